This design comes from an exercise in tuning for small area, a short achievable clock period and few clock cycles on the open sky130 flow, not from production work. The RTL was checked by simulation tests, not by an equivalence proof against the original design. Runs are listed by start time; runs that overlapped did not see each other's results, and the first one shown may already differ from the original design. Some runs may be left out. An edit can pass the tests and still lose a function that they never use.

===== flow/run.sh =====
#!/bin/bash
# synth_recipe.tcl (not shown) runs the flow's synth.tcl, then flattens the netlist and writes it again
# the make line also repeats each setting of config.mk as NAME=value (left out here)
make -C /OpenROAD-flow-scripts/flow DESIGN_CONFIG=/design/flow/config.mk WORK_HOME=/design/flow/orfs CLKGATE_MAP_FILE= SYNTH_SCRIPT=/design/flow/synth_recipe.tcl finish

===== flow/config.mk =====
export PLATFORM = sky130hd
export DESIGN_NAME = PIPELINED_CPU_TOP
export DESIGN_NICKNAME = PIPELINED_CPU_TOP
export VERILOG_FILES = /design/flow/design.v
export SDC_FILE = /design/flow/constraint.sdc
export NUM_CORES = 4
export LEC_CHECK = 0
export CAP_MARGIN = 35
export CORE_MARGIN = 2
export CORE_UTILIZATION = 40
export PLACE_DENSITY = 0.6
export SLEW_MARGIN = 35

===== flow/constraint.sdc =====
create_clock -name core_clock -period 20.0 [get_ports {Clk}]
set_input_delay 4.0000 -clock core_clock [delete_from_list [all_inputs] [get_ports {Clk}]]
set_output_delay 4.0000 -clock core_clock [all_outputs]
set_load 0.01 [all_outputs]

===== flow/design.v =====
`timescale 1ns / 1ps
module csa_lvl #(parameter N = 3, parameter W = 64) (x, y);
    localparam M = 2 * (N / 3) + N % 3;
    input  [N*W-1:0] x;
    output [M*W-1:0] y;
    genvar g;
    generate
        for (g = 0; g < N / 3; g = g + 1) begin : G
            wire [W-1:0] a = x[(3*g)*W +: W];
            wire [W-1:0] b = x[(3*g+1)*W +: W];
            wire [W-1:0] c = x[(3*g+2)*W +: W];
            wire [W-1:0] m = (a & b) | (a & c) | (b & c);
            assign y[(2*g)*W +: W]   = a ^ b ^ c;
            assign y[(2*g+1)*W +: W] = {m[W-2:0], 1'b0};
        end
        if (N % 3 >= 1) begin : R1
            assign y[(2*(N/3))*W +: W] = x[(3*(N/3))*W +: W];
        end
        if (N % 3 == 2) begin : R2
            assign y[(2*(N/3)+1)*W +: W] = x[(3*(N/3)+1)*W +: W];
        end
    endgenerate
endmodule
module PIPELINED_CPU_TOP(Clk, Rst, IMemAddr, IMemData, DMemAddr, DMemWData, DMemWMask, DMemRData);
    input Clk, Rst;
    output [31:0] IMemAddr;
    input  [31:0] IMemData;
    output [31:0] DMemAddr;
    output [31:0] DMemWData;
    output [3:0]  DMemWMask;
    input  [31:0] DMemRData;
    reg  [9:0]  pc;                  
    reg  [31:0] id_ins;              
    reg  [9:0]  id_pc;
    reg         id_v;
    reg  [31:0] ex_a, ex_b;          
    reg  [15:0] ex_imm;
    reg  [4:0]  ex_dst;
    reg         ex_we, ex_late;      
    reg         ex_alusrc, ex_zext, ex_sub, ex_uns;
    reg         ex_sadd, ex_sslt, ex_slog, ex_ssh, ex_sse, ex_spa, ex_slui;
    reg  [1:0]  ex_lop;
    reg         ex_left, ex_rot, ex_arith, ex_var;
    reg         ex_seb, ex_seh, ex_movn, ex_movz;
    reg         ex_mneg, ex_muns;
    reg         ex_mul, ex_mfhi, ex_mflo, ex_mthi, ex_mtlo, ex_mhilo, ex_macc;
    reg  [1:0]  ex_ld, ex_st;        
    reg         ex_fa_m, ex_fa_w, ex_fb_m, ex_fb_w;
    reg  [31:0] mm_res, mm_wd;       
    reg  [3:0]  mm_wm;
    reg  [4:0]  mm_dst;
    reg         mm_we, mm_late;
    reg  [1:0]  mm_ld;
    reg         mm_mul, mm_mfhi, mm_mflo, mm_mthi, mm_mtlo, mm_mhilo, mm_macc;
    reg  [63:0] mm_ps, mm_pc;        
    reg  [31:0] hi, lo;
    reg  [31:0] wb_res, wb_rd;       
    reg  [4:0]  wb_dst;
    reg         wb_we;
    reg  [1:0]  wb_ld;
    wire [1:0]  wb_ba = wb_res[1:0];
    reg  [31:0] wb_ldv;
    always @(*) begin
        wb_ldv = 32'd0;
        case (wb_ld)
            2'b11: if (wb_ba == 2'b00) wb_ldv = wb_rd;
            2'b10: begin
                if (wb_ba == 2'b00)      wb_ldv = {{16{wb_rd[15]}}, wb_rd[15:0]};
                else if (wb_ba == 2'b10) wb_ldv = {{16{wb_rd[15]}}, wb_rd[31:16]};
            end
            2'b01: begin
                case (wb_ba)
                    2'b00: wb_ldv = {{24{wb_rd[7]}},  wb_rd[7:0]};
                    2'b01: wb_ldv = {{24{wb_rd[15]}}, wb_rd[15:8]};
                    2'b10: wb_ldv = {{24{wb_rd[15]}}, wb_rd[23:16]};
                    default: wb_ldv = {{24{wb_rd[15]}}, wb_rd[31:24]};
                endcase
            end
            default: wb_ldv = 32'd0;
        endcase
    end
    wire [31:0] wbval = (wb_ld != 2'b00) ? wb_ldv : wb_res;
    wire [5:0] op = id_ins[31:26];
    wire [4:0] rs = id_ins[25:21];
    wire [4:0] rt = id_ins[20:16];
    wire [4:0] rd = id_ins[15:11];
    wire [4:0] sa = id_ins[10:6];
    wire [5:0] fn = id_ins[5:0];
    reg d_we, d_late, d_rdrt;        
    reg d_alusrc, d_zext, d_sub, d_uns;
    reg d_sadd, d_sslt, d_slog, d_ssh, d_sse, d_spa, d_slui;
    reg [1:0] d_lop;
    reg d_left, d_rot, d_arith, d_var;
    reg d_seb, d_seh, d_movn, d_movz;
    reg d_mneg, d_muns;
    reg d_mul, d_mfhi, d_mflo, d_mthi, d_mtlo, d_mhilo, d_macc;
    reg [1:0] d_ld, d_st;
    reg d_urs, d_urt;                
    reg d_br, d_j, d_jal, d_jr;      
    reg d_brt;                       
    always @(*) begin
        d_we = 0; d_late = 0; d_rdrt = 0;
        d_alusrc = 0; d_zext = 0; d_sub = 0; d_uns = 0;
        d_sadd = 0; d_sslt = 0; d_slog = 0; d_ssh = 0; d_sse = 0; d_spa = 0; d_slui = 0;
        d_lop = 2'b00;
        d_left = 0; d_rot = 0; d_arith = 0; d_var = 0;
        d_seb = 0; d_seh = 0; d_movn = 0; d_movz = 0;
        d_mneg = 0; d_muns = 0;
        d_mul = 0; d_mfhi = 0; d_mflo = 0; d_mthi = 0; d_mtlo = 0; d_mhilo = 0; d_macc = 0;
        d_ld = 2'b00; d_st = 2'b00;
        d_urs = 0; d_urt = 0;
        d_br = 0; d_j = 0; d_jal = 0; d_jr = 0; d_brt = 0;
        case (op)
            6'b000000: begin
                d_we = 1; d_urs = 1; d_urt = 1;
                case (fn)
                    6'b100010: begin d_sadd = 1; d_sub = 1; end                   
                    6'b100100: begin d_slog = 1; d_lop = 2'b00; end               
                    6'b100101: begin d_slog = 1; d_lop = 2'b01; end               
                    6'b100110: begin d_slog = 1; d_lop = 2'b10; end               
                    6'b100111: begin d_slog = 1; d_lop = 2'b11; end               
                    6'b101010: begin d_sslt = 1; d_sub = 1; end                   
                    6'b101011: begin d_sslt = 1; d_sub = 1; d_uns = 1; end        
                    6'b000000: begin d_ssh = 1; d_left = 1; d_urs = 0; end        
                    6'b000010: begin                                              
                        d_urs = 0;
                        if (rs == 5'd0)      d_ssh = 1;
                        else if (rs == 5'd1) begin d_ssh = 1; d_rot = 1; end
                    end
                    6'b000011: begin d_ssh = 1; d_arith = 1; d_urs = 0; end       
                    6'b000100: begin d_ssh = 1; d_left = 1; d_var = 1; end        
                    6'b000110: begin d_ssh = 1; d_var = 1; d_rot = (sa != 5'd0); end  
                    6'b000111: begin d_ssh = 1; d_arith = 1; d_var = 1; end       
                    6'b001011: begin d_spa = 1; d_movn = 1; end                   
                    6'b001010: begin d_spa = 1; d_movz = 1; end                   
                    6'b011000: begin d_we = 0; d_mhilo = 1; end                   
                    6'b011001: begin d_we = 0; d_mhilo = 1; d_muns = 1; end       
                    6'b010000: begin d_mfhi = 1; d_late = 1; d_urs = 0; d_urt = 0; end  
                    6'b010010: begin d_mflo = 1; d_late = 1; d_urs = 0; d_urt = 0; end  
                    6'b010001: begin d_we = 0; d_spa = 1; d_mthi = 1; d_urt = 0; end   
                    6'b010011: begin d_we = 0; d_spa = 1; d_mtlo = 1; d_urt = 0; end   
                    6'b001000: begin d_we = 0; d_jr = 1; d_urs = 0; d_urt = 0; end     
                    default:   begin d_sadd = 1; end                              
                endcase
            end
            6'b000001: begin d_br = 1; end                                        
            6'b000010, 6'b000011: begin                                           
                d_j = ~op[0]; d_jal = op[0];
                d_urs = 1; d_urt = 1;
                case (fn)
                    6'b011000: d_mhilo = 1;                                       
                    6'b011001: begin d_mhilo = 1; d_muns = 1; end                 
                    6'b010001: begin d_spa = 1; d_mthi = 1; end                   
                    6'b010011: begin d_spa = 1; d_mtlo = 1; end                   
                    default: ;
                endcase
            end
            6'b000100, 6'b000101: begin d_br = 1; d_brt = 1; end                  
            6'b000110, 6'b000111: begin d_br = 1; end                             
            6'b001000, 6'b001001: begin d_we = 1; d_rdrt = 1; d_urs = 1; d_alusrc = 1; d_sadd = 1; end
            6'b001010: begin d_we = 1; d_rdrt = 1; d_urs = 1; d_alusrc = 1; d_sslt = 1; d_sub = 1; end
            6'b001011: begin d_we = 1; d_rdrt = 1; d_urs = 1; d_alusrc = 1; d_sslt = 1; d_sub = 1; d_uns = 1; end
            6'b001100: begin d_we = 1; d_rdrt = 1; d_urs = 1; d_alusrc = 1; d_zext = 1; d_slog = 1; d_lop = 2'b00; end
            6'b001101: begin d_we = 1; d_rdrt = 1; d_urs = 1; d_alusrc = 1; d_zext = 1; d_slog = 1; d_lop = 2'b01; end
            6'b001110: begin d_we = 1; d_rdrt = 1; d_urs = 1; d_alusrc = 1; d_zext = 1; d_slog = 1; d_lop = 2'b10; end
            6'b001111: begin d_we = 1; d_rdrt = 1; d_slui = 1; end
            6'b011100: begin
                d_urs = 1; d_urt = 1;
                case (fn)
                    6'b000010: begin d_we = 1; d_mul = 1; d_late = 1; end         
                    6'b000000: begin d_mhilo = 1; d_macc = 1; end                 
                    6'b000100: begin d_mhilo = 1; d_macc = 1; d_mneg = 1; end     
                    default:   begin d_we = 1; d_sadd = 1; end
                endcase
            end
            6'b011111: begin                                                      
                d_we = 1; d_urt = 1; d_sse = 1;
                d_seh = (sa == 5'b11000);
                d_seb = (sa == 5'b10000);
            end
            6'b100000: begin d_we = 1; d_rdrt = 1; d_urs = 1; d_alusrc = 1; d_sadd = 1; d_late = 1; d_ld = 2'b01; end
            6'b100001: begin d_we = 1; d_rdrt = 1; d_urs = 1; d_alusrc = 1; d_sadd = 1; d_late = 1; d_ld = 2'b10; end
            6'b100011: begin d_we = 1; d_rdrt = 1; d_urs = 1; d_alusrc = 1; d_sadd = 1; d_late = 1; d_ld = 2'b11; end
            6'b101000: begin d_urs = 1; d_urt = 1; d_alusrc = 1; d_sadd = 1; d_st = 2'b01; end
            6'b101001: begin d_urs = 1; d_urt = 1; d_alusrc = 1; d_sadd = 1; d_st = 2'b10; end
            6'b101011: begin d_urs = 1; d_urt = 1; d_alusrc = 1; d_sadd = 1; d_st = 2'b11; end
            default: ;
        endcase
    end
    wire [4:0] d_dst = d_rdrt ? rt : rd;
    wire       d_wen = d_we & (d_dst != 5'd0);
    wire        jal_w = id_v & d_jal;
    wire [10:0] pc1   = {1'b0, id_pc} + 11'd1;
    wire [31:0] link  = {19'd0, pc1, 2'b00};
    wire [31:0] rf_wd = Rst ? 32'd0 : wbval;
    wire [32*32-1:0] rfw;
    assign rfw[31:0] = 32'd0;
    genvar gi;
    generate
        for (gi = 1; gi < 32; gi = gi + 1) begin : RF
            reg  [31:0] q;
            wire en;
            wire [31:0] d;
            if (gi == 31) begin : L
                assign en = Rst | jal_w | (wb_we & (wb_dst == gi));
                assign d  = (jal_w & ~Rst) ? link : rf_wd;
            end else begin : N
                assign en = Rst | (wb_we & (wb_dst == gi));
                assign d  = rf_wd;
            end
            always @(posedge Clk) if (en) q <= d;
            assign rfw[gi*32 +: 32] = q;
        end
    endgenerate
    wire [31:0] rf_a = rfw[rs*32 +: 32];
    wire [31:0] rf_b = rfw[rt*32 +: 32];
    wire [31:0] id_a = (wb_we && wb_dst == rs) ? wbval : rf_a;
    wire [31:0] id_b = (wb_we && wb_dst == rt) ? wbval : rf_b;
    wire ex_w_rs = ex_we & (ex_dst == rs);
    wire ex_w_rt = ex_we & (ex_dst == rt);
    wire mm_w_rs = mm_we & (mm_dst == rs);
    wire mm_w_rt = mm_we & (mm_dst == rt);
    wire d_ctl   = d_br | d_jr;
    wire haz_lu  = ex_late & ((d_urs & ex_w_rs) | (d_urt & ex_w_rt));
    wire haz_br  = d_ctl & (ex_w_rs | (mm_late & mm_w_rs)) |
                   (d_br & d_brt) & (ex_w_rt | (mm_late & mm_w_rt));
    wire stall   = id_v & (haz_lu | haz_br);
    wire [31:0] br_a = mm_w_rs ? mm_res : id_a;
    wire [31:0] br_b = mm_w_rt ? mm_res : id_b;
    reg br_cond;
    always @(*) begin
        br_cond = 1'b0;
        case (op[2:0])
            3'b001: br_cond = (rt == 5'd0) ? br_a[31] : ((rt == 5'd1) ? ~br_a[31] : 1'b0);
            3'b100: br_cond = (br_a == br_b);
            3'b101: br_cond = (br_a != br_b);
            3'b110: br_cond = br_a[31] | (br_a == 32'd0);
            3'b111: br_cond = ~br_a[31] & (br_a != 32'd0);
            default: br_cond = 1'b0;
        endcase
    end
    wire signed [17:0] bt = $signed({8'd0, id_pc}) + 18'sd1 + $signed({{2{id_ins[15]}}, id_ins[15:0]});
    wire        bt_ok = (bt >= 18'sd0) && (bt <= 18'sd512);
    wire [9:0]  bt_pc = bt_ok ? bt[9:0] : 10'd0;
    wire        jt_ok = (id_ins[25:0] <= 26'd512);
    wire [9:0]  jt_pc = jt_ok ? id_ins[9:0] : 10'd0;
    wire        rt_ok = (br_a <= 32'd2048);
    wire [9:0]  jr_pc = rt_ok ? br_a[11:2] : 10'd0;
    wire take_b = id_v & d_br & br_cond;
    wire take_j = id_v & (d_j | d_jal);
    wire take_r = id_v & d_jr;
    wire redirect = ~stall & (take_b | take_j | take_r);
    wire [9:0] seq_pc = (pc == 10'd512) ? 10'd0 : pc + 10'd1;
    wire [9:0] nxt_pc = take_b ? bt_pc : (take_j ? jt_pc : (take_r ? jr_pc : seq_pc));
    assign IMemAddr = {20'd0, pc, 2'b00};
    always @(posedge Clk) begin
        if (Rst) begin
            pc <= 10'd0;
            id_v <= 1'b0;
        end else if (!stall) begin
            pc <= redirect ? nxt_pc : seq_pc;
            id_v <= ~redirect;
            id_ins <= IMemData;
            id_pc <= pc;
        end
    end
    wire go = id_v & ~stall & ~Rst;
    always @(posedge Clk) begin
        ex_a <= id_a;
        ex_b <= id_b;
        ex_imm <= id_ins[15:0];
        ex_dst <= d_dst;
        ex_fa_m <= ex_w_rs;
        ex_fb_m <= ex_w_rt;
        ex_fa_w <= mm_w_rs;
        ex_fb_w <= mm_w_rt;
        ex_alusrc <= d_alusrc; ex_zext <= d_zext; ex_sub <= d_sub; ex_uns <= d_uns;
        ex_lop <= d_lop;
        ex_left <= d_left; ex_rot <= d_rot; ex_arith <= d_arith; ex_var <= d_var;
        ex_seb <= d_seb; ex_seh <= d_seh;
        ex_mneg <= d_mneg; ex_muns <= d_muns;
        ex_sadd <= d_sadd; ex_sslt <= d_sslt; ex_slog <= d_slog; ex_ssh <= d_ssh;
        ex_sse <= d_sse; ex_spa <= d_spa; ex_slui <= d_slui;
        if (!go) begin
            ex_we <= 0; ex_late <= 0;
            ex_movn <= 0; ex_movz <= 0;
            ex_mul <= 0; ex_mfhi <= 0; ex_mflo <= 0; ex_mthi <= 0; ex_mtlo <= 0; ex_mhilo <= 0; ex_macc <= 0;
            ex_ld <= 2'b00; ex_st <= 2'b00;
        end else begin
            ex_we <= d_wen; ex_late <= d_late;
            ex_movn <= d_movn; ex_movz <= d_movz;
            ex_mul <= d_mul; ex_mfhi <= d_mfhi; ex_mflo <= d_mflo; ex_mthi <= d_mthi; ex_mtlo <= d_mtlo;
            ex_mhilo <= d_mhilo; ex_macc <= d_macc;
            ex_ld <= d_ld; ex_st <= d_st;
        end
    end
    wire [31:0] A  = (ex_fa_m & mm_we) ? mm_res : (ex_fa_w ? wbval : ex_a);
    wire [31:0] Bf = (ex_fb_m & mm_we) ? mm_res : (ex_fb_w ? wbval : ex_b);
    wire [31:0] immx = {{16{ex_imm[15] & ~ex_zext}}, ex_imm};
    wire [31:0] B  = ex_alusrc ? immx : Bf;
    wire [31:0] Bx  = ex_sub ? ~B : B;
    wire [32:0] sum = {1'b0, A} + {1'b0, Bx} + {32'd0, ex_sub};
    wire lt_s = (A[31] ^ B[31]) ? A[31] : sum[31];
    wire lt_u = ~sum[32];
    wire lt   = ex_uns ? lt_u : lt_s;
    reg [31:0] lg;
    always @(*) begin
        case (ex_lop)
            2'b00: lg = A & B;
            2'b01: lg = A | B;
            2'b10: lg = A ^ B;
            default: lg = ~(A | B);
        endcase
    end
    wire [4:0]  amt   = ex_var ? A[4:0] : ex_imm[10:6];
    wire        big   = ex_var & (ex_rot ? ((A[31:6] != 26'd0) | (A[5] & (A[4:0] != 5'd0)))
                                         : (A[31:5] != 27'd0));
    wire [4:0]  ramt  = ex_left ? (5'd0 - amt) : amt;
    wire [31:0] sin   = {Bf[31] & ~ex_arith, Bf[30:0]};
    wire [31:0] r1 = ramt[0] ? {sin[0],    sin[31:1]}  : sin;
    wire [31:0] r2 = ramt[1] ? {r1[1:0],   r1[31:2]}   : r1;
    wire [31:0] r3 = ramt[2] ? {r2[3:0],   r2[31:4]}   : r2;
    wire [31:0] r4 = ramt[3] ? {r3[7:0],   r3[31:8]}   : r3;
    wire [31:0] r5 = ramt[4] ? {r4[15:0],  r4[31:16]}  : r4;
    wire [31:0] thl;                  
    wire [31:0] thr;                  
    genvar gs;
    generate
        for (gs = 0; gs < 32; gs = gs + 1) begin : TH
            assign thl[gs] = (gs >= amt);
            assign thr[gs] = thl[31 - gs];
        end
    endgenerate
    wire [31:0] shmask = ex_rot ? 32'hFFFF_FFFF : (ex_left ? thl : thr);
    wire [31:0] shres  = big ? {ex_arith & Bf[31], 31'd0}
                             : ((r5 & shmask) | {ex_arith & Bf[31], 31'd0});
    wire [31:0] sev = ex_seh ? {{16{Bf[15]}}, Bf[15:0]} : (ex_seb ? {{24{Bf[7]}}, Bf[7:0]} : 32'd0);
    wire [31:0] res = ({32{ex_sadd}} & sum[31:0]) |
                      ({32{ex_sslt}} & {31'd0, lt}) |
                      ({32{ex_slog}} & lg) |
                      ({32{ex_ssh}}  & shres) |
                      ({32{ex_sse}}  & sev) |
                      ({32{ex_spa}}  & A) |
                      ({32{ex_slui}} & {ex_imm, 16'd0});
    wire bz = (Bf == 32'd0);
    wire x_we = ex_we & ~(ex_movn & bz) & ~(ex_movz & ~bz);
    wire [1:0] ea = sum[1:0];
    reg  [3:0]  x_wm;
    reg  [31:0] x_wd;
    always @(*) begin
        x_wm = 4'b0000;
        x_wd = Bf;
        case (ex_st)
            2'b11: if (ea == 2'b00) x_wm = 4'b1111;
            2'b10: begin
                x_wd = {2{Bf[15:0]}};
                if (ea == 2'b00) x_wm = 4'b0011;
                else if (ea == 2'b10) x_wm = 4'b1100;
            end
            2'b01: begin
                x_wd = {4{Bf[7:0]}};
                case (ea)
                    2'b00: x_wm = 4'b0001;
                    2'b01: x_wm = 4'b0010;
                    2'b10: x_wm = 4'b0100;
                    default: x_wm = 4'b1000;
                endcase
            end
            default: ;
        endcase
    end
    wire [32:0] ma = {A[31] & ~ex_muns, A};
    wire [33:0] mb = {{2{Bf[31] & ~ex_muns}}, Bf};        
    wire [34:0] a1 = {{2{ma[32]}}, ma};
    wire [34:0] a2 = {ma[32], ma, 1'b0};
    wire [19*64-1:0] rows;
    genvar gb;
    generate
        for (gb = 0; gb < 17; gb = gb + 1) begin : BO
            wire b0 = (gb == 0) ? 1'b0 : mb[2*gb-1];
            wire b1 = mb[2*gb];
            wire b2 = mb[2*gb+1];
            wire one = b1 ^ b0;
            wire two = (b2 & ~b1 & ~b0) | (~b2 & b1 & b0);
            wire neg = b2 ^ ex_mneg;
            wire [34:0] mag = one ? a1 : (two ? a2 : 35'd0);
            wire [34:0] p = mag ^ {35{neg}};
            wire [34:0] u = {~p[34], p[33:0]};
            wire [63:0] row = {29'd0, u} << (2 * gb);
            assign rows[gb*64 +: 64] = row;
            assign rows[17*64 + 2*gb] = neg;
            if (gb < 16) begin : Z
                assign rows[17*64 + 2*gb + 1] = 1'b0;
            end
        end
    endgenerate
    assign rows[17*64 + 63:17*64 + 33] = 31'd0;
    assign rows[18*64 +: 64] = 64'hAAAA_AAAC_0000_0000;
    wire [13*64-1:0] l1;
    wire [9*64-1:0]  l2;
    wire [6*64-1:0]  l3;
    wire [4*64-1:0]  l4;
    wire [3*64-1:0]  l5;
    wire [2*64-1:0]  l6;
    csa_lvl #(.N(19)) C1 (.x(rows), .y(l1));
    csa_lvl #(.N(13)) C2 (.x(l1), .y(l2));
    csa_lvl #(.N(9))  C3 (.x(l2), .y(l3));
    csa_lvl #(.N(6))  C4 (.x(l3), .y(l4));
    csa_lvl #(.N(4))  C5 (.x(l4), .y(l5));
    csa_lvl #(.N(3))  C6 (.x(l5), .y(l6));
    always @(posedge Clk) begin
        mm_res <= res;
        mm_wd  <= x_wd;
        mm_dst <= ex_dst;
        mm_ps  <= l6[63:0];
        mm_pc  <= l6[127:64];
        if (Rst) begin
            mm_wm <= 4'b0000; mm_we <= 0; mm_late <= 0; mm_ld <= 2'b00;
            mm_mul <= 0; mm_mfhi <= 0; mm_mflo <= 0; mm_mthi <= 0; mm_mtlo <= 0; mm_mhilo <= 0; mm_macc <= 0;
        end else begin
            mm_wm <= x_wm; mm_we <= x_we; mm_late <= ex_late; mm_ld <= ex_ld;
            mm_mul <= ex_mul; mm_mfhi <= ex_mfhi; mm_mflo <= ex_mflo; mm_mthi <= ex_mthi; mm_mtlo <= ex_mtlo;
            mm_mhilo <= ex_mhilo; mm_macc <= ex_macc;
        end
    end
    assign DMemAddr  = mm_res;
    assign DMemWData = mm_wd;
    assign DMemWMask = mm_wm;
    wire [63:0] acc = mm_macc ? {hi, lo} : 64'd0;
    wire [63:0] s3  = mm_ps ^ mm_pc ^ acc;
    wire [63:0] c3m = (mm_ps & mm_pc) | (mm_ps & acc) | (mm_pc & acc);
    wire [63:0] prod = s3 + {c3m[62:0], 1'b0};
    always @(posedge Clk) begin
        if (Rst) begin
            hi <= 32'd0;
            lo <= 32'd0;
        end else begin
            if (mm_mhilo | mm_mthi) hi <= mm_mthi ? mm_res : prod[63:32];
            if (mm_mhilo | mm_mtlo) lo <= mm_mtlo ? mm_res : prod[31:0];
        end
    end
    wire [31:0] m_res = mm_mul ? prod[31:0] : (mm_mfhi ? hi : (mm_mflo ? lo : mm_res));
    always @(posedge Clk) begin
        wb_res <= m_res;
        wb_rd  <= DMemRData;
        wb_dst <= mm_dst;
        wb_ld  <= mm_ld;
        if (Rst) wb_we <= 0;
        else     wb_we <= mm_we;
    end
endmodule

==> results of run 1 <==
-- sequential cells by signal, indices dropped and copies added, names as in the netlist, 10 cells and up --
name / flops
ex_a: 32
wb_res: 32
RF.q: 992
hi: 32
ex_imm: 16
ex_b: 32
id_ins: 32
id_pc: 10
pc: 10
lo: 32
wb_rd: 32
mm_pc: 59
mm_wd: 32
mm_res: 32
mm_ps: 64
-- cell families (layout without fill, tap and decap cells) --
group,count (synthesis),in the layout,share of synthesized area
buffers and inverters,1562,1606,0.06312
adders and majority gates,911,911,0.1441
other,1,34,0.00003506
DFF,1513,1513,0.3799
xor gates and xnor gates,827,827,0.06771
muxes,1030,1030,0.1280
AOI/OAI and AO/OA,2357,2357,0.1435
and+or+nand+nor,1705,1705,0.07367
-- critical path, stage by stage (launching register included) --
cell,delay (ns)
dfxtp_2,0.79
mux4_2,0.58
and3_1,0.20
a211oi_2,0.23
buf_4,0.31
a21oi_1,0.23
mux2i_1,0.70
clkinv_1,0.51
nor2_1,0.43
nand2b_4,0.58
o22ai_1,0.17
xor2_1,0.19
fa_1,0.55
inv_1,0.06
fa_1,0.58
fa_1,0.46
fa_1,0.50
inv_1,0.05
fa_1,0.52
fa_1,0.42
-- per-layer routing --
| metal | global-route usage | up-vias | part of all wire |
|---|---|---|---|
| li1 | - | 35790 | - |
| met1 | 0.4360 | 43890 | 0.39 |
| met2 | 0.4657 | 6084 | 0.42 |
| met3 | 0.09953 | 1329 | 0.13 |
| met4 | 0.1900 | 12 | 0.070 |
| met5 | 0 | - | 0.00026 |
-- layout by cell type (no fill, tap or decap), types with 463 or more instances in the layout --
cell type  Yosys  layout
nor2_1       620     599
a21oi_1      583     571
o22ai_1      575     571
mux2i_1      712     703
dfxtp_1      479     463
xnor2_1      501     474
edfxtp_1    1034    1034
nand2_1      503     489
inv_1        740     737
fa_1         535     535
-- area by class of cell --
| class | count | area [um2] |
|---|---|---|
| inverters | 773 | 2904 |
| repair buffers | 503 | 4290 |
| well taps | 3533 | 4420 |
| clock inverters | 99 | 985.9 |
| fillers | 24430 | 146400 |
| diodes | 12 | 30.03 |
| multi-input cells | 6852 | 60850 |
| flip-flops and latches | 1513 | 40670 |
| clock buffers | 231 | 5002 |
-- per-stage QoR --
step                      worst slack, ns  cell area, um2  hold slack, ns    util  cells
after floorplan                     13.31          107000          0.3096       -   9927
after global placement              11.43          112700          0.3450  0.4245  13170
after detailed placement            11.65          113000          0.3324  0.4255  13170
after CTS                           11.63          119000          0.3398  0.4481  13500
after global routing                11.49          119100          0.3573  0.4486  13500
final                               11.74          119200          0.3405  0.4487  13520
-- worst max-delay path by stage --
stage	from	endpoint	slack, ns	cells past startpoint
3_3_place_gp	wb_res[1]	mm_res[28]	11.43	25
4_1_cts	wb_res[1]	mm_ps[35]	11.63	21
2_1_floorplan	wb_ld[0]	mm_ps[44]	13.31	23
3_5_place_dp	wb_res[1]	mm_ps[35]	11.65	21
5_1_grt	wb_res[1]	mm_res[28]	11.49	25
6_report	wb_res[1]	mm_ps[31]	11.74	19
==> summary.md, run 1 <==
| Metric | Value |
|---|---|
| Drt first-iter violations | 12740 |
| Crit start category | register |
| Synthesized instance count | 9906 |
| Vias/cell | 6.445 |
| Initial core utilization | 0.4028 |
| CTS tree | yes |
| Placer Congestion | 0.9840 |
| CTS Hold Bufs | 0 |
| #FFs+latches synth | 1513 |
| Setup TNS Final | 0 ns |
| Clk latency of the worst-skew pair | 0.93 ns |
| Post-CTS setup buffer count | 0 |
| Post-synth top flop | edfxtp_1 |
| Final Cycle Share | 0.4131 |
| Routed Antenna Nets | 0 |
| DRT Pass-1 Iters | 6 |
| Post-Syn Area | 107000 um2 |
| Gr ovfl total | 0 |
| Slew HR | 0.2829 |
| Initial antenna violation count | 33 |
| Clk slew on worst S/H paths | 0.06 ns |
| CTS H-tree lvls | 4 |
| Sink Count | 1513 |
| Min-delay worst type | reg2reg |
| Fin crit period | 8.262 ns |
| Tot GR Track Use | 0.3263 |
| Detailed Place HPWL | 309100 um |
| Status | finished clean |
| Hold Path Depth | 0 |
| Max-slew violations | 0 |
| Fmax | 0.1210 GHz |
| Yosys cell types | 114 |
| Final setup vio count | 0 |
| Synth area leaders | edfxtp_1 29%, fa_1 10%, dfxtp_1 9.0% |
| Syn_area_per_cell | 10.80 um2 |
| Die ar. | 271600 um2 |
| Ports | 166 |
| Final Hold Vio Count | 0 |
| Vias in the first global route | 84880 |
| Area Growth Syn to Fin | 11.39% |
| Row count | 189 |
| CTS max path bufs | 4 |
| Ys Warns | 1 |
| Worst-Margin Slew | 1.046 ns |
| Vias | 87110 |
| Count of port buffers added during placement | 143 |
| Hold endpoint | wb_ld[1] |
| Sequential cell area fraction in the yosys report | 0.3799 |
| Die X | 521.1 um |
| Post-cts resize count | 0 |
| Area leader, netlist | edfxtp_1 |
| Post-synth ARST share | 0 |
| WL per Instance | 33.61 um |
| FF-to-FF End | mm_ps[31] |
| Die H | 521.1 um |
| EDFF count, synth | 1034 |
| Crit path DAT | 8.97 ns |
| Layout Nets | 10800 |
| Largest net degree at the start of global routing | 114 |
| First-pass GRT wire length | 637900 um |
| Post-synth top cells | 1034 x edfxtp_1, 740 x inv_1, 712 x mux2i_1, 620 x nor2_1, 583 x a21oi_1 |
| Kind of critical path | reg2reg |
| Share of the synthesized area in the top cell type | 0.2903 |
| Drt drc | 0 |
| Worst endpoint required time | 20.71 ns |
| Clock skew | 0.1297 ns |
| Root buffer cell | clkbuf_16 |
| Total CTS buffers | 183 |
| RSZ-0062 raised after global routing | false |
| Layout cell share with drive strength beyond 1 | 0.1225 |
| Top-count cell post-synth | edfxtp_1 |
| Final wirelength | 454300 um |
| Reg2Reg Depth | 19 |
| Critical path capture point type | register |
| Worst reg2reg setup slack | 11.74 ns |
| Max_cap viols | 0 |
| Reg-to-Reg Start | wb_res[1] |
| Hold_sp | mm_ld[1] |
| Worst Path Max Fanout | 38 |
| Core area | 265600 um2 |
Testbench counts, summed over its fixed seeds: cycles 30,774.
Power of run 1 is not shown: the default activity estimate is doubtful for this run.
==> run 2, diff against run 1 <==
--- a/flow/design.v
+++ b/flow/design.v
@@ -42,44 +42,20 @@
     reg  [1:0]  ex_lop;
     reg         ex_left, ex_rot, ex_arith, ex_var;
     reg         ex_seb, ex_seh, ex_movn, ex_movz;
-    reg         ex_mneg, ex_muns;
-    reg         ex_mul, ex_mfhi, ex_mflo, ex_mthi, ex_mtlo, ex_mhilo, ex_macc;
+    reg         ex_mul, ex_mfhi, ex_mflo, ex_mthi, ex_mtlo, ex_mhilo, ex_macc, ex_mop;
     reg  [1:0]  ex_ld, ex_st;        
     reg         ex_fa_m, ex_fa_w, ex_fb_m, ex_fb_w;
     reg  [31:0] mm_res, mm_wd;       
     reg  [3:0]  mm_wm;
     reg  [4:0]  mm_dst;
-    reg         mm_we, mm_late;
+    reg         mm_we;
     reg  [1:0]  mm_ld;
-    reg         mm_mul, mm_mfhi, mm_mflo, mm_mthi, mm_mtlo, mm_mhilo, mm_macc;
-    reg  [63:0] mm_ps, mm_pc;        
     reg  [31:0] hi, lo;
-    reg  [31:0] wb_res, wb_rd;       
+    reg         rst_q;               
+    reg  [31:0] wb_res;              
     reg  [4:0]  wb_dst;
     reg         wb_we;
-    reg  [1:0]  wb_ld;
-    wire [1:0]  wb_ba = wb_res[1:0];
-    reg  [31:0] wb_ldv;
-    always @(*) begin
-        wb_ldv = 32'd0;
-        case (wb_ld)
-            2'b11: if (wb_ba == 2'b00) wb_ldv = wb_rd;
-            2'b10: begin
-                if (wb_ba == 2'b00)      wb_ldv = {{16{wb_rd[15]}}, wb_rd[15:0]};
-                else if (wb_ba == 2'b10) wb_ldv = {{16{wb_rd[15]}}, wb_rd[31:16]};
-            end
-            2'b01: begin
-                case (wb_ba)
-                    2'b00: wb_ldv = {{24{wb_rd[7]}},  wb_rd[7:0]};
-                    2'b01: wb_ldv = {{24{wb_rd[15]}}, wb_rd[15:8]};
-                    2'b10: wb_ldv = {{24{wb_rd[15]}}, wb_rd[23:16]};
-                    default: wb_ldv = {{24{wb_rd[15]}}, wb_rd[31:24]};
-                endcase
-            end
-            default: wb_ldv = 32'd0;
-        endcase
-    end
-    wire [31:0] wbval = (wb_ld != 2'b00) ? wb_ldv : wb_res;
+    wire [31:0] wbval = wb_res;
     wire [5:0] op = id_ins[31:26];
     wire [4:0] rs = id_ins[25:21];
     wire [4:0] rt = id_ins[20:16];
@@ -94,6 +70,7 @@
     reg d_seb, d_seh, d_movn, d_movz;
     reg d_mneg, d_muns;
     reg d_mul, d_mfhi, d_mflo, d_mthi, d_mtlo, d_mhilo, d_macc;
+    reg d_hlop;                      
     reg [1:0] d_ld, d_st;
     reg d_urs, d_urt;                
     reg d_br, d_j, d_jal, d_jr;      
@@ -107,6 +84,7 @@
         d_seb = 0; d_seh = 0; d_movn = 0; d_movz = 0;
         d_mneg = 0; d_muns = 0;
         d_mul = 0; d_mfhi = 0; d_mflo = 0; d_mthi = 0; d_mtlo = 0; d_mhilo = 0; d_macc = 0;
+        d_hlop = 0;
         d_ld = 2'b00; d_st = 2'b00;
         d_urs = 0; d_urt = 0;
         d_br = 0; d_j = 0; d_jal = 0; d_jr = 0; d_brt = 0;
@@ -133,12 +111,12 @@
                     6'b000111: begin d_ssh = 1; d_arith = 1; d_var = 1; end       
                     6'b001011: begin d_spa = 1; d_movn = 1; end                   
                     6'b001010: begin d_spa = 1; d_movz = 1; end                   
-                    6'b011000: begin d_we = 0; d_mhilo = 1; end                   
-                    6'b011001: begin d_we = 0; d_mhilo = 1; d_muns = 1; end       
-                    6'b010000: begin d_mfhi = 1; d_late = 1; d_urs = 0; d_urt = 0; end  
-                    6'b010010: begin d_mflo = 1; d_late = 1; d_urs = 0; d_urt = 0; end  
-                    6'b010001: begin d_we = 0; d_spa = 1; d_mthi = 1; d_urt = 0; end   
-                    6'b010011: begin d_we = 0; d_spa = 1; d_mtlo = 1; d_urt = 0; end   
+                    6'b011000: begin d_we = 0; d_mhilo = 1; d_hlop = 1; end       
+                    6'b011001: begin d_we = 0; d_mhilo = 1; d_muns = 1; d_hlop = 1; end  
+                    6'b010000: begin d_mfhi = 1; d_hlop = 1; d_urs = 0; d_urt = 0; end  
+                    6'b010010: begin d_mflo = 1; d_hlop = 1; d_urs = 0; d_urt = 0; end  
+                    6'b010001: begin d_we = 0; d_mthi = 1; d_hlop = 1; d_urt = 0; end   
+                    6'b010011: begin d_we = 0; d_mtlo = 1; d_hlop = 1; d_urt = 0; end   
                     6'b001000: begin d_we = 0; d_jr = 1; d_urs = 0; d_urt = 0; end     
                     default:   begin d_sadd = 1; end                              
                 endcase
@@ -148,10 +126,10 @@
                 d_j = ~op[0]; d_jal = op[0];
                 d_urs = 1; d_urt = 1;
                 case (fn)
-                    6'b011000: d_mhilo = 1;                                       
-                    6'b011001: begin d_mhilo = 1; d_muns = 1; end                 
-                    6'b010001: begin d_spa = 1; d_mthi = 1; end                   
-                    6'b010011: begin d_spa = 1; d_mtlo = 1; end                   
+                    6'b011000: begin d_mhilo = 1; d_hlop = 1; end                 
+                    6'b011001: begin d_mhilo = 1; d_muns = 1; d_hlop = 1; end     
+                    6'b010001: begin d_mthi = 1; d_hlop = 1; end                  
+                    6'b010011: begin d_mtlo = 1; d_hlop = 1; end                  
                     default: ;
                 endcase
             end
@@ -167,9 +145,9 @@
             6'b011100: begin
                 d_urs = 1; d_urt = 1;
                 case (fn)
-                    6'b000010: begin d_we = 1; d_mul = 1; d_late = 1; end         
-                    6'b000000: begin d_mhilo = 1; d_macc = 1; end                 
-                    6'b000100: begin d_mhilo = 1; d_macc = 1; d_mneg = 1; end     
+                    6'b000010: begin d_we = 1; d_mul = 1; d_hlop = 1; d_late = 1; end  
+                    6'b000000: begin d_mhilo = 1; d_macc = 1; d_hlop = 1; end     
+                    6'b000100: begin d_mhilo = 1; d_macc = 1; d_mneg = 1; d_hlop = 1; end  
                     default:   begin d_we = 1; d_sadd = 1; end
                 endcase
             end
@@ -192,7 +170,7 @@
     wire        jal_w = id_v & d_jal;
     wire [10:0] pc1   = {1'b0, id_pc} + 11'd1;
     wire [31:0] link  = {19'd0, pc1, 2'b00};
-    wire [31:0] rf_wd = Rst ? 32'd0 : wbval;
+    wire [31:0] rf_wd = rst_q ? 32'd0 : wbval;
     wire [32*32-1:0] rfw;
     assign rfw[31:0] = 32'd0;
     genvar gi;
@@ -202,29 +180,36 @@
             wire en;
             wire [31:0] d;
             if (gi == 31) begin : L
-                assign en = Rst | jal_w | (wb_we & (wb_dst == gi));
-                assign d  = (jal_w & ~Rst) ? link : rf_wd;
+                assign en = rst_q | jal_w | (wb_we & (wb_dst == gi));
+                assign d  = (jal_w & ~rst_q) ? link : rf_wd;
             end else begin : N
-                assign en = Rst | (wb_we & (wb_dst == gi));
+                assign en = rst_q | (wb_we & (wb_dst == gi));
                 assign d  = rf_wd;
             end
             always @(posedge Clk) if (en) q <= d;
             assign rfw[gi*32 +: 32] = q;
         end
     endgenerate
-    wire [31:0] rf_a = rfw[rs*32 +: 32];
-    wire [31:0] rf_b = rfw[rt*32 +: 32];
-    wire [31:0] id_a = (wb_we && wb_dst == rs) ? wbval : rf_a;
-    wire [31:0] id_b = (wb_we && wb_dst == rt) ? wbval : rf_b;
+    wire [31:0] id_a = (wb_we && wb_dst == rs) ? wbval : rfw[rs*32 +: 32];
+    wire [31:0] id_b = (wb_we && wb_dst == rt) ? wbval : rfw[rt*32 +: 32];
     wire ex_w_rs = ex_we & (ex_dst == rs);
     wire ex_w_rt = ex_we & (ex_dst == rt);
     wire mm_w_rs = mm_we & (mm_dst == rs);
     wire mm_w_rt = mm_we & (mm_dst == rt);
     wire d_ctl   = d_br | d_jr;
+    wire d_mop   = d_mul | d_mhilo;
+    reg  mm_mul;
+    wire mm_late = (mm_ld != 2'b00) | mm_mul;
     wire haz_lu  = ex_late & ((d_urs & ex_w_rs) | (d_urt & ex_w_rt));
     wire haz_br  = d_ctl & (ex_w_rs | (mm_late & mm_w_rs)) |
                    (d_br & d_brt) & (ex_w_rt | (mm_late & mm_w_rt));
-    wire stall   = id_v & (haz_lu | haz_br);
+    wire haz_mo  = d_mop & ((d_urs & (ex_w_rs | (mm_late & mm_w_rs))) |
+                            (d_urt & (ex_w_rt | (mm_late & mm_w_rt))));
+    reg  [1:0]  ph;                  
+    reg         mu_hl;               
+    wire haz_hl  = d_hlop & (((ph == 2'd0) & ex_mop) | (ph == 2'd1) | ((ph == 2'd2) & mu_hl));
+    wire stall_ex = ex_mul & (ph == 2'd0);
+    wire stall   = stall_ex | (id_v & (haz_lu | haz_br | haz_mo | haz_hl));
     wire [31:0] br_a = mm_w_rs ? mm_res : id_a;
     wire [31:0] br_b = mm_w_rt ? mm_res : id_b;
     reg br_cond;
@@ -246,58 +231,159 @@
     wire [9:0]  jt_pc = jt_ok ? id_ins[9:0] : 10'd0;
     wire        rt_ok = (br_a <= 32'd2048);
     wire [9:0]  jr_pc = rt_ok ? br_a[11:2] : 10'd0;
-    wire take_b = id_v & d_br & br_cond;
-    wire take_j = id_v & (d_j | d_jal);
-    wire take_r = id_v & d_jr;
-    wire redirect = ~stall & (take_b | take_j | take_r);
-    wire [9:0] seq_pc = (pc == 10'd512) ? 10'd0 : pc + 10'd1;
-    wire [9:0] nxt_pc = take_b ? bt_pc : (take_j ? jt_pc : (take_r ? jr_pc : seq_pc));
+    wire take_b = d_br & br_cond;
+    wire take_j = d_j | d_jal;
+    wire [9:0] id_seq = (id_pc == 10'd512) ? 10'd0 : id_pc + 10'd1;
+    wire ok_b = (pc == bt_pc);
+    wire ok_j = (pc == jt_pc);
+    wire ok_r = rt_ok ? (pc == br_a[11:2]) : (pc == 10'd0);
+    wire ok_s = (pc == id_seq);
+    wire good = take_b ? ok_b : (take_j ? ok_j : (d_jr ? ok_r : ok_s));
+    wire redirect = id_v & ~stall & ~good;
+    wire [9:0] nxt_pc = take_b ? bt_pc : (take_j ? jt_pc : (d_jr ? jr_pc : id_seq));
+    reg  [9:0] ras;                  
+    wire [5:0] f_op = IMemData[31:26];
+    wire f_j  = (f_op[5:1] == 5'b00001);
+    wire f_jr = (f_op == 6'd0) & (IMemData[5:0] == 6'b001000);
+    wire f_bb = ((f_op[5:2] == 4'b0001) | (f_op == 6'b000001)) & (IMemData[15:6] == 10'h3FF);
+    wire [9:0] pc_1  = pc + 10'd1;
+    wire [3:0] pc_1m = pc_1[9:6] - 4'd1;
+    wire [6:0] f_lo  = {1'b0, pc_1[5:0]} + {1'b0, IMemData[5:0]};
+    wire [9:0] f_bt  = {f_lo[6] ? pc_1[9:6] : pc_1m, f_lo[5:0]};
+    wire [9:0] seq_pc = (pc == 10'd512) ? 10'd0 : pc_1;
+    wire [9:0] f_nxt = f_j ? IMemData[9:0] : (f_jr ? ras : (f_bb ? f_bt : seq_pc));
     assign IMemAddr = {20'd0, pc, 2'b00};
     always @(posedge Clk) begin
-        if (Rst) begin
+        if (rst_q) begin
             pc <= 10'd0;
             id_v <= 1'b0;
         end else if (!stall) begin
-            pc <= redirect ? nxt_pc : seq_pc;
+            pc <= redirect ? nxt_pc : f_nxt;
             id_v <= ~redirect;
             id_ins <= IMemData;
             id_pc <= pc;
         end
+        if (rst_q) ras <= 10'd0;
+        else if (jal_w) ras <= pc1[9:0];
     end
-    wire go = id_v & ~stall & ~Rst;
+    wire go = id_v & ~stall & ~rst_q;
     always @(posedge Clk) begin
-        ex_a <= id_a;
-        ex_b <= id_b;
+        ex_a <= br_a;
+        ex_b <= br_b;
         ex_imm <= id_ins[15:0];
-        ex_dst <= d_dst;
         ex_fa_m <= ex_w_rs;
         ex_fb_m <= ex_w_rt;
         ex_fa_w <= mm_w_rs;
         ex_fb_w <= mm_w_rt;
-        ex_alusrc <= d_alusrc; ex_zext <= d_zext; ex_sub <= d_sub; ex_uns <= d_uns;
-        ex_lop <= d_lop;
-        ex_left <= d_left; ex_rot <= d_rot; ex_arith <= d_arith; ex_var <= d_var;
-        ex_seb <= d_seb; ex_seh <= d_seh;
-        ex_mneg <= d_mneg; ex_muns <= d_muns;
-        ex_sadd <= d_sadd; ex_sslt <= d_sslt; ex_slog <= d_slog; ex_ssh <= d_ssh;
-        ex_sse <= d_sse; ex_spa <= d_spa; ex_slui <= d_slui;
-        if (!go) begin
-            ex_we <= 0; ex_late <= 0;
-            ex_movn <= 0; ex_movz <= 0;
-            ex_mul <= 0; ex_mfhi <= 0; ex_mflo <= 0; ex_mthi <= 0; ex_mtlo <= 0; ex_mhilo <= 0; ex_macc <= 0;
-            ex_ld <= 2'b00; ex_st <= 2'b00;
-        end else begin
-            ex_we <= d_wen; ex_late <= d_late;
-            ex_movn <= d_movn; ex_movz <= d_movz;
-            ex_mul <= d_mul; ex_mfhi <= d_mfhi; ex_mflo <= d_mflo; ex_mthi <= d_mthi; ex_mtlo <= d_mtlo;
-            ex_mhilo <= d_mhilo; ex_macc <= d_macc;
-            ex_ld <= d_ld; ex_st <= d_st;
+        if (rst_q | ~stall_ex) begin
+            ex_dst <= d_dst;
+            ex_alusrc <= d_alusrc; ex_zext <= d_zext; ex_sub <= d_sub; ex_uns <= d_uns;
+            ex_lop <= d_lop;
+            ex_left <= d_left; ex_rot <= d_rot; ex_arith <= d_arith; ex_var <= d_var;
+            ex_seb <= d_seb; ex_seh <= d_seh;
+            ex_sadd <= d_sadd; ex_sslt <= d_sslt; ex_slog <= d_slog; ex_ssh <= d_ssh;
+            ex_sse <= d_sse; ex_spa <= d_spa; ex_slui <= d_slui;
+            if (!go) begin
+                ex_we <= 0; ex_late <= 0;
+                ex_movn <= 0; ex_movz <= 0;
+                ex_mul <= 0; ex_mfhi <= 0; ex_mflo <= 0; ex_mthi <= 0; ex_mtlo <= 0; ex_mhilo <= 0; ex_macc <= 0;
+                ex_mop <= 0;
+                ex_ld <= 2'b00; ex_st <= 2'b00;
+            end else begin
+                ex_we <= d_wen; ex_late <= d_late;
+                ex_movn <= d_movn; ex_movz <= d_movz;
+                ex_mul <= d_mul; ex_mfhi <= d_mfhi; ex_mflo <= d_mflo; ex_mthi <= d_mthi; ex_mtlo <= d_mtlo;
+                ex_mhilo <= d_mhilo; ex_macc <= d_macc;
+                ex_mop <= d_mop;
+                ex_ld <= d_ld; ex_st <= d_st;
+            end
         end
     end
     wire [31:0] A  = (ex_fa_m & mm_we) ? mm_res : (ex_fa_w ? wbval : ex_a);
     wire [31:0] Bf = (ex_fb_m & mm_we) ? mm_res : (ex_fb_w ? wbval : ex_b);
     wire [31:0] immx = {{16{ex_imm[15] & ~ex_zext}}, ex_imm};
     wire [31:0] B  = ex_alusrc ? immx : Bf;
+    reg  [32:0] mu_a;                
+    reg  [36:0] mu_b;                
+    reg         mu_neg, mu_acc;
+    reg  [34:0] mu_s, mu_c;          
+    reg         mu_cy;
+    reg  [35:0] mu_lo;               
+    wire [32:0] ma  = mu_a;
+    wire [12:0] mw  = mu_b[12:0];
+    wire        mng = mu_neg;
+    wire [34:0] a1  = {{2{ma[32]}}, ma};
+    wire [34:0] a2  = {ma[32], ma, 1'b0};
+    wire [9*47-1:0] mrows;
+    genvar gb;
+    generate
+        for (gb = 0; gb < 6; gb = gb + 1) begin : BO
+            wire b0 = mw[2*gb];
+            wire b1 = mw[2*gb+1];
+            wire b2 = mw[2*gb+2];
+            wire one = b1 ^ b0;
+            wire two = (b2 & ~b1 & ~b0) | (~b2 & b1 & b0);
+            wire neg = b2 ^ mng;
+            wire [34:0] mag = one ? a1 : (two ? a2 : 35'd0);
+            wire [34:0] p = mag ^ {35{neg}};
+            wire [34:0] u = {~p[34], p[33:0]};
+            assign mrows[gb*47 +: 47] = {12'd0, u} << (2 * gb);
+            assign mrows[6*47 + 2*gb] = neg;
+            assign mrows[6*47 + 2*gb + 1] = 1'b0;
+        end
+    endgenerate
+    assign mrows[6*47 + 46:6*47 + 12] = 35'd0;
+    assign mrows[7*47 +: 47] = {12'd0, mu_s};
+    assign mrows[8*47 +: 47] = {12'd0, mu_c};
+    wire [6*47-1:0] n1;
+    wire [4*47-1:0] n2;
+    wire [3*47-1:0] n3;
+    wire [2*47-1:0] n4;
+    csa_lvl #(.N(9), .W(47)) M1 (.x(mrows), .y(n1));
+    csa_lvl #(.N(6), .W(47)) M2 (.x(n1), .y(n2));
+    csa_lvl #(.N(4), .W(47)) M3 (.x(n2), .y(n3));
+    csa_lvl #(.N(3), .W(47)) M4 (.x(n3), .y(n4));
+    wire [12:0] ret = {1'b0, n4[11:0]} + {1'b0, n4[47+11:47]} + {12'd0, mu_cy};
+    wire [31:0] mu_res = {ret[7:0], mu_lo[35:24], mu_lo[23:12]};
+    reg  [1:0] ph_n;
+    always @(*) begin
+        case (ph)
+            2'd0: ph_n = ex_mop ? 2'd1 : 2'd0;
+            2'd1: ph_n = 2'd2;
+            2'd2: ph_n = mu_hl ? 2'd3 : 2'd0;
+            default: ph_n = 2'd0;
+        endcase
+        if (rst_q) ph_n = 2'd0;
+    end
+    wire mu_keep = ~rst_q & (((ph == 2'd0) & ex_mop) | (ph == 2'd1) | ((ph == 2'd2) & mu_hl));
+    always @(posedge Clk) begin
+        ph  <= ph_n;
+        if (go & d_mop) begin
+            mu_a <= {br_a[31] & ~d_muns, br_a};
+            mu_b <= {{4{br_b[31] & ~d_muns}}, br_b, 1'b0};
+            mu_neg <= d_mneg;
+        end else
+            mu_b <= {12'd0, mu_b[36:12]};
+        if (ph == 2'd0) begin
+            mu_acc <= ex_macc;
+            mu_hl <= ex_mhilo;
+        end
+        mu_s  <= n4[46:12] & {35{mu_keep}};
+        mu_c  <= n4[47+46:47+12] & {35{mu_keep}};
+        mu_cy <= ret[12] & mu_keep;
+        if (ph != 2'd3) mu_lo <= {ret[11:0], mu_lo[35:12]};
+    end
+    wire [63:0] mu_fin = (mu_acc ? {hi, lo} : 64'd0) + {mu_s[27:0], 36'd0} + {mu_c[27:0], 36'd0} +
+                         {27'd0, mu_cy, 36'd0} + {28'd0, mu_lo} + 64'hAAAA_AAAC_0000_0000;
+    wire        mu_w  = (ph == 2'd3);
+    wire        hi_en = rst_q | mu_w | ex_mthi;
+    wire        lo_en = rst_q | mu_w | ex_mtlo;
+    wire [31:0] hi_d  = rst_q ? 32'd0 : (mu_w ? mu_fin[63:32] : A);
+    wire [31:0] lo_d  = rst_q ? 32'd0 : (mu_w ? mu_fin[31:0] : A);
+    always @(posedge Clk) begin
+        if (hi_en) hi <= hi_d;
+        if (lo_en) lo <= lo_d;
+    end
     wire [31:0] Bx  = ex_sub ? ~B : B;
     wire [32:0] sum = {1'b0, A} + {1'b0, Bx} + {32'd0, ex_sub};
     wire lt_s = (A[31] ^ B[31]) ? A[31] : sum[31];
@@ -341,7 +427,9 @@
                       ({32{ex_ssh}}  & shres) |
                       ({32{ex_sse}}  & sev) |
                       ({32{ex_spa}}  & A) |
-                      ({32{ex_slui}} & {ex_imm, 16'd0});
+                      ({32{ex_slui}} & {ex_imm, 16'd0}) |
+                      ({32{ex_mfhi}} & hi) |
+                      ({32{ex_mflo}} & lo);
     wire bz = (Bf == 32'd0);
     wire x_we = ex_we & ~(ex_movn & bz) & ~(ex_movz & ~bz);
     wire [1:0] ea = sum[1:0];
@@ -369,83 +457,47 @@
             default: ;
         endcase
     end
-    wire [32:0] ma = {A[31] & ~ex_muns, A};
-    wire [33:0] mb = {{2{Bf[31] & ~ex_muns}}, Bf};        
-    wire [34:0] a1 = {{2{ma[32]}}, ma};
-    wire [34:0] a2 = {ma[32], ma, 1'b0};
-    wire [19*64-1:0] rows;
-    genvar gb;
-    generate
-        for (gb = 0; gb < 17; gb = gb + 1) begin : BO
-            wire b0 = (gb == 0) ? 1'b0 : mb[2*gb-1];
-            wire b1 = mb[2*gb];
-            wire b2 = mb[2*gb+1];
-            wire one = b1 ^ b0;
-            wire two = (b2 & ~b1 & ~b0) | (~b2 & b1 & b0);
-            wire neg = b2 ^ ex_mneg;
-            wire [34:0] mag = one ? a1 : (two ? a2 : 35'd0);
-            wire [34:0] p = mag ^ {35{neg}};
-            wire [34:0] u = {~p[34], p[33:0]};
-            wire [63:0] row = {29'd0, u} << (2 * gb);
-            assign rows[gb*64 +: 64] = row;
-            assign rows[17*64 + 2*gb] = neg;
-            if (gb < 16) begin : Z
-                assign rows[17*64 + 2*gb + 1] = 1'b0;
-            end
-        end
-    endgenerate
-    assign rows[17*64 + 63:17*64 + 33] = 31'd0;
-    assign rows[18*64 +: 64] = 64'hAAAA_AAAC_0000_0000;
-    wire [13*64-1:0] l1;
-    wire [9*64-1:0]  l2;
-    wire [6*64-1:0]  l3;
-    wire [4*64-1:0]  l4;
-    wire [3*64-1:0]  l5;
-    wire [2*64-1:0]  l6;
-    csa_lvl #(.N(19)) C1 (.x(rows), .y(l1));
-    csa_lvl #(.N(13)) C2 (.x(l1), .y(l2));
-    csa_lvl #(.N(9))  C3 (.x(l2), .y(l3));
-    csa_lvl #(.N(6))  C4 (.x(l3), .y(l4));
-    csa_lvl #(.N(4))  C5 (.x(l4), .y(l5));
-    csa_lvl #(.N(3))  C6 (.x(l5), .y(l6));
     always @(posedge Clk) begin
         mm_res <= res;
         mm_wd  <= x_wd;
         mm_dst <= ex_dst;
-        mm_ps  <= l6[63:0];
-        mm_pc  <= l6[127:64];
-        if (Rst) begin
-            mm_wm <= 4'b0000; mm_we <= 0; mm_late <= 0; mm_ld <= 2'b00;
-            mm_mul <= 0; mm_mfhi <= 0; mm_mflo <= 0; mm_mthi <= 0; mm_mtlo <= 0; mm_mhilo <= 0; mm_macc <= 0;
+        if (rst_q | stall_ex) begin
+            mm_wm <= 4'b0000; mm_we <= 0; mm_ld <= 2'b00; mm_mul <= 0;
         end else begin
-            mm_wm <= x_wm; mm_we <= x_we; mm_late <= ex_late; mm_ld <= ex_ld;
-            mm_mul <= ex_mul; mm_mfhi <= ex_mfhi; mm_mflo <= ex_mflo; mm_mthi <= ex_mthi; mm_mtlo <= ex_mtlo;
-            mm_mhilo <= ex_mhilo; mm_macc <= ex_macc;
+            mm_wm <= x_wm; mm_we <= x_we; mm_ld <= ex_ld; mm_mul <= ex_mul;
         end
     end
     assign DMemAddr  = mm_res;
     assign DMemWData = mm_wd;
     assign DMemWMask = mm_wm;
-    wire [63:0] acc = mm_macc ? {hi, lo} : 64'd0;
-    wire [63:0] s3  = mm_ps ^ mm_pc ^ acc;
-    wire [63:0] c3m = (mm_ps & mm_pc) | (mm_ps & acc) | (mm_pc & acc);
-    wire [63:0] prod = s3 + {c3m[62:0], 1'b0};
-    always @(posedge Clk) begin
-        if (Rst) begin
-            hi <= 32'd0;
-            lo <= 32'd0;
-        end else begin
-            if (mm_mhilo | mm_mthi) hi <= mm_mthi ? mm_res : prod[63:32];
-            if (mm_mhilo | mm_mtlo) lo <= mm_mtlo ? mm_res : prod[31:0];
-        end
+    always @(posedge Clk) rst_q <= Rst;
+    wire [31:0] m_res = mm_mul ? mu_res : mm_res;
+    wire [1:0]  ba = mm_res[1:0];
+    wire [31:0] rdw = DMemRData;
+    reg  [31:0] ldv;
+    always @(*) begin
+        ldv = 32'd0;
+        case (mm_ld)
+            2'b11: if (ba == 2'b00) ldv = rdw;
+            2'b10: begin
+                if (ba == 2'b00)      ldv = {{16{rdw[15]}}, rdw[15:0]};
+                else if (ba == 2'b10) ldv = {{16{rdw[15]}}, rdw[31:16]};
+            end
+            2'b01: begin
+                case (ba)
+                    2'b00: ldv = {{24{rdw[7]}},  rdw[7:0]};
+                    2'b01: ldv = {{24{rdw[15]}}, rdw[15:8]};
+                    2'b10: ldv = {{24{rdw[15]}}, rdw[23:16]};
+                    default: ldv = {{24{rdw[15]}}, rdw[31:24]};
+                endcase
+            end
+            default: ldv = 32'd0;
+        endcase
     end
-    wire [31:0] m_res = mm_mul ? prod[31:0] : (mm_mfhi ? hi : (mm_mflo ? lo : mm_res));
     always @(posedge Clk) begin
-        wb_res <= m_res;
-        wb_rd  <= DMemRData;
+        wb_res <= (mm_ld != 2'b00) ? ldv : m_res;
         wb_dst <= mm_dst;
-        wb_ld  <= mm_ld;
-        if (Rst) wb_we <= 0;
+        if (rst_q) wb_we <= 0;
         else     wb_we <= mm_we;
     end
 endmodule
==> run 2 against run 1 <==
Area after synthesis is 11% lower. Critical path type unchanged. Critical endpoint is now pc[4]. Sequential share of layout area is 5.8 points higher. Clock skew decreased by 0.057 ns.
==> summary.md, run 2 <==
| Metric | Value |
|---|---|
| Reg-to-Reg Start | id_ins[21] |
| Vias | 74590 (-14%) |
| Vias/cell | 6.366 (-1.2%) |
| Ports | 166 (unchanged) |
| Max-slew violations | 0 (unchanged) |
| Most frequent cells in the layout | 1210 x edfxtp_1, 867 x nand2_1, 577 x inv_1, 570 x a21oi_1, 436 x nor2_1 |
| WL per Instance | 33.24 um (-1.1%) |
| CTS Hold Bufs | 0 (unchanged) |
| Die X | 492.7 um (-5.5%) |
| Area Growth Syn to Fin | 12.37% |
| Post-synth ARST share | 0 (unchanged) |
| Status | finished clean |
| Row count | 179 (-5.3%) |
| Critical path capture point type | register |
| Die H | 492.7 um (-5.5%) |
| Worst endpoint required time | 20.76 ns (+0.05 ns) |
| Syn_area_per_cell | 11.39 um2 (+5.5%) |
| Count of port buffers added during placement | 143 (unchanged) |
| Synthesized instance count | 8387 (-15%) |
| Hold_sp | mm_dst[4] |
| Drt first-iter violations | 10700 (-16%) |
| Ys Warns | 1 (unchanged) |
| Reg2Reg Depth | 21 (+2) |
| Initial antenna violation count | 29 (-12%) |
| Share of the synthesized area in the top cell type | 0.3804 (+0.09014) |
| Detailed Place HPWL | 265500 um (-14%) |
| Worst Path Max Fanout | 37 (-2.6%) |
| CTS tree | yes |
| Layout Nets | 9045 (-16%) |
| CTS H-tree lvls | 4 (unchanged) |
| Max reg flops | 992 (unchanged) |
| Max_cap viols | 0 (unchanged) |
| Placer Congestion | 0.9663 (-1.8%) |
| Layout cell share with drive strength beyond 1 | 0.1455 (+0.02308) |
| Final wirelength | 389500 um (-14%) |
| Final hold slack | 0.3989 ns (+0.05835 ns) |
| Biggest regs | RF.q (992), mu_lo (36) |
| Top-count cell post-synth | edfxtp_1 |
| CTS max path bufs | 3 (-1) |
| Final Hold Vio Count | 0 (unchanged) |
| Total CTS buffers | 169 (-7.7%) |
| FF-to-FF End | pc[4] |
| Clk slew on worst S/H paths | 0.07 ns (about the same) |
| Post-CTS setup buffer count | 0 (unchanged) |
| Post-cts resize count | 0 (unchanged) |
| Min-delay worst type | reg2reg |
| Die ar. | 242700 um2 (-11%) |
| Routed Antenna Nets | 0 (unchanged) |
| RSZ-0062 raised after global routing | false |
| Final Cycle Share | 0.4186 (+0.005505) |
| Drt drc | 0 (unchanged) |
| Dpl cells | 11390 (-14%) |
| Core area | 237600 um2 (-11%) |
| Clk latency of the worst-skew pair | 0.87 ns (-0.06 ns) |
| Fmax | 0.1195 GHz (-1.3%) |
| Slew HR | 0.2800 (-0.002913) |
| First-pass GRT wire length | 545600 um (-14%) |
| Final Non-Filler Cells | 11720 (-13%) |
| Tot GR Track Use | 0.3137 (-0.01260) |
| Final setup vio count | 0 (unchanged) |
| Root buffer cell | clkbuf_16 |
| Largest net degree at the start of global routing | 101 (-11%) |
| Most flop-heavy register | RF.q |
| Yosys cell types | 93 (-18%) |
| Fin crit period | 8.372 ns (+0.1101 ns) |
| Fill count | 21590 (-12%) |
| Clock skew | 0.07264 ns (-0.05703 ns) |
| Post-synth top flop | edfxtp_1 |
| Hold Path Depth | 0 (unchanged) |
| Sink Count | 1535 (+1.5%) |
| Post-Syn Area | 95510 um2 (-11%) |
| DRT Pass-1 Iters | 10 (+4) |
| #FFs+latches synth | 1535 (+1.5%) |
| Crit path DAT | 9.13 ns (+0.16 ns) |
| EDFF count, synth | 1210 (+17%) |
| Kind of critical path | reg2reg |
| Post-synth top cells | 1210 x edfxtp_1, 878 x nand2_1, 582 x inv_1, 578 x a21oi_1, 445 x nor2_1 |
| Synth area leaders | edfxtp_1 38%, mux4_2 9.6%, dfxtp_1 6.8% |
| Setup TNS Final | 0 ns (unchanged) |
| Hold endpoint | wb_dst[4] |
| Gr ovfl total | 0 (unchanged) |
| Most common cell after layout, fill and taps aside | edfxtp_1 |
| Crit start category | register |
| Initial core utilization | 0.4019 (-0.0008451) |
| Area leader, netlist | edfxtp_1 |
| Worst reg2reg setup slack | 11.63 ns (-0.11 ns) |
| Sequential cell area fraction in the yosys report | 0.4485 (+0.06861) |
| Worst-Margin Slew | 1.053 ns (+0.007062 ns) |
| Vias in the first global route | 72090 (-15%) |
[run 2: area by class of cell]
class,count,area [um2],area share
multi-input combinational,5680,48850,0.4551
sequential,1535,42850,0.3993
clock buffer,223,4649,0.04332
tap,3167,3963,0.03692
timing repair buffer,421,3667,0.03417
inverter,585,2197,0.02047
clock inverter,90,1109,0.01033
antenna,16,40.04,0.0003731
[run 2: cell families after synthesis]
group,Yosys count,synth area share
AO/OA/AOI/OAI,1646,0.1126
XOR/XNOR,456,0.04189
adder cells (fa/ha/maj),588,0.09476
buffers and inverters,1193,0.05130
flip-flops,1535,0.4485
multiplexers,940,0.1540
other,1,0.00003926
AND/OR/NAND/NOR,2028,0.09693
[run 2: worst max-delay path, cell delays in order (launching register included)]
cell      delay [ns]
edfxtp_1        0.33
buf_4           0.42
buf_4           0.45
buf_4           0.46
buf_4           0.57
buf_4           0.69
mux4_2          0.59
mux2_2          0.28
nand2_1         0.07
o21ai_1         0.09
a222oi_1        0.72
xor2_1          0.28
nand4_1         0.11
or4_1           0.48
nor4_1          0.56
a22oi_1         0.37
xnor2_2         0.24
a31oi_4         0.54
mux2i_1         0.26
buf_4           0.27
nor4_1          0.08
a311o_1         0.32
[run 2: worst max-delay path by stage]
stage,startpoint,endpoint,slack (ns),cells past startpoint
2_1_floorplan,IMemData[0],pc[9],13.59,15
3_5_place_dp,id_ins[21],pc[2],11.59,21
4_1_cts,id_ins[21],pc[2],11.60,21
3_3_place_gp,id_ins[21],pc[2],11.41,20
6_report,id_ins[21],pc[4],11.63,21
5_1_grt,id_ins[21],pc[3],11.31,21
[run 2: routing by layer]
layer	GRT usage	up-vias	part of all wire	wire [um]
li1	-	30900	-	-
met1	0.3996	37320	0.37	143600
met2	0.4669	5085	0.43	168400
met3	0.09333	1260	0.12	48010
met4	0.1973	28	0.075	29320
met5	0	-	0.00053	206
[run 2: metrics by stage]
stage	setup WS, ns	area [um2]	util
global route	11.31	107300	0.4516
detailed placement	11.59	101400	0.4266
global placement	11.41	101100	0.4253
floorplan	13.59	95590	-
finish	11.63	107300	0.4517
CTS	11.60	107100	0.4509
Testbench counts for the RTL of run 2, summed over its fixed seeds: cycles 29,908.
Power of run 2 is not shown: the default activity estimate is doubtful for this run.
==> run 3, diff against run 2 <==
==> flow/flow/run.sh (new file) <==
#!/bin/bash
# The standard layout (standard.sh: the standard synthesis, floorplan,
# placement, CTS, routing) with two changes in how the layout is made:
#  - ORFS's repair_timing steps (floorplan, CTS, global route) are asked to
#    leave extra setup slack, so that timing repair works on this design's
#    real critical paths (the SDC and the clock period stay the design's);
#  - the port buffers that ORFS puts on every input and output are buf_4
#    cells instead of the delay-buffer cell it picks by default.
# make's full output goes to flow_make.log; each ORFS step also keeps its own
# log under orfs/logs.
set -euo pipefail
export SETUP_SLACK_MARGIN=14.6
export BUFFER_PORTS_ARGS="-buffer_cell sky130_fd_sc_hd__buf_4"
bash standard.sh > flow_make.log 2>&1
==> flow/standard.sh (new file) <==
#!/bin/bash
# synth_recipe.tcl (not shown) runs the flow's synth.tcl, then flattens the netlist and writes it again
# the make line also repeats each setting of config.mk as NAME=value (left out here)
make -C /OpenROAD-flow-scripts/flow DESIGN_CONFIG=/design/flow/config.mk WORK_HOME=/design/flow/orfs CLKGATE_MAP_FILE= SYNTH_SCRIPT=/design/flow/synth_recipe.tcl "${@:-finish}"
removed: flow/run.sh
==> run 3 against run 2 <==
First-iteration DRC count rose by 9.9%. Synthesized cell count unchanged. Non-clock buffer count rose by 243. Global-route usage is 1.5 points higher. Cell area up 4.4%. Routed wire length grew 5.3%. Via count increased by 3.5%. Count of clock-buffer cells in the layout fell by 7. Setup slack better by 2.6 ns. Area after synthesis unchanged. Largest cell class unchanged.
==> summary.md, run 3 <==
| Metric | Value |
|---|---|
| Status | finished clean |
| CTS max path bufs | 3 (unchanged) |
| Count of port buffers added during placement | 143 (unchanged) |
| Syn_area_per_cell | 11.39 um2 (unchanged) |
| Row count | 179 (unchanged) |
| Final Cycle Share | 0.2909 (-0.1277) |
| Area leader, netlist | edfxtp_1 |
| Max-slew violations | 0 (unchanged) |
| RSZ-0062 raised after global routing | true |
| Final wirelength | 410100 um (+5.3%) |
| Slowest CP cell | fa_2 |
| Fmax | 0.1719 GHz (+44%) |
| Min-delay worst type | reg2reg |
| Most frequent cells in the layout | 1210 x edfxtp_1, 859 x nand2_1, 578 x inv_1, 552 x a21oi_1, 467 x buf_4 |
| Sink Count | 1535 (unchanged) |
| Tot GR Track Use | 0.3282 (+0.01456) |
| WL per Instance | 34.27 um (+3.1%) |
| Drt drc | 0 (unchanged) |
| Crit-path leading delay family | compound AO/OA/AOI/OAI gates |
| Final Hold Vio Count | 0 (unchanged) |
| Gr ovfl total | 0 (unchanged) |
| Share of the synthesized area in the top cell type | 0.3804 (unchanged) |
| Clk latency of the worst-skew pair | 0.88 ns (about the same) |
| Total CTS buffers | 169 (unchanged) |
| CTS Hold Bufs | 0 (unchanged) |
| Worst-Margin Slew | 1.027 ns (-0.02622 ns) |
| Top-count cell post-synth | edfxtp_1 |
| Max_cap viols | 0 (unchanged) |
| Synthesized instance count | 8387 (unchanged) |
| Post-synth top flop | edfxtp_1 |
| Root buffer cell | clkbuf_16 |
| Critical Path Max Stage Delay | 0.37 ns (-0.35 ns) |
| Synth area leaders | edfxtp_1 38%, mux4_2 9.6%, dfxtp_1 6.8% |
| Slew HR | 0.3156 (+0.03563) |
| #FFs+latches synth | 1535 (unchanged) |
| Detailed Place HPWL | 267300 um (+0.69%) |
| Setup TNS Final | 0 ns (unchanged) |
| DRT Pass-1 Iters | 10 (unchanged) |
| EDFF count, synth | 1210 (unchanged) |
| Ports | 166 (unchanged) |
| Vias/cell | 6.453 (+1.4%) |
| Critical path capture point type | register |
| Fin crit period | 5.818 ns (-2.553 ns) |
| Crit path DAT | 6.57 ns (-2.56 ns) |
| DP Area | 101100 um2 (-0.29%) |
| Initial antenna violation count | 36 (+24%) |
| Cell area after layout | 112100 um2 (+4.4%) |
| Final setup vio count | 0 (unchanged) |
| Post-Syn Area | 95510 um2 (unchanged) |
| Biggest regs | RF.q (992), mu_lo (36) |
| Die ar. | 242700 um2 (unchanged) |
| Post-synth top cells | 1210 x edfxtp_1, 878 x nand2_1, 582 x inv_1, 578 x a21oi_1, 445 x nor2_1 |
| Die H | 492.7 um (unchanged) |
| Drt first-iter violations | 11750 (+9.9%) |
| Core area | 237600 um2 (unchanged) |
| Post-synth ARST share | 0 (unchanged) |
| Layout Nets | 9289 (+2.7%) |
| Vias in the first global route | 73870 (+2.5%) |
| Placer Congestion | 0.9645 (-0.19%) |
| First-pass GRT wire length | 567900 um (+4.1%) |
| Ys Warns | 1 (unchanged) |
| Layout cell share with drive strength beyond 1 | 0.2075 (+0.06192) |
| Clock skew | 0.06102 ns (-0.01161 ns) |
| Die X | 492.7 um (unchanged) |
| Vias | 77220 (+3.5%) |
| Yosys cell types | 93 (unchanged) |
| CP cell instances | buf_8 -> ha_4 -> fa_2 -> a21oi_2 -> nor2_2 -> o21a_1 -> o21ai_1 -> nand2b_1 -> or2_4 -> xnor2_2 -> a21oi_1 -> o211ai_1 -> mux2i_1 -> nand2_1 -> o211ai_1 -> o211ai_1 |
| CTS tree | yes |
| Worst endpoint required time | 20.75 ns (about the same) |
| Most common cell after layout, fill and taps aside | edfxtp_1 |
| Kind of critical path | in2reg |
| Max reg flops | 992 (unchanged) |
| Sequential cell area fraction in the yosys report | 0.4485 (unchanged) |
| Routed Antenna Nets | 0 (unchanged) |
| CTS H-tree lvls | 4 (unchanged) |
| Number of buffer and inverter stages on the critical path | 1 (-5) |
| Worst Path Max Fanout | 3 (-92%) |
| Crit start category | input port |
| Largest net degree at the start of global routing | 65 (-36%) |
| Initial core utilization | 0.4019 (unchanged) |
| Clk slew on worst S/H paths | 0.07 ns (about the same) |
| Area Growth Syn to Fin | 17.36% |
| Most flop-heavy register | RF.q |
| Most Frequent Cell on Critical Path | o211ai_1 |
## run 3: cell counts after synthesis
Identical to the previous run, type by type.
## run 3: logic make-up (layout without fill, tap and decap cells)
group                    Yosys count  in the layout  share of synthesized area
AO/OA/AOI/OAI                   1646           1647                     0.1126
flip-flops                      1535           1535                     0.4485
AND/OR/NAND/NOR                 2028           2028                    0.09693
adder cells (fa/ha/maj)          588            588                    0.09476
multiplexers                     940            940                     0.1540
XOR/XNOR                         456            456                    0.04189
other                              1             47                 0.00003926
buffers and inverters           1193           1557                    0.05130
## run 3: worst paths after layout
check                   start         to  cells after the start  slack, ns
hold reg to reg     mm_dst[1]  wb_dst[1]                      0       0.39
setup / recovery  IMemData[0]      pc[9]                     16      14.18
setup reg to reg   id_ins[21]      pc[3]                     21      14.26
hold / removal      mm_dst[1]  wb_dst[1]                      0       0.39
## run 3: area by class of cell
cell class	instances	area, um2
Tap cell	3167	3963
Antenna cell	25	62.56
Sequential cell	1535	42990
Clock inverter	92	1134
Fill cell	21080	125500
Timing Repair Buffer	664	7191
Multi-Input combinational cell	5681	50010
Clock buffer	216	4538
Inverter	585	2206
## run 3: repair_timing
action | 4_1_cts | 5_1_grt
pin swaps | 50 | 46
cloned | 29 | 8
endpoints found under the setup margin | 111 | 60
buffers inserted | 126 | 82
gates resized for setup | 437 | 146
## run 3: per-layer routing
metal	share of wire	vias to the layer above	global-route usage
met4	0.083	10	0.2295
met2	0.43	5840	0.4810
li1	-	31400	-
met3	0.13	1397	0.09066
met1	0.36	38570	0.4201
met5	0.00018	-	0
## run 3: stage by stage
stage	instances	hold WS, ns	worst slack, ns	util
global placement	11370	0.3904	11.08	0.4239
finish	11970	0.3921	14.18	0.4717
global route	11950	0.4010	14.12	0.4716
detailed placement	11390	0.3867	11.45	0.4254
CTS	11850	0.3944	14.31	0.4648
floorplan	8408	0.3721	13.75	-
Power of run 3 is not shown: the default activity estimate is doubtful for this run.
==> run 4, diff against run 3 <==
--- a/flow/config.mk
+++ b/flow/config.mk
@@ -8,5 +8,7 @@
 export CAP_MARGIN = 35
 export CORE_MARGIN = 2
 export CORE_UTILIZATION = 40
+export CTS_CLUSTER_DIAMETER = 70
+export CTS_CLUSTER_SIZE = 22
 export PLACE_DENSITY = 0.6
 export SLEW_MARGIN = 35
==> run 4 against run 3 <==
Worst hold slack better by 0.0075 ns. Register-to-register slack lost 0.09 ns. Highest routed layer unchanged. Critical path type is now reg2reg. Area after synthesis did not move. Utilization down 0.55 points. First-iteration DRC count down 6.1%. Synthesized cell count unchanged. Sequential share of layout area up 0.43 points. Via count decreased by 0.59%. Cell count is 0.65% lower. Critical endpoint is now pc[7].
==> summary.md, run 4 <==
| Metric | Value |
|---|---|
| WL per Instance | 34.33 um (+0.17%) |
| Area leader, netlist | edfxtp_1 |
| Synth area leaders | edfxtp_1 38%, mux4_2 9.6%, dfxtp_1 6.8% |
| Hold endpoint | wb_dst[1] |
| Synthesized instance count | 8387 (unchanged) |
| Total CTS buffers | 115 (-32%) |
| Most frequent cells in the layout | 1210 x edfxtp_1, 859 x nand2_1, 578 x inv_1, 558 x a21oi_1, 499 x buf_4 |
| Die ar. | 242700 um2 (unchanged) |
| Initial core utilization | 0.4019 (unchanged) |
| Slowest CP cell | a221o_1 |
| Vias/cell | 6.458 (about the same) |
| Die X | 492.7 um (unchanged) |
| Syn_area_per_cell | 11.39 um2 (unchanged) |
| Largest net degree at the start of global routing | 65 (unchanged) |
| Setup TNS Final | 0 ns (unchanged) |
| Hold_sp | mm_dst[1] |
| Vias in the first global route | 73340 (-0.72%) |
| Area Growth Syn to Fin | 16.00% |
| Routed Antenna Nets | 0 (unchanged) |
| Biggest regs | RF.q (992), mu_lo (36) |
| DRT Pass-1 Iters | 10 (unchanged) |
| Sequential cell area fraction in the yosys report | 0.4485 (unchanged) |
| Row count | 179 (unchanged) |
| Initial antenna violation count | 36 (unchanged) |
| Die H | 492.7 um (unchanged) |
| CP cell instances | buf_8 -> xnor2_1 -> nand4_1 -> or2_1 -> buf_4 -> nand2_1 -> buf_4 -> nor3_1 -> a221o_1 -> xor2_1 -> nand4_1 -> nor4_4 -> a22oi_2 -> xnor2_2 -> a31oi_4 -> buf_6 -> mux2_2 -> and3_1 -> a311o_1 |
| Tot GR Track Use | 0.3260 (-0.002225) |
| Critical path capture point type | register |
| Count of port buffers added during placement | 143 (unchanged) |
| Crit path DAT | 6.58 ns (about the same) |
| #FFs+latches synth | 1535 (unchanged) |
| Kind of critical path | reg2reg |
| Fin crit period | 5.831 ns (+0.01270 ns) |
| EDFF count, synth | 1210 (unchanged) |
| Drt drc | 0 (unchanged) |
| Crit start category | register |
| First-pass GRT wire length | 564700 um (-0.56%) |
| Drt first-iter violations | 11040 (-6.1%) |
| Vias | 76760 (-0.59%) |
| Layout cell share with drive strength beyond 1 | 0.2061 (-0.001336) |
| Min-delay worst type | reg2reg |
| Reg-to-Reg Start | id_ins[24] |
| Final setup vio count | 0 (unchanged) |
| Clock skew | 0.08011 ns (+0.01909 ns) |
| Max reg flops | 992 (unchanged) |
| Status | finished clean |
| Fmax | 0.1715 GHz (-0.22%) |
| Root buffer cell | clkbuf_16 |
| Share of the synthesized area in the top cell type | 0.3804 (unchanged) |
| CTS tree | yes |
| Fin util | 0.4663 (-0.005466) |
| Ports | 166 (unchanged) |
| Sink Count | 1535 (unchanged) |
| Worst endpoint required time | 20.75 ns (about the same) |
| Detailed Place HPWL | 267300 um (unchanged) |
| Clk latency of the worst-skew pair | 0.87 ns (about the same) |
| Most common cell after layout, fill and taps aside | edfxtp_1 |
| Final Cycle Share | 0.2916 (+0.0006350) |
| Worst reg2reg setup slack | 14.17 ns (-0.09 ns) |
| Gr ovfl total | 0 (unchanged) |
| CTS H-tree lvls | 3 (-1) |
| Slew HR | 0.2840 (-0.03156) |
| Final Hold Vio Count | 0 (unchanged) |
| Core area | 237600 um2 (unchanged) |
| Most flop-heavy register | RF.q |
| Post-synth top flop | edfxtp_1 |
| Hold Path Depth | 0 (unchanged) |
| Max_cap viols | 0 (unchanged) |
| Post-synth ARST share | 0 (unchanged) |
| CTS Hold Bufs | 0 (unchanged) |
| Worst-Margin Slew | 1.074 ns (+0.04734 ns) |
| Post-Syn Area | 95510 um2 (unchanged) |
| Yosys cell types | 93 (unchanged) |
| Reg2Reg Depth | 19 (-9.5%) |
| Clk slew on worst S/H paths | 0.09 ns (+0.02 ns) |
| Worst Path Max Fanout | 30 (+27) |
| Layout Nets | 9259 (-0.32%) |
| Ys Warns | 1 (unchanged) |
| Post-synth top cells | 1210 x edfxtp_1, 878 x nand2_1, 582 x inv_1, 578 x a21oi_1, 445 x nor2_1 |
| Top-count cell post-synth | edfxtp_1 |
| FF-to-FF End | pc[7] |
| CTS max path bufs | 3 (unchanged) |
| Critical Path Max Stage Delay | 0.48 ns (+0.11 ns) |
| Final wirelength | 408100 um (-0.48%) |
| Placer Congestion | 0.9645 (unchanged) |
| RSZ-0062 raised after global routing | true |
| Max-slew violations | 0 (unchanged) |
run 4: worst max-delay path, delay by kind of cell (launching register included):
family | cells | cell delay, ns
AO/OA/AOI/OAI | 4 | 1.40
multiplexers | 1 | 0.31
AND/OR/NAND/NOR | 7 | 1.73
buffers and inverters | 4 | 1.24
flip-flops | 1 | 0.37
XOR/XNOR | 3 | 0.58
run 4: worst max-delay path by stage:
stage	startpoint	end	slack, ns	depth (start not counted)
5_1_grt	IMemData[0]	pc[9]	14.14	16
6_report	id_ins[24]	pc[7]	14.17	19
3_5_place_dp	id_ins[21]	pc[2]	11.45	21
4_1_cts	IMemData[0]	pc[9]	14.28	16
3_3_place_gp	id_ins[21]	pc[2]	11.08	21
2_1_floorplan	IMemData[0]	pc[9]	13.75	15
run 4: per-layer routing:
metal / global-route usage / vias to the layer above / wire length, um
met5: 0 / - / 80
met4: 0.2220 / 8 / 34390
met3: 0.08603 / 1368 / 50550
met2: 0.4816 / 5648 / 174600
met1: 0.4189 / 38400 / 148500
li1: - / 31330 / -
run 4: timing repair:
| item | in CTS | in global routing |
|---|---|---|
| pin swaps | 58 | 43 |
| endpoints found under the setup margin | 114 | 53 |
| gates resized for setup | 448 | 140 |
| endpoints found under the hold margin | 0 | 0 |
| buffers inserted | 138 | 89 |
| gates cloned | 32 | 9 |
run 4: final cells by class:
type | count | area [um2]
clock inverter | 77 | 1054
tap | 3167 | 3963
multi-input combinational | 5681 | 50070
fill | 21260 | 126800
sequential | 1535 | 42970
antenna | 26 | 65.06
inverter | 585 | 2206
clock buffer | 128 | 3022
timing repair buffer | 688 | 7447
run 4: cells by family after synthesis:
family | count (synthesis) | synth area share
simple gates | 2028 | 0.09693
compound gates | 1646 | 0.1126
flops | 1535 | 0.4485
buf+inv | 1193 | 0.05130
mux | 940 | 0.1540
fa+ha+maj | 588 | 0.09476
xor+xnor | 456 | 0.04189
other cells | 1 | 0.00003926
run 4: per-stage QoR:
step	setup slack (ns)	cells	cell area (um2)	hold slack, ns
after floorplan	13.75	8408	95670	0.3721
after global placement	11.08	11370	100700	0.3904
after detailed placement	11.45	11390	101100	0.3867
after CTS	14.28	11760	109100	0.3907
after global routing	14.14	11880	110800	0.3999
final	14.17	11890	110800	0.3996
Power of run 4 is not shown: the default activity estimate is doubtful for this run.
==> run 5, diff against run 4 <==
--- a/flow/config.mk
+++ b/flow/config.mk
@@ -8,7 +8,6 @@
 export CAP_MARGIN = 35
 export CORE_MARGIN = 2
 export CORE_UTILIZATION = 40
-export CTS_CLUSTER_DIAMETER = 70
-export CTS_CLUSTER_SIZE = 22
 export PLACE_DENSITY = 0.6
 export SLEW_MARGIN = 35
+export TNS_END_PERCENT = 30
==> run 5 against run 4 <==
Setup slack got worse by 0.11 ns. Critical path depth did not move. Count of clock-buffer cells in the layout rose by 86. Utilization up 0.42 points. Critical path type unchanged. Die area stayed put. Worst hold slack got worse by 0.015 ns. Highest routed layer unchanged. First-iteration DRC count rose by 16%.
==> summary.md, run 5 <==
| Metric | Value |
|---|---|
| Status | finished clean |
| Ys Warns | 1 (unchanged) |
| Area of the multi-input gates | 49850 um2 (-0.44%) |
| Hold Path Depth | 0 (unchanged) |
| Clk slew on worst S/H paths | 0.06 ns (-0.03 ns) |
| Final wirelength | 412100 um (+0.98%) |
| Post-synth top flop | edfxtp_1 |
| Most common cell after layout, fill and taps aside | edfxtp_1 |
| Dpl cells | 11390 (-0.018%) |
| Reg2Reg Depth | 19 (unchanged) |
| Die H | 492.7 um (unchanged) |
| Row count | 179 (unchanged) |
| Critical path capture point type | register |
| Ports | 166 (unchanged) |
| Post-synth top cells | 1210 x edfxtp_1, 878 x nand2_1, 582 x inv_1, 578 x a21oi_1, 445 x nor2_1 |
| CTS Hold Bufs | 0 (unchanged) |
| Sink Count | 1535 (unchanged) |
| Reg-to-Reg Start | id_ins[19] |
| Post-synth ARST share | 0 (unchanged) |
| Cell area after layout | 111800 um2 (+0.90%) |
| Crit path DAT | 6.68 ns (+0.10 ns) |
| Sequential cell area fraction in the yosys report | 0.4485 (unchanged) |
| WL per Instance | 34.48 um (+0.45%) |
| #FFs+latches synth | 1535 (unchanged) |
| CP cell instances | buf_6 -> buf_12 -> nor3b_2 -> buf_4 -> a221o_1 -> a221o_1 -> a222oi_1 -> xor2_1 -> o21ai_1 -> or4_4 -> nor4_4 -> a22oi_2 -> xnor2_2 -> a31oi_4 -> buf_4 -> buf_6 -> mux2_4 -> and3_1 -> a311o_1 |
| Syn_area_per_cell | 11.39 um2 (unchanged) |
| Crit start category | register |
| FF-to-FF End | pc[1] |
| Total CTS buffers | 167 (+45%) |
| Share of the synthesized area in the top cell type | 0.3804 (unchanged) |
| Synthesized instance count | 8387 (unchanged) |
| Detailed Place HPWL | 267300 um (about the same) |
| Die ar. | 242700 um2 (unchanged) |
| Layout cell share with drive strength beyond 1 | 0.2025 (-0.003583) |
| Worst reg2reg setup slack | 14.06 ns (-0.11 ns) |
| Hold_sp | mm_dst[0] |
| Core area | 237600 um2 (unchanged) |
| Hold endpoint | wb_dst[0] |
| Final setup vio count | 0 (unchanged) |
| Fmax | 0.1682 GHz (-1.9%) |
| Sequential cell area | 42940 um2 (about the same) |
| Vias/cell | 6.512 (+0.85%) |
| Worst endpoint required time | 20.74 ns (about the same) |
| Yosys cell types | 93 (unchanged) |
| Root buffer cell | clkbuf_16 |
| Post-Syn Area | 95510 um2 (unchanged) |
| CTS H-tree lvls | 4 (+1) |
| Worst Path Max Fanout | 31 (+3.3%) |
| Biggest regs | RF.q (992), mu_lo (36) |
| Min-delay worst type | reg2reg |
| Max reg flops | 992 (unchanged) |
| Drt drc | 0 (unchanged) |
| Final Cycle Share | 0.2972 (+0.005655) |
| Slowest CP cell | or4_4 |
| Count of port buffers added during placement | 143 (unchanged) |
| CTS max path bufs | 3 (unchanged) |
| Vias in the first global route | 73750 (+0.56%) |
| Slew HR | 0.2374 (-0.04666) |
| Synth area leaders | edfxtp_1 38%, mux4_2 9.6%, dfxtp_1 6.8% |
| Worst-Margin Slew | 1.143 ns (+0.06935 ns) |
| Max_cap viols | 0 (unchanged) |
| Vias | 77820 (+1.4%) |
| CTS tree | yes |
| Final hold slack | 0.3848 ns (-0.01484 ns) |
| Area Growth Syn to Fin | 17.04% |
| Die X | 492.7 um (unchanged) |
| Fill count | 21080 (-0.81%) |
| Placer Congestion | 0.9912 (+2.8%) |
| EDFF count, synth | 1210 (unchanged) |
| Most frequent cells in the layout | 1210 x edfxtp_1, 859 x nand2_1, 576 x inv_1, 554 x a21oi_1, 481 x buf_4 |
| Layout Nets | 9263 (+0.043%) |
| Area leader, netlist | edfxtp_1 |
| Clock skew | 0.1002 ns (+0.02007 ns) |
| Kind of critical path | reg2reg |
| Crit-path leading delay family | compound AO/OA/AOI/OAI gates |
| RSZ-0062 raised after global routing | true |
| Initial antenna violation count | 41 (+14%) |
| Tot GR Track Use | 0.3289 (+0.002850) |
| Top-count cell post-synth | edfxtp_1 |
| DRT Pass-1 Iters | 14 (+4) |
| Setup TNS Final | 0 ns (unchanged) |
| DP Area | 101100 um2 (about the same) |
| Drt first-iter violations | 12800 (+16%) |
| Initial core utilization | 0.4019 (unchanged) |
| Clk latency of the worst-skew pair | 0.89 ns (+0.02 ns) |
| First-pass GRT wire length | 568400 um (+0.65%) |
| Largest net degree at the start of global routing | 69 (+6.2%) |
| Fin crit period | 5.944 ns (+0.1131 ns) |
| Most flop-heavy register | RF.q |
| Critical Path Max Stage Delay | 0.54 ns (+0.06 ns) |
| Number of buffer and inverter stages on the critical path | 5 (+1) |
| Gr ovfl total | 0 (unchanged) |
| Routed Antenna Nets | 0 (unchanged) |
| Max-slew violations | 0 (unchanged) |
| Final Hold Vio Count | 0 (unchanged) |
| Final Non-Filler Cells | 11950 (+0.53%) |
==> run 5: changes by cell type in the layout (fill, tap and decap cells not counted), moves of 10 or more <==
cell and delta:
clkbuf_8 +10, clkinv_2 +20, buf_4 -18, clkbuf_1 +24, buf_6 -20, clkinv_8 -11
dfxtp_1 +16, clkinv_1 +19, buf_12 -20, inv_8 -10, clkbuf_16 +52
==> run 5: logic make-up after synthesis <==
| group | count (synthesis) | synth area share |
|---|---|---|
| xor+xnor | 456 | 0.04189 |
| buf+inv | 1193 | 0.05130 |
| mux | 940 | 0.1540 |
| fa+ha+maj | 588 | 0.09476 |
| compound gates | 1646 | 0.1126 |
| flops | 1535 | 0.4485 |
| other cells | 1 | 0.00003926 |
| simple gates | 2028 | 0.09693 |
==> run 5: final cells by class <==
class	count	share of cell area
clock buffer	214	0.04081
multi-input combinational	5681	0.4459
clock inverter	99	0.01052
antenna	29	0.0006492
inverter	585	0.01981
sequential	1535	0.3841
tap	3167	0.03545
timing repair buffer	640	0.06278
==> run 5: worst max-delay path by stage <==
| stage | from | endpoint | slack (ns) | cells past startpoint |
|---|---|---|---|---|
| global route | id_ins[16] | pc[1] | 14.15 | 19 |
| finish | id_ins[19] | pc[1] | 14.06 | 19 |
| global placement | id_ins[16] | pc[2] | 11.54 | 20 |
| CTS | mm_res[18] | DMemAddr[18] | 14.35 | 2 |
| detailed placement | id_ins[16] | pc[0] | 11.62 | 20 |
| floorplan | IMemData[0] | pc[9] | 13.75 | 15 |
==> run 5: what timing repair did <==
item,in CTS,in global routing
resized for setup,338,139
pin swaps,59,53
hold endpoints to repair,0,0
setup buffers,122,46
endpoints found under the setup margin,97,76
cloned,41,8
==> run 5: routing by layer <==
layer / track usage / vias to the layer above / routed length [um] / share of wire
met5: 0.003914 / - / 286 / 0.00069
met2: 0.4740 / 6272 / 172800 / 0.42
met3: 0.1096 / 1642 / 58920 / 0.14
met1: 0.4177 / 38480 / 146100 / 0.35
met4: 0.2233 / 22 / 33990 / 0.082
li1: - / 31400 / - / -
==> run 5: stage by stage <==
stage,utilization,setup slack (ns)
finish,0.4704,14.06
global route,0.4703,14.15
CTS,0.4646,14.35
detailed placement,0.4255,11.62
global placement,0.4238,11.54
floorplan,-,13.75
Power of run 5 is not shown: the default activity estimate is doubtful for this run.
==> run 6, diff against run 5 <==
--- a/flow/flow/run.sh
+++ b/flow/flow/run.sh
@@ -9,6 +9,6 @@
 # make's full output goes to flow_make.log; each ORFS step also keeps its own
 # log under orfs/logs.
 set -euo pipefail
-export SETUP_SLACK_MARGIN=14.6
+export SETUP_SLACK_MARGIN=14.8
 export BUFFER_PORTS_ARGS="-buffer_cell sky130_fd_sc_hd__buf_4"
 bash standard.sh > flow_make.log 2>&1
==> run 6 against run 5 <==
Area after synthesis did not move. Sequential share of layout area fell by 0.58 points. First-iteration DRC count fell by 2.5%. Critical path depth did not move. Cell count rose by 0.67%. Critical endpoint is now pc[4]. Sequential cell count did not move. Cell area rose by 1.6%. Setup slack improved by 0.042 ns. Clock skew fell by 0.025 ns. Global-route usage rose by 0.48 points. Highest routed layer unchanged.
==> summary.md, run 6 <==
| Metric | Value |
|---|---|
| Routed Antenna Nets | 0 (unchanged) |
| Synthesized instance count | 8387 (unchanged) |
| Critical path capture point type | register |
| Crit path DAT | 6.68 ns (about the same) |
| Post-synth top flop | edfxtp_1 |
| Final setup vio count | 0 (unchanged) |
| Clk latency of the worst-skew pair | 0.89 ns (about the same) |
| Most Frequent Cell on Critical Path | nor4_1 |
| CP cell instances | buf_12 -> buf_16 -> nand3b_1 -> buf_4 -> o22ai_1 -> nor4_1 -> a221o_1 -> xor2_1 -> nor4_1 -> nand4_1 -> nor4_4 -> a22oi_2 -> xnor2_2 -> a31oi_4 -> buf_6 -> buf_8 -> mux2_2 -> and3_1 -> a311o_1 |
| Placer Congestion | 0.9854 (-0.59%) |
| Sink Count | 1535 (unchanged) |
| Largest net degree at the start of global routing | 71 (+2.9%) |
| Initial antenna violation count | 41 (unchanged) |
| Fill count | 21010 (-0.33%) |
| Most frequent cells in the layout | 1210 x edfxtp_1, 858 x nand2_1, 578 x inv_1, 547 x a21oi_1, 511 x buf_4 |
| Share of the synthesized area in the top cell type | 0.3804 (unchanged) |
| Biggest regs | RF.q (992), mu_lo (36) |
| Yosys cell types | 93 (unchanged) |
| Vias/cell | 6.475 (-0.57%) |
| Drt drc | 0 (unchanged) |
| RSZ-0062 raised after global routing | true |
| Post-synth top cells | 1210 x edfxtp_1, 878 x nand2_1, 582 x inv_1, 578 x a21oi_1, 445 x nor2_1 |
| Worst-Margin Slew | 1.126 ns (-0.01746 ns) |
| Crit-path leading delay family | simple AND/OR/NAND/NOR gates |
| Setup TNS Final | 0 ns (unchanged) |
| Worst Path Max Fanout | 24 (-23%) |
| Fin util | 0.4778 (+0.007382) |
| Fin crit period | 5.903 ns (-0.04150 ns) |
| Syn_area_per_cell | 11.39 um2 (unchanged) |
| Crit start category | register |
| Gr ovfl total | 0 (unchanged) |
| DRT Pass-1 Iters | 9 (-5) |
| CTS H-tree lvls | 4 (unchanged) |
| Count of port buffers added during placement | 143 (unchanged) |
| Clock skew | 0.07481 ns (-0.02537 ns) |
| Min-delay worst type | reg2reg |
| Area of the multi-input gates | 50300 um2 (+0.91%) |
| Vias in the first global route | 74940 (+1.6%) |
| Fmax | 0.1694 GHz (+0.70%) |
| Kind of critical path | reg2reg |
| Worst endpoint required time | 20.78 ns (+0.04 ns) |
| Post-Syn Area | 95510 um2 (unchanged) |
| Core area | 237600 um2 (unchanged) |
| Synth area leaders | edfxtp_1 38%, mux4_2 9.6%, dfxtp_1 6.8% |
| WL per Instance | 34.68 um (+0.56%) |
| Area Growth Syn to Fin | 18.88% |
| Max reg flops | 992 (unchanged) |
| Top-count cell post-synth | edfxtp_1 |
| Row count | 179 (unchanged) |
| #FFs+latches synth | 1535 (unchanged) |
| Max-slew violations | 0 (unchanged) |
| Clk slew on worst S/H paths | 0.07 ns (about the same) |
| Area leader, netlist | edfxtp_1 |
| Die ar. | 242700 um2 (unchanged) |
| Critical Path Max Stage Delay | 0.93 ns (+0.39 ns) |
| Ports | 166 (unchanged) |
| Die H | 492.7 um (unchanged) |
| Root buffer cell | clkbuf_16 |
| CTS tree | yes |
| Ys Warns | 1 (unchanged) |
| Layout Nets | 9344 (+0.87%) |
| Post-synth ARST share | 0 (unchanged) |
| Max_cap viols | 0 (unchanged) |
| Initial core utilization | 0.4019 (unchanged) |
| Most common cell after layout, fill and taps aside | edfxtp_1 |
| Total CTS buffers | 171 (+2.4%) |
| Final wirelength | 417100 um (+1.2%) |
| Final hold slack | 0.4036 ns (+0.01884 ns) |
| EDFF count, synth | 1210 (unchanged) |
| First-pass GRT wire length | 576500 um (+1.4%) |
| Drt first-iter violations | 12480 (-2.5%) |
| Sequential cell area fraction in the yosys report | 0.4485 (unchanged) |
| Final Hold Vio Count | 0 (unchanged) |
| Slowest CP cell | nor4_1 |
| CTS Hold Bufs | 0 (unchanged) |
| Die X | 492.7 um (unchanged) |
| Slew HR | 0.2425 (+0.005152) |
| Detailed Place HPWL | 265600 um (-0.63%) |
| Most flop-heavy register | RF.q |
| Vias | 77900 (+0.098%) |
| Final Cycle Share | 0.2951 (-0.002075) |
| CTS max path bufs | 3 (unchanged) |
| Tot GR Track Use | 0.3336 (+0.004758) |
| Number of buffer and inverter stages on the critical path | 5 (unchanged) |
| Layout cell share with drive strength beyond 1 | 0.2192 (+0.01666) |
| Sequential cell area | 42950 um2 (about the same) |
| Status | finished clean |
## run 6: cell counts after synthesis
Identical to the previous run, type by type.
## run 6: stage by stage
step / area, um2 / setup WS, ns / cells
3_3_place_gp: 100800 / 10.62 / 11380
6_report: 113500 / 14.10 / 12030
3_5_place_dp: 101100 / 10.87 / 11390
2_1_floorplan: 95640 / 13.75 / 8408
5_1_grt: 113500 / 14.10 / 12010
4_1_cts: 111900 / 14.25 / 11930
## run 6: repair_timing
action                     CTS  global route
gates cloned                50             4
resized for setup          439           192
setup endpoints to repair  187           119
setup buffers              174            67
pin swaps                   88            57
## run 6: logic make-up after synthesis
group | share of synthesized area
AOI/OAI and AO/OA | 0.1126
xor gates and xnor gates | 0.04189
adders and majority gates | 0.09476
buffers and inverters | 0.05130
DFF | 0.4485
muxes | 0.1540
other | 0.00003926
and+or+nand+nor | 0.09693
## run 6: layer usage
metal  track usage  vias up  wire (um)
met5             0        -        154
met4        0.2248       22      33800
met3       0.09885     1547      53770
met2        0.4972     5868     181100
met1        0.4188    38910     148300
li1              -    31560          -
## run 6: path summary, 6_finish.rpt
check	start	to	slack, ns	depth (start not counted)
worst max-delay path	id_ins[19]	pc[4]	14.10	19
worst max register to register	id_ins[19]	pc[4]	14.10	19
worst min register to register	mm_dst[0]	wb_dst[0]	0.40	0
worst min-delay path	mm_dst[0]	wb_dst[0]	0.40	0
## run 6: cell type report
class / count / share of cell area
Antenna cell: 26 / 0.0005730
Tap cell: 3167 / 0.03490
Sequential cell: 1535 / 0.3783
Inverter: 585 / 0.01945
Timing Repair Buffer: 718 / 0.07109
Clock inverter: 103 / 0.01234
Multi-Input combinational cell: 5680 / 0.4430
Clock buffer: 216 / 0.04036
Power of run 6 is not shown: the default activity estimate is doubtful for this run.

## afterwards: timing with drivers on the ports
How much do the figures lean on ideal ports? The routed layouts below were timed once more, with nothing changed but the port constraints.
Step 1 sets driving cells, clkbuf_16 on the clock port and buf_2 on the other inputs (assumed; they add their load-dependent delay and slew).
Step 2 also shifts input and output timing later by t, the mid clock arrival at the registers, as if the neighbouring blocks saw the same clock.
Slacks: no drivers / after step 1 / after step 2; pairs: no drivers / after step 1.
| run | t, ns | setup WS [ns] | hold slack, ns |
|---|---|---|---|
| run 1 | 0.957 | 11.738 / 11.738 / 11.738 | 0.341 / 0.341 / 0.341 |
| run 2 | 0.935 | 11.628 / 11.628 / 11.628 | 0.399 / 0.399 / 0.399 |
| run 3 | 0.948 | 14.182 / 14.235 / 13.288 | 0.392 / 0.392 / 0.392 |
| run 4 | 0.923 | 14.169 / 14.169 / 13.338 | 0.400 / 0.400 / 0.400 |
| run 5 | 0.931 | 14.056 / 14.056 / 13.396 | 0.385 / 0.385 / 0.385 |
| run 6 | 0.946 | 14.097 / 14.097 / 13.259 | 0.404 / 0.404 / 0.404 |
After both steps every run listed still meets setup and hold. For run 3, which loses most, drivers alone change the setup slack by +0.053 ns; drivers and shift together by -0.894 ns.
